Source: an optimization exercise on an open RTL-to-GDS flow (aim: small area and a short achievable clock period). Production flows keep margins and buffers that such runs may drop.
Only simulation tests tie the RTL to the original design; equivalence was not proved.
Order is by start time. A run may have started before the one above it ended, and the first run may already hold edits.
The series may have gaps, and a smaller design here may also do less where the tests do not look.
Power is estimated from default activity; no workload was simulated.

`design/flow/constraint.sdc`:
```
create_clock -name core_clock -period 12.0 [get_ports {clk}]
set_input_delay 2.4000 -clock core_clock [delete_from_list [all_inputs] [get_ports {clk}]]
set_output_delay 2.4000 -clock core_clock [all_outputs]
set_load 0.01 [all_outputs]
```
`design/flow/config.mk`:
```
export PLATFORM = sky130hd
export DESIGN_NAME = MyFloatAccum
export DESIGN_NICKNAME = MyFloatAccum
export VERILOG_FILES = /design/flow/design.v
export SDC_FILE = /design/flow/constraint.sdc
export NUM_CORES = 4
export LEC_CHECK = 0
export CAP_MARGIN = 20
export CORE_MARGIN = 2
export CORE_UTILIZATION = 40
export SLEW_MARGIN = 20
```
`design/flow/design.v`:
```
`timescale 1ns / 1ps
module clz #(
             parameter DATA_W = 279,
             parameter OUT_W = 9
             )
  (
   input [DATA_W-1:0]     data_i,
   output reg [OUT_W-1:0] data_o
   );
   localparam BIT_W = $clog2(DATA_W+1);
   integer                         i;
   always @* begin
      data_o = DATA_W[BIT_W-1:0];
      for (i=0; i < DATA_W; i=i+1) begin
         if (data_i[i]) begin
            data_o = (DATA_W[BIT_W-1:0] - i[BIT_W-1:0] - 1);
         end
      end
   end
endmodule
`timescale 1ns / 1ps
module FloatToLargeInteger (
   input [31:0] in_i,
   output reg [278:0] out_o   
);
   wire [  7:0] exponent = in_i[30:23];
   wire [ 23:0] mantissa = {(exponent == 8'h00 ? 1'b0 : 1'b1), in_i[22:0]};
   wire         sign = in_i[31];
   reg  [278:0] temp;
   always @* begin
      temp       = 0;
      temp[23:0] = mantissa;
      out_o      = sign ? -(temp << exponent) : (temp << exponent);
   end
endmodule   
`timescale 1ns / 1ps
/*verilator lint_off WIDTH*/
module MyFloatAccum #(
   parameter DATA_W   = 32,
   parameter STRIDE_W = 16,
   parameter DELAY_W  = 7
) (
   input clk,
   input rst,
   input run,
   input running,
   input [STRIDE_W-1:0] strideMinusOne,
   input [DATA_W-1:0] in0,
   (* versat_latency = 4 *) output reg [31:0] out0,
   input [DELAY_W-1:0] delay0
);
   reg [31:0] delay;
   wire [31:0] delay0_int, stride_int;
   generate
      if (DELAY_W < 32) begin : gen_pad_delay0
         assign delay0_int = {{(32 - DELAY_W) {1'b0}}, delay0};
      end else begin : gen_delay0
         assign delay0_int = delay0;
      end
      if (STRIDE_W < 32) begin : gen_pad_stride
         assign stride_int = {{(32 - STRIDE_W) {1'b0}}, strideMinusOne};
      end else begin : gen_stride
         assign stride_int = strideMinusOne;
      end
   endgenerate
   always @(posedge clk, posedge rst) begin
      if (rst) begin
         delay <= 0;
      end else if (run) begin
         delay <= delay0_int;
      end else if (|delay) begin
         delay <= delay - 1;
      end else begin
         delay <= stride_int;
      end
   end
   wire         doAccum = (delay == 0);
   wire [278:0] in0_decoded;
   reg  [278:0] accum;
   reg          doAccum_2;
   FloatToLargeInteger conv (
      .in_i (in0),
      .out_o(in0_decoded)
   );
   reg [278:0] in0_decoded_reg;
   always @(posedge clk, posedge rst) begin
      if (rst) begin
         doAccum_2       <= 0;
         in0_decoded_reg <= 0;
      end else if (running) begin
         doAccum_2       <= doAccum;
         in0_decoded_reg <= in0_decoded;
      end
   end
   always @(posedge clk, posedge rst) begin
      if (rst) begin
         accum <= 0;
      end else begin
         if (doAccum_2) begin
            accum <= in0_decoded_reg;
         end else if (running) begin
            accum <= in0_decoded_reg + accum;
         end
      end
   end
   wire [8:0] lzc, nlzc;
   wire [278:0] negatedAccum = -accum;
   clz #(
      .DATA_W(279)
   ) count (
      .data_i(accum),
      .data_o(lzc)
   );
   clz #(
      .DATA_W(279)
   ) countNeg (
      .data_i(negatedAccum),
      .data_o(nlzc)
   );
   reg          sign_reg;
   reg  [  7:0] exponent;
   reg  [278:0] accum_reg;
   reg  [278:0] accumNeg_reg;
   wire         sign = accum[278];
   always @(posedge clk, posedge rst) begin
      if (rst) begin
         sign_reg     <= 0;
         accum_reg    <= 0;
         accumNeg_reg <= 0;
         exponent     <= 0;
      end else if (running) begin
         accum_reg    <= accum;
         accumNeg_reg <= negatedAccum;
         sign_reg     <= sign;
         if (lzc == 9'd279) begin
            exponent <= 0;
         end else begin
            if (sign) begin
               exponent <= 8'hff - nlzc[7:0];
            end else begin
               exponent <= 8'hff - lzc[7:0];
            end
         end
      end
   end
   reg        signal_final;
   reg [ 7:0] exponent_final;
   reg [22:0] mantissa_final;
   always @(posedge clk, posedge rst) begin
      if (rst) begin
         signal_final   <= 0;
         exponent_final <= 0;
         mantissa_final <= 0;
      end else if (running) begin
         signal_final   <= sign_reg;
         exponent_final <= exponent;
         if (sign_reg) begin
            mantissa_final <= accumNeg_reg[{1'b0, exponent}+:23];
         end else begin
            mantissa_final <= accum_reg[{1'b0, exponent}+:23];
         end
      end
   end
   assign out0 = {signal_final, exponent_final, mantissa_final};
endmodule
```
`design/flow/run.sh`:
```
#!/bin/bash
# synth_recipe.tcl (not shown) runs the flow's synth.tcl, then flattens the netlist and writes it again
# the make line also repeats each setting of config.mk as NAME=value (left out here)
make -C /OpenROAD-flow-scripts/flow DESIGN_CONFIG=/design/flow/config.mk WORK_HOME=/design/flow/orfs CLKGATE_MAP_FILE= SYNTH_SCRIPT=/design/flow/synth_recipe.tcl finish
```
==> results of run 1 <==
[worst reg2reg max path: stages, from the launching register on]
cell and delay [ns]:
dfrtp_1 0.36, buf_4 0.21, or4_1 0.64, or3_1 0.52
nor4_2 0.92, nand4_2 0.46, nor4_2 0.94, nand4_1 0.61
or3_1 0.70, nor4_2 0.69, nor2b_1 0.24, xnor2_1 0.11
or2_2 0.33, nor3_1 0.54, nor2b_1 0.37, nand2_1 0.18
nor2_1 0.21, nand3_1 0.20, o31ai_1 0.56, o22ai_1 0.16
[power by group through the flow]
stage	Sequential, mW	Clock [mW]	Combinational [mW]
after global routing	8.26	5.01	23.3
final	8.10	4.78	21.9
after detailed placement	8.02	0	21.2
after floorplan	6.66	0	14.9
after CTS	7.94	4.85	21.3
after global placement	7.91	0	20.9
[cells by family after synthesis]
family	Yosys count	synth area share, %
adder cells (fa/ha/maj)	285	3.45
XOR/XNOR	768	6.49
buffers and inverters	1109	4.12
multiplexers	1439	19.7
AO/OA/AOI/OAI	3160	18.7
flip-flops	1187	28.7
AND/OR/NAND/NOR	4233	18.8
[path summary, 6_finish.rpt]
check	slack, ns	to	cells after the start
setup / recovery	2.54	in0_decoded_reg[269]	19
hold / removal	0.50	exponent_final[4]	1
setup reg to reg	2.87	exponent[7]	19
hold reg to reg	0.50	exponent_final[4]	1
max in group asynchronous	7.56	accum[274]	5
min in group asynchronous	2.02	mantissa_final[12]	3
[per-layer routing]
| layer | vias to the layer above | GRT usage (%) |
|---|---|---|
| met5 | - | 0 |
| met4 | 0 | 20.2 |
| met3 | 938 | 8.86 |
| met2 | 5023 | 48.6 |
| met1 | 49800 | 48.8 |
| li1 | 44100 | - |
[cells in the mapped netlist (all sizes together) (85+ instances only)]
| cell type | n |
|---|---|
| nor2 | 1275 |
| o31ai | 92 |
| a31oi | 187 |
| xnor2 | 528 |
| nand2 | 1454 |
| inv | 233 |
| buf | 146 |
| mux2 | 595 |
| nand4 | 112 |
| clkbuf | 723 |
| ha | 284 |
| dfrtp | 1187 |
| and3 | 106 |
| nor3 | 284 |
| a21o | 187 |
| mux4 | 423 |
| or3 | 94 |
| o21ai | 847 |
| mux2i | 421 |
| a21oi | 1017 |
| nand2b | 112 |
| o21bai | 85 |
| nor4 | 179 |
| a211oi | 96 |
| xor2 | 240 |
| or2 | 86 |
| nand3 | 221 |
[per-stage QoR]
stage / std cells / setup WS (ns) / power, mW
5_1_grt: 15400 / 2.20 / 36.6
6_report: 15400 / 2.54 / 34.8
2_1_floorplan: 12200 / -6.79 / 21.6
4_1_cts: 15400 / 2.66 / 34.1
3_5_place_dp: 15100 / 1.82 / 29.2
3_3_place_gp: 15100 / 1.86 / 28.8
[cell type report]
type                            count  share of cell area, %
Inverter                          238                  0.811
Clock inverter                     70                  0.883
Tap cell                         3384                   3.73
Clock buffer                      196                   3.68
Multi-Input combinational cell   9885                   61.5
Sequential cell                  1187                   26.2
Antenna cell                       10                 0.0220
Timing Repair Buffer              422                   3.17
==> notes.md, run 1 <==
* Post-DP HPWL at ~370 mm
* Internal at around 17 mW
* Pins Over Slew Limit at 0
* Total CTS buffers at 149
* Async SR Flop Fraction at 100%
* Cell count after synthesis at ~12000
* Critical path arrival at approximately 10 ns
* Final setup fails at 0
* WHS at around 0.50 ns
* Area contributors post-synth: dfrtp_1 (29%), mux4_2 (9.2%), mux2_2 (6.5%), nand2_1 (5.3%), a21oi_1 (4.9%)
* Top FF cell, synth: dfrtp_1
* Clk buf depth at 3
* Worst hold path type: reg -> reg
* Fraction of the yosys area taken by sequential cells at 28.7%
* Final clock period utilization by the worst path at roughly four fifths
* Vias at approximately 100000
* DRC at 0
* Yosys reg bits at approximately 1200
* Initial DRC Count at between 10000 and 15000
* Die area at between 200000 and 300000 sq um
* Worst path max stage delay at approximately 0.76 ns
* Clock sinks at between 1000 and 1500
* Fillers at around 25000
* All-Layer GR Usage at 35.0%
* Most common cell after layout, fill and taps aside: nand2_1
* Rel. slew slack at between 15 and 20%
* Synth area leader: dfrtp_1
* CTS-repair resized insts at 0
* Status: complete, no violations
* Initial antenna violation count at 12
* Static leakage at approximately 45 nW
* Clock Latency Late Sink at between 0.8 and 0.9 ns
* Post-synth top area share at between 20 and 30%
* CTS tree: yes
* Met2 wire length at 190 mm
* Crit path cell chain: clkdlybuf4s50_1 -> buf_4 -> inv_1 -> buf_4 -> mux4_2 -> a22oi_2 -> o22ai_2 -> nor2_1 -> nand2_1 -> o41ai_1 -> nand3_1 -> nor3_2 -> nand3_1 -> or4_1 -> or2_1 -> a21o_1 -> o21ai_1 -> xnor2_1 -> mux2_2
* Final Hold Viols at 0
* Final core occ at 44.1%
* Routed met1 length at ~200 mm
* Dpl cell area at 108000 sq um
* Synth warn at 4
* Placer Congestion at roughly 1.1
* Max cap viols at 0
* Switching share of power at roughly half
* Comb pwr share at 63.0%
* Routed wire length at approximately 470 mm
* Synth Net Count at 12500
* Worst clock skew at between 0.04 and 0.05 ns
* Multi-input logic area at ~70000 sq um
* Post-CTS setup repair buffer count at 0
* FF+latch area at 29700 sq um
* CP max-delay cell: or4_1
* Mean Syn Cell Area at roughly 8.5 sq um
* Post-route cell area at 113000 sq um
* Seq pwr share at between 20% and 30%
* Worst-Margin Slew at 1.23 ns
* Die Span Y at a little over 500 microns
* Min-delay src: exponent_final[4]
* Psw at roughly 18 mW
* Crit path launch type: input port
* Crit path capture type: flip-flop
* Crit path buf inv count at 4
* Commonest non-fill, non-tap cells in the layout: nand2_1 (1453), nor2_1 (1270), dfrtp_1 (1180)
* Max reg flops at about 560
* Fraction of final layout cells with drive strength greater than 1 at between 10% and 20%
* Synthesized cell area at approximately 100000 sq um
* WL met3 at 48.6 mm
* CP startpoint: in0[25]
* Port Buffer Count at 90
* Post-synth EDFFs at 0
* Antenna Nets Post-Route at 0
* Die Wd at between 500 and 600 microns
* Largest delay contributor family on the critical path: simple AND/OR/NAND/NOR gates
* H-tree depth at 4
* Root Buffer: clkbuf_16
* P&R area growth vs syn at 9.55%
* Top Layer Used: met4
* Rows at ~190
* Final #Nets at 12200
* Largest net degree at the start of global routing at around 210
* Grt ovf at 0
* Setup TNS at 0 ns
* First-pass GRT wire length at ~670 mm
* P per Cell Area at between 300 and 400 nW/um^2
* Routed len/inst at between 30 and 40 microns
* Number of global-route vias before repair at approximately 93000
* Starting Density at approximately two fifths
* Worst r2r src: accum[39]
* RSZ-0062 raised after global routing: no
* Vias per inst at about 6.5
* Tmin final at 9.46 ns
* Boundary pin count at between 90 and 100
* Pre-antenna DRT Iters at 8
* Crit path max fanout at 25
* Crit Path Class: in -> reg
* Worst-path clk slew at 0.05 ns
* Core area at between 200000 and 300000 sq um
* Worst path required time at approximately 13 ns
* Post-synth cell types at 117
* VDD IR max at ~200 uV
* Fmax at roughly 0.11 GHz
* CTS Hold Bufs at 0
* Clock Power Share at between 10% and 20%
==> run 2: changes to the inputs <==
==> design/flow/design.v (replaced) <==
`timescale 1ns / 1ps
module clz #(
   parameter LOG_W = 8
) (
   input  [(1<<LOG_W)-1:0] data_i,
   output                  valid_o,
   output [   LOG_W-1:0]   pos_o
);
   localparam W = 1 << LOG_W;
   wire [W-1:0] v[0:LOG_W];
   wire [W*LOG_W-1:0] p[0:LOG_W];
   assign v[0] = data_i;
   assign p[0] = 0;
   genvar l, g;
   generate
      for (l = 1; l <= LOG_W; l = l + 1) begin : lvl
         for (g = 0; g < (W >> l); g = g + 1) begin : grp
            wire vh = v[l-1][2*g+1];
            wire vl = v[l-1][2*g];
            wire [LOG_W-1:0] ph = p[l-1][(2*g+1)*LOG_W+:LOG_W];
            wire [LOG_W-1:0] pl = p[l-1][(2*g)*LOG_W+:LOG_W];
            assign v[l][g] = vh | vl;
            assign p[l][g*LOG_W+:LOG_W] = vh ? (ph | (1 << (l - 1))) : pl;
         end
         assign v[l][W-1:(W>>l)] = 0;
         assign p[l][W*LOG_W-1:(W>>l)*LOG_W] = 0;
      end
   endgenerate
   assign valid_o = v[LOG_W][0];
   assign pos_o   = p[LOG_W][LOG_W-1:0];
endmodule
module ctz #(
   parameter LOG_W = 9
) (
   input  [(1<<LOG_W)-1:0] data_i,
   output                  valid_o,
   output [   LOG_W-1:0]   pos_o
);
   localparam W = 1 << LOG_W;
   wire [W-1:0] v[0:LOG_W];
   wire [W*LOG_W-1:0] p[0:LOG_W];
   assign v[0] = data_i;
   assign p[0] = 0;
   genvar l, g;
   generate
      for (l = 1; l <= LOG_W; l = l + 1) begin : lvl
         for (g = 0; g < (W >> l); g = g + 1) begin : grp
            wire vh = v[l-1][2*g+1];
            wire vl = v[l-1][2*g];
            wire [LOG_W-1:0] ph = p[l-1][(2*g+1)*LOG_W+:LOG_W];
            wire [LOG_W-1:0] pl = p[l-1][(2*g)*LOG_W+:LOG_W];
            assign v[l][g] = vh | vl;
            assign p[l][g*LOG_W+:LOG_W] = vl ? pl : (ph | (1 << (l - 1)));
         end
         assign v[l][W-1:(W>>l)] = 0;
         assign p[l][W*LOG_W-1:(W>>l)*LOG_W] = 0;
      end
   endgenerate
   assign valid_o = v[LOG_W][0];
   assign pos_o   = p[LOG_W][LOG_W-1:0];
endmodule
`timescale 1ns / 1ps
module FloatToLargeInteger (
   input  [31:0] in_i,
   output [55:0] win_o,
   output [ 2:0] seg_o
);
   wire [ 7:0] exponent = in_i[30:23];
   wire [23:0] mantissa = {(|exponent), in_i[22:0]};
   wire        sign     = in_i[31];
   wire [24:0] smant    = sign ? -{1'b0, mantissa} : {1'b0, mantissa};
   assign win_o = {{31{smant[24]}}, smant} << exponent[4:0];
   assign seg_o = exponent[7:5];
endmodule   
module FloatToLargeIntegerPlace (
   input      [ 55:0] win_i,
   input      [  2:0] seg_i,
   output reg [278:0] out_o
);
   wire        fill = win_i[55];
   reg  [ 7:0] sel;
   integer j, k;
   always @* begin
      for (k = 0; k < 8; k = k + 1) sel[k] = (seg_i == k);
      for (j = 0; j < 279; j = j + 1) begin
         out_o[j] = 1'b0;
         for (k = 0; k < 8; k = k + 1) begin
            if (j >= 32 * k && j < 32 * k + 56) out_o[j] = out_o[j] | (sel[k] & win_i[j-32*k]);
            else if (j >= 32 * k + 56) out_o[j] = out_o[j] | (sel[k] & fill);
         end
      end
   end
endmodule   
`timescale 1ns / 1ps
/*verilator lint_off WIDTH*/
module MyFloatAccum #(
   parameter DATA_W   = 32,
   parameter STRIDE_W = 16,
   parameter DELAY_W  = 7
) (
   input clk,
   input rst,
   input run,
   input running,
   input [STRIDE_W-1:0] strideMinusOne,
   input [DATA_W-1:0] in0,
   (* versat_latency = 4 *) output reg [31:0] out0,
   input [DELAY_W-1:0] delay0
);
   localparam CNT_W = (STRIDE_W > DELAY_W) ? STRIDE_W : DELAY_W;
   reg [CNT_W-1:0] delay;
   always @(posedge clk, posedge rst) begin
      if (rst) begin
         delay <= 0;
      end else if (run) begin
         delay <= delay0;
      end else if (|delay) begin
         delay <= delay - 1;
      end else begin
         delay <= strideMinusOne;
      end
   end
   wire [55:0] win0;
   wire [ 2:0] seg0;
   FloatToLargeInteger conv (
      .in_i (in0),
      .win_o(win0),
      .seg_o(seg0)
   );
   reg  [55:0] win0_reg;
   reg  [ 2:0] seg0_reg;
   reg         doAccum_2;
   always @(posedge clk, posedge rst) begin
      if (rst) begin
         doAccum_2 <= 0;
         win0_reg  <= 0;
         seg0_reg  <= 0;
      end else if (running) begin
         doAccum_2 <= (delay == 0);
         win0_reg  <= win0;
         seg0_reg  <= seg0;
      end
   end
   wire [278:0] addend;
   FloatToLargeIntegerPlace place (
      .win_i(win0_reg),
      .seg_i(seg0_reg),
      .out_o(addend)
   );
   reg  [278:0] accum;
   wire [278:0] sum;
   add279 adder (
      .a_i ((doAccum_2 ? 279'd0 : accum)),
      .b_i (addend),
      .en_i(doAccum_2 | running),
      .y_o (sum)
   );
   always @(posedge clk, posedge rst) begin
      if (rst) begin
         accum <= 0;
      end else begin
         accum <= sum;
      end
   end
   wire         sign = accum[278];
   wire [278:0] y = accum ^ {279{sign}};
   wire         hiValid;
   wire [  7:0] hiPos;
   clz #(
      .LOG_W(8)
   ) countHi (
      .data_i (y[278:23]),
      .valid_o(hiValid),
      .pos_o  (hiPos)
   );
   reg  [  4:0] loPos;
   reg          loValid;
   integer i;
   always @* begin
      loPos   = 0;
      loValid = 0;
      for (i = 0; i < 23; i = i + 1) begin
         if (y[i]) begin
            loPos   = i;
            loValid = 1;
         end
      end
   end
   wire [277:0] sh0 = y[277:0];
   wire [149:0] sh7 = hiPos[7] ? sh0[128+:150] : sh0[0+:150];
   wire [ 85:0] sh6 = hiPos[6] ? sh7[64+:86] : sh7[0+:86];
   wire [ 53:0] sh5 = hiPos[5] ? sh6[32+:54] : sh6[0+:54];
   wire [  2:0] onesHi = {&sh0[127:0], &sh7[63:0], &sh6[31:0]};
   wire         carryHi = sign & (&(onesHi | ~hiPos[7:5]));
   wire [ 22:0] yLo = y[22:0];
   wire         carryLo = sign & ~|(yLo & (yLo + 23'd1));
   wire [  7:0] expo = hiValid ? hiPos : loValid ? (8'd233 + loPos) : sign ? 8'd232 : 8'd0;
   reg          sign_reg;
   reg          small_reg;
   reg          carry_reg;
   reg  [  7:0] expo_reg;
   reg  [ 53:0] sh5_reg;
   always @(posedge clk, posedge rst) begin
      if (rst) begin
         sign_reg  <= 0;
         small_reg <= 0;
         carry_reg <= 0;
         expo_reg  <= 0;
         sh5_reg   <= 0;
      end else if (running) begin
         sign_reg  <= sign;
         small_reg <= ~hiValid;
         carry_reg <= hiValid ? carryHi : carryLo;
         expo_reg  <= expo;
         sh5_reg   <= sh5;
      end
   end
   wire [ 37:0] sh4 = expo_reg[4] ? sh5_reg[16+:38] : sh5_reg[0+:38];
   wire [ 29:0] sh3 = expo_reg[3] ? sh4[8+:30] : sh4[0+:30];
   wire [ 25:0] sh2 = expo_reg[2] ? sh3[4+:26] : sh3[0+:26];
   wire [ 23:0] sh1 = expo_reg[1] ? sh2[2+:24] : sh2[0+:24];
   wire [ 22:0] win = expo_reg[0] ? sh1[1+:23] : sh1[0+:23];
   wire [  4:0] onesLo = {&sh5_reg[15:0], &sh4[7:0], &sh3[3:0], &sh2[1:0], sh1[0]};
   wire         carry = carry_reg & (small_reg | (&(onesLo | ~expo_reg[4:0])));
   wire [ 23:0] mantSum = {1'b0, win} + carry;
   wire         expInc = small_reg ? carry : mantSum[23];
   always @(posedge clk, posedge rst) begin
      if (rst) begin
         out0 <= 0;
      end else if (running) begin
         out0 <= {sign_reg, expo_reg + expInc, small_reg ? 23'd0 : mantSum[22:0]};
      end
   end
endmodule
module add279 (
   input  [278:0] a_i,
   input  [278:0] b_i,
   input          en_i,
   output [278:0] y_o
);
   localparam N = 279;
   reg [N-1:0] g, p, G, P;
   integer i, l;
   always @* begin
      g = a_i & b_i;
      p = a_i ^ b_i;
      G = g;
      P = p;
      for (l = 0; l < 9; l = l + 1) begin
         for (i = 0; i < N; i = i + 1) begin
            if (i & (1 << l)) begin
               G[i] = G[i] | (P[i] & G[((i>>l)<<l)-1]);
               P[i] = P[i] & P[((i>>l)<<l)-1];
            end
         end
      end
   end
   assign y_o = a_i ^ ({N{en_i}} & (b_i ^ {G[N-2:0], 1'b0}));
endmodule
--- a/design/flow/config.mk
+++ b/design/flow/config.mk
@@ -9,3 +9,3 @@
 export CORE_MARGIN = 2
-export CORE_UTILIZATION = 40
+export CORE_UTILIZATION = 55
 export SLEW_MARGIN = 20
==> notes.md, run 2 <==
* Status: complete, no violations
* Async SR Flop Fraction at 100%
* Grt ovf at 0
* Final Hold Viols at 0
* Worst Hold End: out0[0]
* P per Cell Area at ~240 nW/um^2
* Worst-case reg-to-reg path depth at 22
* Most instantiated cells after synthesis: nand2_1 (599), nor2_1 (576), a21oi_1 (471)
* All-Layer GR Usage at 46.2%
* Top FF cell, synth: dfrtp_1
* Worst r2r src: seg0_reg[2]
* Post-synth cell types at between 100 and 150
* Number of global-route vias before repair at roughly 48000
* Worst path max stage delay at around 0.90 ns
* Largest net degree at the start of global routing at between 150 and 200
* CP max-delay cell: o221ai_1
* Fraction of the yosys area taken by sequential cells at a little over a fifth
* CTS Hold Bufs at 0
* Synth Net Count at approximately 7000
* Synth warn at 4
* Die area at approximately 96000 sq um
* Pins Over Slew Limit at 0
* Area contributors post-synth: dfrtp_1 (22%), xnor2_1 (7.6%), ha_1 (6.9%), a21oi_1 (4.6%), nand2_1 (4.4%)
* Boundary pin count at slightly above 90
* Fmax at between 0.1 and 0.15 GHz
* Clock sinks at ~450
* Setup TNS at 0 ns
* DRC at 0
* Crit path max fanout at 33
* Worst-path clk slew at approximately 0.060 ns
* CTS tree: yes
* Rows at about 110
* Min-delay src: out0[0]
* Post-synth top area share at a little over a fifth
* Crit path capture type: flip-flop
* Max reg flops at around 280
* Synth area leader: dfrtp_1
* Clock Latency Late Sink at around 0.70 ns
* Crit path launch type: flip-flop
* Worst path required time at between 10 and 15 ns
* Max cap viols at 0
* Crit path cell chain: nor2b_2 -> buf_4 -> nor2b_2 -> buf_4 -> a21o_1 -> buf_4 -> a21oi_1 -> inv_1 -> ha_1 -> nand4_1 -> nor3_1 -> a221oi_1 -> o21ai_0 -> a211oi_2 -> o221ai_1 -> o2111ai_1 -> a21boi_1 -> o211ai_1 -> a21boi_0 -> o21a_1 -> o21ai_0 -> xnor2_1
* Worst-Margin Slew at 1.39 ns
* Most common cell in the synthesized netlist: nand2_1
* Yosys reg bits at about 450
* Starting Density at a little under three fifths
* CP most frequent cell: buf_4
* Post-DP HPWL at 167 mm
* Commonest non-fill, non-tap cells in the layout: nand2_1 (598), nor2_1 (574), a21oi_1 (471)
* Core area at about 93000 sq um
* Final setup fails at 0
* Final clock period utilization by the worst path at between 60% and 70%
* Fillers at between 8000 and 9000
* Initial DRC Count at around 7700
* Placer Congestion at approximately 1.1
* Cell count after synthesis at ~6700
* Port Buffer Count at 90
* Static leakage at 23.2 nW
* Antenna Nets Post-Route at 0
* Post-synth EDFFs at 0
* Crit Path Class: reg -> reg
* Fraction of final layout cells with drive strength greater than 1 at ~6.4%
* Vias per inst at between 6 and 7
* Worst hold path type: reg -> reg
* First-pass GRT wire length at between 300 and 400 mm
* RSZ-0062 raised after global routing: no
* Mean Syn Cell Area at between 7 and 8 sq um
* Routed wire length at around 230 mm
* Die Wd at 310 microns
* Root Buffer: clkbuf_16
* Reg-to-reg endpoint: accum[174]
* Tmin final at between 7 and 8 ns
* VDD IR max at ~170 uV
* Setup Slack @ Placement at between 5 and 6 ns
* CTS-repair resized insts at 0
* Worst clock skew at 0.0315 ns
* Clk buf depth at 3
* Critical path arrival at ~8.0 ns
* Flop-to-flop setup slack at 4.55 ns
* Vias at ~54000
* Pre-antenna DRT Iters at 7
* Total CTS buffers at 56
* Post-CTS setup repair buffer count at 0
* Most common cell after layout, fill and taps aside: nand2_1
* Initial antenna violation count at 21
* Worst Hold Path Cells at 1
* P&R area growth vs syn at 6.06%
* Synthesized cell area at 51500 sq um
* Rel. slew slack at ~7.5%
* Final #Nets at just under 7000
* H-tree depth at 2
* Die Span Y at approximately 310 microns
* Setup WS post-layout at approximately 4.6 ns
* Routed len/inst at 29.5 microns
## run 2: changes by cell type after synthesis, sizes merged, moves of 374 or more
cell / before / now
dfrtp: 1187 / 452
o21ai: 847 / 388
nand2: 1454 / 600
mux4: 423 / 35
a21oi: 1017 / 479
clkbuf: 723 / 349
mux2: 595 / 61
nor2: 1275 / 576
## run 2: worst max-delay path, delay by kind of cell, from the launching register on
kind            cells  cell delay, ns
compound gates     12            3.71
simple gates        4            1.37
buf+inv             4            1.31
flops               1            0.51
xor+xnor            1            0.18
fa+ha+maj           1            0.16
## run 2: final cells by class
type	count	area [sq um]	area share, %
multi-input combinational	5462	37200	68.0
timing repair buffer	186	1690	3.09
inverter	250	945	1.73
antenna	22	55.1	0.101
tap	1254	1570	2.87
clock inverter	25	338	0.618
sequential	452	11300	20.7
clock buffer	77	1550	2.84
## run 2: how the worst max path moves through the flow
stage            startpoint         end  slack, ns  depth (start not counted)
2_1_floorplan           rst    accum[0]       3.49                          1
3_3_place_gp   win0_reg[55]  accum[174]       5.17                         22
3_5_place_dp    seg0_reg[2]  accum[167]       5.06                         22
4_1_cts         seg0_reg[2]  accum[167]       5.00                         22
5_1_grt         seg0_reg[2]  accum[174]       4.47                         22
6_report        seg0_reg[2]  accum[174]       4.55                         22
## run 2: cell families after synthesis
| group | after synthesis | synth area share [%] |
|---|---|---|
| xor gates and xnor gates | 652 | 11.1 |
| buffers and inverters | 770 | 6.04 |
| muxes | 263 | 6.12 |
| AOI/OAI and AO/OA | 1970 | 26.1 |
| and+or+nand+nor | 2292 | 21.8 |
| DFF | 452 | 21.9 |
| adders and majority gates | 285 | 6.92 |
## run 2: metal layers
metal	part of all wire (%)	GRT usage [%]	up-vias
li1	-	-	23800
met3	13	15.7	755
met5	0.14	1.06	-
met4	7.6	30.3	29
met1	38	58.5	25600
met2	41	66.5	3329
## run 2: per-stage QoR
step / util [%] / power [mW] / instances / cell area (sq um) / hold WS (ns)
floorplan: - / 8.19 / 6684 / 51500 / 0.467
global placement: 56.7 / 10.7 / 7604 / 52700 / 0.472
detailed placement: 56.7 / 10.8 / 7604 / 52700 / 0.473
CTS: 58.7 / 12.6 / 7706 / 54600 / 0.489
global route: 58.7 / 13.6 / 7712 / 54600 / 0.502
finish: 58.7 / 13.0 / 7728 / 54700 / 0.483
## run 2: report_power, final
part / total [mW] / internal (mW) / switching, mW / leakage (nW)
combinational: 7.56 / 2.94 / 4.61 / 16.7
clock: 1.84 / 1.05 / 0.784 / 0.920
sequential: 3.62 / 2.08 / 1.54 / 5.57
total: 13.0 / 6.08 / 6.93 / 23.2
==> run 3: changes to the inputs <==
--- a/design/flow/design.v
+++ b/design/flow/design.v
@@ -65,3 +65,5 @@
    output [55:0] win_o,
-   output [ 2:0] seg_o
+   output [ 7:0] selLo_o,
+   output [ 8:1] selHi_o,
+   output [ 8:2] selFill_o
 );
@@ -71,4 +73,19 @@
    wire [24:0] smant    = sign ? -{1'b0, mantissa} : {1'b0, mantissa};
-   assign win_o = {{31{smant[24]}}, smant} << exponent[4:0];
-   assign seg_o = exponent[7:5];
+   wire        fill     = smant[24];
+   wire [ 2:0] seg      = exponent[7:5];
+   assign win_o = {{31{fill}}, smant} << exponent[4:0];
+   genvar m;
+   generate
+      for (m = 0; m <= 8; m = m + 1) begin : gen_sel
+         if (m <= 7) begin : gen_lo
+            assign selLo_o[m] = (seg == m);
+         end
+         if (m >= 1) begin : gen_hi
+            assign selHi_o[m] = (seg == m - 1);
+         end
+         if (m >= 2) begin : gen_fill
+            assign selFill_o[m] = fill & (seg < m - 1);
+         end
+      end
+   endgenerate
 endmodule   
@@ -76,16 +93,17 @@
    input      [ 55:0] win_i,
-   input      [  2:0] seg_i,
+   input      [  7:0] selLo_i,
+   input      [  8:1] selHi_i,
+   input      [  8:2] selFill_i,
    output reg [278:0] out_o
 );
-   wire        fill = win_i[55];
-   reg  [ 7:0] sel;
-   integer j, k;
+   wire [63:0] winx = {{8{win_i[55]}}, win_i};
+   integer j, m, t;
    always @* begin
-      for (k = 0; k < 8; k = k + 1) sel[k] = (seg_i == k);
       for (j = 0; j < 279; j = j + 1) begin
+         m = j / 32;
+         t = j % 32;
          out_o[j] = 1'b0;
-         for (k = 0; k < 8; k = k + 1) begin
-            if (j >= 32 * k && j < 32 * k + 56) out_o[j] = out_o[j] | (sel[k] & win_i[j-32*k]);
-            else if (j >= 32 * k + 56) out_o[j] = out_o[j] | (sel[k] & fill);
-         end
+         if (m <= 7) out_o[j] = out_o[j] | (selLo_i[m] & winx[t]);
+         if (m >= 1) out_o[j] = out_o[j] | (selHi_i[m] & winx[32+t]);
+         if (m >= 2) out_o[j] = out_o[j] | selFill_i[m];
       end
@@ -123,10 +141,16 @@
    wire [55:0] win0;
-   wire [ 2:0] seg0;
+   wire [ 7:0] selLo;
+   wire [ 8:1] selHi;
+   wire [ 8:2] selFill;
    FloatToLargeInteger conv (
-      .in_i (in0),
-      .win_o(win0),
-      .seg_o(seg0)
+      .in_i     (in0),
+      .win_o    (win0),
+      .selLo_o  (selLo),
+      .selHi_o  (selHi),
+      .selFill_o(selFill)
    );
    reg  [55:0] win0_reg;
-   reg  [ 2:0] seg0_reg;
+   reg  [ 7:0] selLo_reg;
+   reg  [ 8:1] selHi_reg;
+   reg  [ 8:2] selFill_reg;
    reg         doAccum_2;
@@ -134,9 +158,13 @@
       if (rst) begin
-         doAccum_2 <= 0;
-         win0_reg  <= 0;
-         seg0_reg  <= 0;
+         doAccum_2   <= 0;
+         win0_reg    <= 0;
+         selLo_reg   <= 0;
+         selHi_reg   <= 0;
+         selFill_reg <= 0;
       end else if (running) begin
-         doAccum_2 <= (delay == 0);
-         win0_reg  <= win0;
-         seg0_reg  <= seg0;
+         doAccum_2   <= (delay == 0);
+         win0_reg    <= win0;
+         selLo_reg   <= selLo;
+         selHi_reg   <= selHi;
+         selFill_reg <= selFill;
       end
@@ -145,6 +173,16 @@
    FloatToLargeIntegerPlace place (
-      .win_i(win0_reg),
-      .seg_i(seg0_reg),
-      .out_o(addend)
-   );
+      .win_i    (win0_reg),
+      .selLo_i  (selLo_reg),
+      .selHi_i  (selHi_reg),
+      .selFill_i(selFill_reg),
+      .out_o    (addend)
+   );
+   reg          accumZero;
+   always @(posedge clk, posedge rst) begin
+      if (rst) begin
+         accumZero <= 1'b1;
+      end else begin
+         accumZero <= 1'b0;
+      end
+   end
    reg  [278:0] accum;
@@ -152,3 +190,3 @@
    add279 adder (
-      .a_i ((doAccum_2 ? 279'd0 : accum)),
+      .a_i (((doAccum_2 | accumZero) ? 279'd0 : accum)),
       .b_i (addend),
@@ -157,8 +195,4 @@
    );
-   always @(posedge clk, posedge rst) begin
-      if (rst) begin
-         accum <= 0;
-      end else begin
-         accum <= sum;
-      end
+   always @(posedge clk) begin
+      accum <= sum;
    end
@@ -210,6 +244,6 @@
       end else if (running) begin
-         sign_reg  <= sign;
-         small_reg <= ~hiValid;
-         carry_reg <= hiValid ? carryHi : carryLo;
-         expo_reg  <= expo;
+         sign_reg  <= sign & ~accumZero;
+         small_reg <= ~hiValid | accumZero;
+         carry_reg <= (hiValid ? carryHi : carryLo) & ~accumZero;
+         expo_reg  <= accumZero ? 8'd0 : expo;
          sh5_reg   <= sh5;
--- a/design/flow/config.mk
+++ b/design/flow/config.mk
@@ -10,2 +10,3 @@
 export CORE_UTILIZATION = 55
+export SETUP_SLACK_MARGIN = 5
 export SLEW_MARGIN = 20
==> notes.md, run 3 <==
* Main combinational cell family by area after synthesis: compound AO/OA/AOI/OAI gates
* Crit path launch type: flip-flop
* Synth warn at 4
* Non-filler cells, final at 7839
* DRC at 0
* Setup TNS at 0 ns
* Post-synth cell types at 96
* Post-synth top area share at between 10 and 15%
* Fmax at approximately 0.15 GHz
* Reg-to-reg endpoint: carry_reg
* Area contributors post-synth: dfxtp_1 (11%), dfrtp_1 (9.1%), xnor2_1 (7.8%), ha_1 (7.0%), nand2_1 (5.8%)
* Max cap viols at 0
* Number of global-route vias before repair at between 40000 and 50000
* Starting Density at 55.4%
* Post-Synth Adder-Cell Area at 7.04%
* Die area at approximately 95000 sq um
* Most instantiated cells after synthesis: nand2_1 (780), a21oi_1 (545), nor2_1 (527)
* Worst Hold End: win0_reg[16]
* Async SR Flop Fraction at between 40% and 50%
* Antenna Nets Post-Route at 0
* Largest net degree at the start of global routing at ~150
* Routed wire length at about 230 mm
* Final clock period utilization by the worst path at a little under three fifths
* Root Buffer: clkbuf_16
* Routed len/inst at 29.3 microns
* Min-delay src: win0_reg[16]
* FF+latch area at between 10000 and 15000 sq um
* Worst-case reg-to-reg path depth at 16
* Final #Nets at 6934
* H-tree depth at 2
* Pins Over Slew Limit at 0
* Most common cell in the synthesized netlist: nand2_1
* CTS Hold Bufs at 0
* Mean Syn Cell Area at approximately 7.4 sq um
* Total CTS buffers at 58
* Post-synth EDFFs at 0
* Switching share of power at about half
* Seq pwr share at a little under a third
* Placer Congestion at ~1.1
* Comb pwr share at 47.7%
* Final total power at between 9 and 10 mW
* Final Hold Viols at 0
* Post-DP HPWL at between 150 and 200 mm
* Routed met1 length at 89.3 mm
* Static leakage at 22.7 nW
* Compound-Gate Fraction of Synth Area at between 20% and 30%
* Grt ovf at 0
* Fraction of final layout cells with drive strength greater than 1 at about 5.8%
* Fillers at 8631
* Worst-Margin Slew at approximately 1.4 ns
* Post-synthesis mux area share at just over 6%
* Clock Power Share at between 20% and 30%
* VDD IR max at approximately 130 uV
* Simple-gate share of the synthesized area at approximately a quarter
* Yosys reg bits at approximately 470
* Rel. slew slack at under 10%
* Fraction of the yosys area taken by sequential cells at a little over 20%
* Psw at around 4.5 mW
* First-pass GRT wire length at roughly 330 mm
* Post-Synth XOR/XNOR Area at between 10% and 20%
* Flop-to-flop setup slack at between 5 and 6 ns
* Final setup fails at 0
* Crit path cell chain: buf_4 -> nand2_1 -> o22ai_1 -> nand4_2 -> nor4_4 -> buf_4 -> and2_4 -> buf_6 -> mux2i_1 -> mux2i_1 -> xnor2_1 -> nor4_1 -> nand4_1 -> nor4_1 -> a41oi_1 -> o41ai_1
* Worst hold path type: reg -> reg
* Die Span Y at slightly above 300 microns
* Status: complete, no violations
* WL met3 at roughly 32 mm
* CTS tree: yes
* Commonest non-fill, non-tap cells in the layout: nand2_1 (779), a21oi_1 (545), nor2_1 (525)
* Worst path max stage delay at around 0.9 ns
* Vias at ~55000
* Synthesized cell area at around 51000 sq um
* Multi-input logic area at approximately 38000 sq um
* Initial DRC Count at between 8000 and 9000
* Synth area leader: dfxtp_1
* Clock Latency Late Sink at roughly 0.71 ns
* Crit path max fanout at 74
* P&R area growth vs syn at 6.82%
* Crit path capture type: flip-flop
* Internal at around 4.8 mW
* Worst clock skew at ~0.053 ns
* Met2 wire length at 90.2 mm
* Cell count after synthesis at roughly 6800
* Top Layer Used: met5
* Top FF cell, synth: dfxtp_1
* All-Layer GR Usage at 46.8%
* Crit Path Class: reg -> reg
* RSZ-0062 raised after global routing: yes
* Critical path arrival at ~7.5 ns
* Most common cell after layout, fill and taps aside: nand2_1
* Boundary pin count at between 90 and 100
* Worst Hold Path Cells at 1
* Max reg flops at 279
* Worst-path clk slew at about 0.08 ns
* Vias per inst at about 7
* Synth Net Count at 7184
* Tmin final at about 6.9 ns
* Clock sinks at roughly 470
* P per Cell Area at 172 nW/um^2
* Initial antenna violation count at 11
* Worst r2r src: accum[278]
* Core area at between 90000 and 100000 sq um
* Port Buffer Count at 90
* Worst path required time at about 13 ns
* Clk buf depth at 3
* Die Wd at roughly 310 microns
* Pre-antenna DRT Iters at 7
* Rows at 111
* Placed cells at roughly 7700
* CP max-delay cell: dfxtp_4
-- run 3: cell types whose count changed in the layout (fill, tap and decap cells not counted), sizes merged, moves of 57 or more --
cell,before,now
nand2,600,781
nor2b,222,40
dfxtp,0,279
dfrtp,452,185
o21ai,388,331
and2,72,255
a21oi,479,546
-- run 3: worst max path at each step --
stage | slack (ns) | to | cells past startpoint | from
floorplan | 6.63 | win0_reg[31] | 12 | in0[12]
global placement | 5.23 | accum[241] | 17 | selHi_reg[5]
detailed placement | 5.17 | carry_reg | 16 | accum[278]
CTS | 5.09 | carry_reg | 16 | accum[278]
global route | 4.91 | carry_reg | 16 | accum[278]
finish | 5.12 | carry_reg | 16 | accum[278]
-- run 3: kinds of logic (layout without fill, tap and decap cells) --
kind of cell | after synthesis | in the layout
fa+ha+maj | 285 | 285
simple gates | 2500 | 2500
flops | 465 | 465
compound gates | 1932 | 1932
other cells | 1 | 14
xor+xnor | 651 | 651
mux | 263 | 263
buf+inv | 743 | 543
-- run 3: worst max-delay path: cells and delay by family (launching register included) --
kind,cells,cell delay [ns]
and+or+nand+nor,7,2.51
buffers and inverters,3,1.56
AOI/OAI and AO/OA,3,0.95
DFF,1,0.91
muxes,2,0.53
xor gates and xnor gates,1,0.17
-- run 3: repair_timing --
action / 4_1_cts / 5_1_grt
gates resized for setup: 0 / 7
endpoints found under the setup margin: 0 / 8
setup buffers: 0 / 0
-- run 3: metal layers --
layer  vias to the layer above  track usage [%]
met5                         -             1.09
li1                      24400                -
met4                        12             30.7
met3                       831             14.2
met1                     25800             61.9
met2                      3802             65.2
-- run 3: final cells by class --
cell class | instances | area share [%]
antenna | 13 | 0.0601
timing repair buffer | 208 | 3.40
clock buffer | 77 | 2.96
tap | 1186 | 2.74
clock inverter | 33 | 0.976
multi-input combinational | 5632 | 69.3
inverter | 225 | 1.57
sequential | 465 | 19.0
-- run 3: power groups by stage --
| stage | combinational, mW | clock (mW) | sequential [mW] |
|---|---|---|---|
| floorplan | 3.15 | 0 | 2.18 |
| global placement | 4.19 | 0 | 2.77 |
| detailed placement | 4.24 | 0 | 2.77 |
| CTS | 4.26 | 2.02 | 2.74 |
| global route | 4.70 | 2.07 | 2.81 |
| finish | 4.43 | 2.03 | 2.83 |
-- run 3: metrics by stage --
step / instance area, sq um / hold slack (ns) / utilization, % / setup slack (ns)
after floorplan: 50700 / 0.448 / - / 6.63
after global placement: 51900 / 0.462 / 56.7 / 5.23
after detailed placement: 51900 / 0.467 / 56.7 / 5.17
after CTS: 54000 / 0.483 / 59.0 / 5.09
after global routing: 54100 / 0.500 / 59.1 / 4.91
final: 54100 / 0.476 / 59.1 / 5.12
==> run 4: changes to the inputs <==
--- a/design/flow/config.mk
+++ b/design/flow/config.mk
@@ -10,3 +10,2 @@
 export CORE_UTILIZATION = 55
-export SETUP_SLACK_MARGIN = 5
 export SLEW_MARGIN = 20
==> notes.md, run 4 <==
* Status: complete, no violations
* Clk buf depth at 3
* Flop-to-flop setup slack at roughly 4.8 ns
* DRC at 0
* Critical path arrival at ~7.8 ns
* Crit path launch type: flip-flop
* Die Wd at 307 microns
* Synth Net Count at 7184
* CTS-repair resized insts at 0
* Fraction of final layout cells with drive strength greater than 1 at 5.70%
* Fmax at approximately 0.14 GHz
* Initial antenna violation count at 13
* Pre-antenna DRT Iters at 9
* Clock Latency Late Sink at approximately 0.73 ns
* Top FF cell, synth: dfxtp_1
* Vias at about 55000
* Static leakage at roughly 23 nW
* Post-synth cell types at between 90 and 100
* Post-DP HPWL at around 170 mm
* Largest delay contributor family on the critical path: compound AO/OA/AOI/OAI gates
* P&R area growth vs syn at 6.40%
* Most common cell in the synthesized netlist: nand2_1
* Rel. slew slack at between 10% and 20%
* Crit path buf inv count at 3
* Async SR Flop Fraction at 40.0%
* Total CTS buffers at 57
* Dpl cell area at around 52000 sq um
* All-Layer GR Usage at 46.6%
* Post-route cell area at about 54000 sq um
* Synthesized cell area at approximately 50000 sq um
* Crit path capture type: flip-flop
* RSZ-0062 raised after global routing: no
* Synth area leader: dfxtp_1
* Initial DRC Count at 8108
* Die area at 94600 sq um
* Final Hold Viols at 0
* Clock sinks at between 400 and 500
* Area contributors post-synth: dfxtp_1 (11%), dfrtp_1 (9.1%), xnor2_1 (7.8%), ha_1 (7.0%), nand2_1 (5.8%)
* Port Buffer Count at 90
* Tmin final at around 7.2 ns
* CTS tree: yes
* CTS Hold Bufs at 0
* Antenna Nets Post-Route at 0
* Vias per inst at 6.99
* Mean Syn Cell Area at 7.41 sq um
* Worst path max stage delay at around 0.87 ns
* Final setup fails at 0
* Worst-Margin Slew at ~1.3 ns
* Worst Hold Path Cells at 1
* Most common cell after layout, fill and taps aside: nand2_1
* Worst r2r src: doAccum_2
* Final total power at 9.10 mW
* Worst-path clk slew at around 0.06 ns
* CP most frequent cell: buf_4
* Routed len/inst at roughly 30 microns
* GRT busiest layer: met2
* Number of global-route vias before repair at just under 50000
* GR Util met1 at a little over three fifths
* Starting Density at 55.4%
* Placer Congestion at between 1 and 1.5
* Worst path required time at about 13 ns
* Boundary pin count at 91
* Max cap viols at 0
* Largest net degree at the start of global routing at between 200 and 250
* GR Util met2 at around two thirds
* Worst Hold End: win0_reg[23]
* Crit path max fanout at 56
* Setup TNS at 0 ns
* Pins Over Slew Limit at 0
* Final clock period utilization by the worst path at approximately three fifths
* Crit Path Class: reg -> reg
* P per Cell Area at around 170 nW/um^2
* Met3 Usage GRT at ~13%
* Core area at 91500 sq um
* Cell count after synthesis at roughly 6800
* Fraction of the yosys area taken by sequential cells at approximately a fifth
* Grt ovf at 0
* Commonest non-fill, non-tap cells in the layout: nand2_1 (779), a21oi_1 (544), nor2_1 (525)
* Worst-case reg-to-reg path depth at 19
* Final #Nets at about 7000
* Post-synth top area share at 11.0%
* First-pass GRT wire length at about 330 mm
* VDD IR max at 124 uV
* Post-CTS setup repair buffer count at 0
* Fillers at between 8000 and 9000
* H-tree depth at 2
* Most instantiated cells after synthesis: nand2_1 (780), a21oi_1 (545), nor2_1 (527)
* Crit path cell chain: nor2_4 -> buf_4 -> buf_4 -> and2_1 -> ha_1 -> a211oi_1 -> o211ai_1 -> a21oi_1 -> o21ai_0 -> a211oi_1 -> buf_4 -> a2111o_1 -> nand3_1 -> a31oi_1 -> o21ai_0 -> a21boi_0 -> a21o_1 -> nand2_1 -> a2111oi_0
* Max reg flops at 279
* Worst clock skew at between 0.06 and 0.07 ns
* Reg-to-reg endpoint: accum[155]
* Rows at 111
* Synth warn at 4
* Post-synth EDFFs at 0
* Min-delay src: win0_reg[23]
* CP max-delay cell: a31oi_1
* Die Span Y at approximately 300 microns
* Root Buffer: clkbuf_16
* Worst hold path type: reg -> reg
* Routed wire length at roughly 230 mm
* Yosys reg bits at about 470
-- run 4: cell types whose count changed in the layout (fill, tap and decap cells not counted), sizes merged --
cell / before / now
bufinv: 12 / 6
diode: 13 / 8
clkbuf: 77 / 81
buf: 119 / 122
inv: 224 / 222
clkinv: 18 / 17
clkinvlp: 4 / 3
-- run 4: where the power goes --
| group | leakage (nW) | switching (mW) | internal [mW] |
|---|---|---|---|
| sequential | 4.59 | 0.899 | 1.91 |
| clock | 0.957 | 0.792 | 1.08 |
| combinational | 17.1 | 2.75 | 1.66 |
| total | 22.7 | 4.44 | 4.65 |
-- run 4: area by class of cell --
type | instances | area (sq um) | share of cell area [%]
diodes | 8 | 20.0 | 0.0371
flip-flops and latches | 465 | 10300 | 19.0
multi-input cells | 5632 | 37500 | 69.6
clock inverters | 23 | 312 | 0.578
inverters | 225 | 855 | 1.59
clock buffers | 81 | 1650 | 3.05
repair buffers | 211 | 1840 | 3.41
well taps | 1186 | 1480 | 2.75
-- run 4: worst max-delay path by stage --
| stage | startpoint | end | slack [ns] | depth (start not counted) |
|---|---|---|---|---|
| 2_1_floorplan | rst | carry_reg | 4.54 | 1 |
| 3_3_place_gp | doAccum_2 | accum[155] | 5.45 | 19 |
| 3_5_place_dp | doAccum_2 | accum[155] | 5.23 | 19 |
| 4_1_cts | doAccum_2 | accum[155] | 5.21 | 19 |
| 5_1_grt | doAccum_2 | accum[155] | 4.73 | 19 |
| 6_report | doAccum_2 | accum[155] | 4.79 | 19 |
-- run 4: metrics by stage --
step / util, % / hold WS (ns) / setup slack, ns / instances
2_1_floorplan: - / 0.448 / 4.54 / 6840
3_3_place_gp: 56.7 / 0.466 / 5.45 / 7719
3_5_place_dp: 56.7 / 0.468 / 5.23 / 7719
4_1_cts: 58.9 / 0.483 / 5.21 / 7823
5_1_grt: 58.9 / 0.502 / 4.73 / 7823
6_report: 58.9 / 0.483 / 4.79 / 7831
-- run 4: metal layers --
layer	up-vias	wire length, microns
li1	24400	-
met1	26100	89500
met2	3521	89900
met3	738	31300
met4	4	17500
met5	-	22
-- run 4: kinds of logic (layout without fill, tap and decap cells) --
kind of cell,Yosys count,in the layout,synth area share (%)
AND/OR/NAND/NOR,2500,2500,23.9
AO/OA/AOI/OAI,1932,1932,25.6
buffers and inverters,743,540,5.86
XOR/XNOR,651,651,11.3
flip-flops,465,465,20.2
adder cells (fa/ha/maj),285,285,7.04
multiplexers,263,263,6.09
other,1,9,0.00740
==> run 5: changes to the inputs <==
--- a/design/flow/design.v
+++ b/design/flow/design.v
@@ -67,3 +67,4 @@
    output [ 8:1] selHi_o,
-   output [ 8:2] selFill_o
+   output [ 8:0] selConst_o,
+   output        cin_o
 );
@@ -72,6 +73,7 @@
    wire        sign     = in_i[31];
-   wire [24:0] smant    = sign ? -{1'b0, mantissa} : {1'b0, mantissa};
-   wire        fill     = smant[24];
    wire [ 2:0] seg      = exponent[7:5];
-   assign win_o = {{31{fill}}, smant} << exponent[4:0];
+   wire [24:0] xmant    = {1'b0, mantissa} ^ {25{sign}};
+   assign win_o = ({{31{sign}}, xmant} << exponent[4:0]) |
+                  ({56{sign}} & ~({56{1'b1}} << exponent[4:0]));
+   assign cin_o = sign;
    genvar m;
@@ -85,5 +87,3 @@
          end
-         if (m >= 2) begin : gen_fill
-            assign selFill_o[m] = fill & (seg < m - 1);
-         end
+         assign selConst_o[m] = sign & ((m > seg + 1) | (m < seg));
       end
@@ -95,3 +95,3 @@
    input      [  8:1] selHi_i,
-   input      [  8:2] selFill_i,
+   input      [  8:0] selConst_i,
    output reg [278:0] out_o
@@ -104,6 +104,5 @@
          t = j % 32;
-         out_o[j] = 1'b0;
+         out_o[j] = selConst_i[m];
          if (m <= 7) out_o[j] = out_o[j] | (selLo_i[m] & winx[t]);
          if (m >= 1) out_o[j] = out_o[j] | (selHi_i[m] & winx[32+t]);
-         if (m >= 2) out_o[j] = out_o[j] | selFill_i[m];
       end
@@ -143,9 +142,11 @@
    wire [ 8:1] selHi;
-   wire [ 8:2] selFill;
+   wire [ 8:0] selConst;
+   wire        cin;
    FloatToLargeInteger conv (
-      .in_i     (in0),
-      .win_o    (win0),
-      .selLo_o  (selLo),
-      .selHi_o  (selHi),
-      .selFill_o(selFill)
+      .in_i      (in0),
+      .win_o     (win0),
+      .selLo_o   (selLo),
+      .selHi_o   (selHi),
+      .selConst_o(selConst),
+      .cin_o     (cin)
    );
@@ -154,3 +155,4 @@
    reg  [ 8:1] selHi_reg;
-   reg  [ 8:2] selFill_reg;
+   reg  [ 8:0] selConst_reg;
+   reg         cin_reg;
    reg         doAccum_2;
@@ -162,3 +164,4 @@
          selHi_reg   <= 0;
-         selFill_reg <= 0;
+         selConst_reg <= 0;
+         cin_reg     <= 0;
       end else if (running) begin
@@ -168,3 +171,4 @@
          selHi_reg   <= selHi;
-         selFill_reg <= selFill;
+         selConst_reg <= selConst;
+         cin_reg     <= cin;
       end
@@ -176,3 +180,3 @@
       .selHi_i  (selHi_reg),
-      .selFill_i(selFill_reg),
+      .selConst_i(selConst_reg),
       .out_o    (addend)
@@ -187,7 +191,30 @@
    end
+   localparam ZERO_COPIES = 4;
+   localparam ZERO_PART = (279 + ZERO_COPIES - 1) / ZERO_COPIES;
+   reg  [ZERO_COPIES-1:0] zeroAccum;
+   genvar zc;
+   generate
+      for (zc = 0; zc < ZERO_COPIES; zc = zc + 1) begin : gen_zero
+         always @(posedge clk, posedge rst) begin
+            if (rst) begin
+               zeroAccum[zc] <= 1'b1;
+            end else if (running) begin
+               zeroAccum[zc] <= (delay == 0);
+            end else begin
+               zeroAccum[zc] <= zeroAccum[zc] & ~accumZero;
+            end
+         end
+      end
+   endgenerate
    reg  [278:0] accum;
+   reg  [278:0] accumIn;
+   integer b;
+   always @* begin
+      for (b = 0; b < 279; b = b + 1) accumIn[b] = accum[b] & ~zeroAccum[b/ZERO_PART];
+   end
    wire [278:0] sum;
    add279 adder (
-      .a_i (((doAccum_2 | accumZero) ? 279'd0 : accum)),
+      .a_i (accumIn),
       .b_i (addend),
+      .c_i (cin_reg),
       .en_i(doAccum_2 | running),
@@ -199,12 +226,21 @@
    wire         sign = accum[278];
-   wire [278:0] y = accum ^ {279{sign}};
-   wire         hiValid;
-   wire [  7:0] hiPos;
+   wire         hiValidP, hiValidN;
+   wire [  7:0] hiPosP, hiPosN;
+   clz #(
+      .LOG_W(8)
+   ) countHiP (
+      .data_i (accum[278:23]),
+      .valid_o(hiValidP),
+      .pos_o  (hiPosP)
+   );
    clz #(
       .LOG_W(8)
-   ) countHi (
-      .data_i (y[278:23]),
-      .valid_o(hiValid),
-      .pos_o  (hiPos)
+   ) countHiN (
+      .data_i (~accum[278:23]),
+      .valid_o(hiValidN),
+      .pos_o  (hiPosN)
    );
+   wire         hiValid = sign ? hiValidN : hiValidP;
+   wire [  7:0] hiPos = sign ? hiPosN : hiPosP;
+   wire [ 22:0] yLo = accum[22:0] ^ {23{sign}};
    reg  [  4:0] loPos;
@@ -216,3 +252,3 @@
       for (i = 0; i < 23; i = i + 1) begin
-         if (y[i]) begin
+         if (yLo[i]) begin
             loPos   = i;
@@ -222,3 +258,3 @@
    end
-   wire [277:0] sh0 = y[277:0];
+   wire [277:0] sh0 = accum[277:0];
    wire [149:0] sh7 = hiPos[7] ? sh0[128+:150] : sh0[0+:150];
@@ -226,5 +262,4 @@
    wire [ 53:0] sh5 = hiPos[5] ? sh6[32+:54] : sh6[0+:54];
-   wire [  2:0] onesHi = {&sh0[127:0], &sh7[63:0], &sh6[31:0]};
-   wire         carryHi = sign & (&(onesHi | ~hiPos[7:5]));
-   wire [ 22:0] yLo = y[22:0];
+   wire [  2:0] zerosHi = {~|sh0[127:0], ~|sh7[63:0], ~|sh6[31:0]};
+   wire         carryHi = sign & (&(zerosHi | ~hiPos[7:5]));
    wire         carryLo = sign & ~|(yLo & (yLo + 23'd1));
@@ -255,5 +290,5 @@
    wire [ 23:0] sh1 = expo_reg[1] ? sh2[2+:24] : sh2[0+:24];
-   wire [ 22:0] win = expo_reg[0] ? sh1[1+:23] : sh1[0+:23];
-   wire [  4:0] onesLo = {&sh5_reg[15:0], &sh4[7:0], &sh3[3:0], &sh2[1:0], sh1[0]};
-   wire         carry = carry_reg & (small_reg | (&(onesLo | ~expo_reg[4:0])));
+   wire [ 22:0] win = (expo_reg[0] ? sh1[1+:23] : sh1[0+:23]) ^ {23{sign_reg}};
+   wire [  4:0] zerosLo = {~|sh5_reg[15:0], ~|sh4[7:0], ~|sh3[3:0], ~|sh2[1:0], ~sh1[0]};
+   wire         carry = carry_reg & (small_reg | (&(zerosLo | ~expo_reg[4:0])));
    wire [ 23:0] mantSum = {1'b0, win} + carry;
@@ -271,2 +306,3 @@
    input  [278:0] b_i,
+   input          c_i,
    input          en_i,
@@ -280,2 +316,3 @@
       p = a_i ^ b_i;
+      g[0] = g[0] | (p[0] & c_i);
       G = g;
@@ -291,3 +328,3 @@
    end
-   assign y_o = a_i ^ ({N{en_i}} & (b_i ^ {G[N-2:0], 1'b0}));
+   assign y_o = a_i ^ ({N{en_i}} & (b_i ^ {G[N-2:0], c_i}));
 endmodule
==> design/flow/flow/run.sh (new file) <==
#!/bin/bash
set -o pipefail
cp standard.sh standard_sh_copy.log
export SETUP_SLACK_MARGIN=6.5
bash standard.sh > standard.log 2>&1
==> design/flow/standard.sh (new file) <==
#!/bin/bash
# synth_recipe.tcl (not shown) runs the flow's synth.tcl, then flattens the netlist and writes it again
# the make line also repeats each setting of config.mk as NAME=value (left out here)
make -C /OpenROAD-flow-scripts/flow DESIGN_CONFIG=/design/flow/config.mk WORK_HOME=/design/flow/orfs CLKGATE_MAP_FILE= SYNTH_SCRIPT=/design/flow/synth_recipe.tcl "${@:-finish}"
removed: design/flow/run.sh
==> notes.md, run 5 <==
* Status: complete, no violations
* Routed len/inst at between 20 and 30 microns
* Non-filler cells, final at 7451
* Post-synth top area share at a little under an eighth
* Worst-Margin Slew at approximately 1.3 ns
* Rows at between 100 and 150
* Top FF cell, synth: dfxtp_1
* Worst clock skew at 0.0370 ns
* Crit Path Class: reg -> reg
* Pins Over Slew Limit at 0
* Crit path cell chain: a221o_1 -> ha_1 -> nand4_1 -> or4_1 -> nor4_2 -> buf_2 -> and3_1 -> a21boi_4 -> a21oi_4 -> a21oi_4 -> o21ai_0 -> a21boi_0 -> o21a_1 -> o21ai_0 -> xnor2_1
* Starting Density at between 50% and 60%
* Worst path required time at between 10 and 15 ns
* Post-synth cell types at 118
* Initial antenna violation count at 20
* Grt ovf at 0
* Fraction of the yosys area taken by sequential cells at between 20% and 30%
* WL met3 at roughly 31 mm
* Critical path arrival at between 6 and 7 ns
* CTS Hold Bufs at 0
* Async SR Flop Fraction at between 40% and 50%
* Routed wire length at 221 mm
* P&R area growth vs syn at 8.13%
* Crit path max fanout at 9
* Commonest non-fill, non-tap cells in the layout: nand2_1 (864), nor2_1 (512), a21oi_1 (505)
* Die area at 90000 sq um
* Clock sinks at approximately 470
* Clk buf depth at 3
* Antenna Nets Post-Route at 0
* Most instantiated cells after synthesis: nand2_1 (865), a21oi_1 (515), nor2_1 (515)
* Die Span Y at around 300 microns
* Core area at between 80000 and 90000 sq um
* Routed met1 length at about 84 mm
* CTS tree: yes
* Worst-path clk slew at approximately 0.07 ns
* H-tree depth at 2
* Synth warn at 4
* Crit path capture type: flip-flop
* DRC at 0
* Rel. slew slack at between 10 and 15%
* VDD IR max at between 200 and 250 uV
* Pre-antenna DRT Iters at 8
* Initial DRC Count at 7681
* Met2 wire length at roughly 90 mm
* Clock Latency Late Sink at 0.72 ns
* Cell count after synthesis at between 6000 and 7000
* Area contributors post-synth: dfxtp_1 (12%), dfrtp_1 (9.7%), xnor2_1 (8.0%), ha_1 (7.4%), nand2_1 (6.7%)
* Post-synth EDFFs at 0
* Vias per inst at about 7
* First-pass GRT wire length at around 320 mm
* Fmax at between 0.15 and 0.2 GHz
* Placed cells at approximately 7300
* Number of global-route vias before repair at approximately 47000
* Synthesized cell area at 48200 sq um
* Die Wd at 300 microns
* Final clock period utilization by the worst path at between 40 and 50%
* Max cap viols at 0
* Top Layer Used: met5
* WHS at about 0.5 ns
* Tmin final at roughly 5.5 ns
* Most common cell in the synthesized netlist: nand2_1
* Fraction of final layout cells with drive strength greater than 1 at under 10%
* Largest net degree at the start of global routing at 142
* Worst hold path type: reg -> reg
* Final #Nets at 6576
* Final Hold Viols at 0
* Placer Congestion at between 1 and 1.5
* Static leakage at ~22 nW
* Final setup fails at 0
* All-Layer GR Usage at a little under half
* Vias at roughly 52000
* Boundary pin count at ~90
* RSZ-0062 raised after global routing: yes
* Mean Syn Cell Area at between 7 and 8 sq um
* Total CTS buffers at 60
* Worst path max stage delay at 0.82 ns
* Root Buffer: clkbuf_16
* Synth area leader: dfxtp_1
* CP max-delay cell: dfrtp_1
* Crit path launch type: flip-flop
* P per Cell Area at 285 nW/um^2
* Max reg flops at 279
* Post-DP HPWL at between 150 and 200 mm
* Most common cell after layout, fill and taps aside: nand2_1
* Synth Net Count at 6741
* Yosys reg bits at between 400 and 500
* Port Buffer Count at 90
* Setup TNS at 0 ns
run 5: changes by cell type after synthesis, sizes merged, moves of 52 or more:
cell / change
clkbuf: -54
nand2: +86
o22ai: -52
and2: -229
nand3: -62
nor2b: +185
run 5: layout make-up:
cell class	instances	area [sq um]
Inverter	207	785
Antenna cell	13	32.5
Tap cell	1155	1450
Clock inverter	28	383
Sequential cell	471	10400
Clock buffer	86	1770
Timing Repair Buffer	189	1680
Fill cell	8036	34600
Multi-Input combinational cell	5302	35600
run 5: where the power goes:
group          leakage, nW  internal [mW]  switching (mW)  total (mW)
clock network         1.05           1.19           0.815        2.01
logic                 16.2           3.58            5.13        8.71
registers             4.64           2.29            1.85        4.14
total                 21.9           7.06            7.79        14.9
run 5: worst paths after layout:
kind                               from           end  slack, ns  depth (start not counted)
setup / recovery           win0_reg[50]    accum[274]       6.53                         15
hold / removal                  out0[2]       out0[2]       0.49                          1
setup reg to reg           win0_reg[50]    accum[274]       6.53                         15
hold reg to reg                 out0[2]       out0[2]       0.49                          1
max in group asynchronous           rst  win0_reg[17]       7.71                          4
min in group asynchronous           rst     doAccum_2       2.10                          2
run 5: cell families after synthesis:
family | share of synthesized area [%]
multiplexers | 7.12
adder cells (fa/ha/maj) | 7.42
other | 0.00778
flip-flops | 21.6
AO/OA/AOI/OAI | 23.8
XOR/XNOR | 11.2
AND/OR/NAND/NOR | 23.8
buffers and inverters | 5.08
run 5: per-layer routing:
metal / vias to the layer above / track usage [%]
li1: 22800 / -
met1: 24400 / 60.6
met2: 3517 / 66.7
met3: 854 / 17.5
met4: 12 / 31.4
met5: - / 0.582
run 5: worst max-delay path: cells and delay by family, from the launching register on:
kind / cells / cell delay [ns]
simple gates: 4 / 1.44
compound gates: 8 / 2.24
xor+xnor: 1 / 0.16
fa+ha+maj: 1 / 0.36
buf+inv: 1 / 0.29
flops: 1 / 0.82
run 5: what timing repair did:
| item | 4_1_cts | 5_1_grt |
|---|---|---|
| setup endpoints to repair | 147 | 105 |
| endpoints found under the hold margin | 0 | 0 |
| pin swaps | 2 | 4 |
| gates resized for setup | 20 | 42 |
| setup buffers | 4 | 1 |
run 5: through the flow:
step | instance area [sq um] | power (mW) | util (%) | worst slack [ns]
after global routing | 52100 | 15.6 | 60.0 | 6.41
after global placement | 49600 | 12.2 | 57.2 | 5.16
final | 52100 | 14.9 | 60.1 | 6.53
after floorplan | 48200 | 9.45 | - | 7.13
after CTS | 51900 | 14.4 | 59.8 | 6.50
after detailed placement | 49600 | 12.3 | 57.2 | 5.83
==> run 6: changes to the inputs <==
--- a/design/flow/design.v
+++ b/design/flow/design.v
@@ -262,4 +262,6 @@
    wire [ 53:0] sh5 = hiPos[5] ? sh6[32+:54] : sh6[0+:54];
-   wire [  2:0] zerosHi = {~|sh0[127:0], ~|sh7[63:0], ~|sh6[31:0]};
-   wire         carryHi = sign & (&(zerosHi | ~hiPos[7:5]));
+   wire [ 37:0] sh4 = hiPos[4] ? sh5[16+:38] : sh5[0+:38];
+   wire [ 29:0] sh3 = hiPos[3] ? sh4[8+:30] : sh4[0+:30];
+   wire [  4:0] zerosHi = {~|sh0[127:0], ~|sh7[63:0], ~|sh6[31:0], ~|sh5[15:0], ~|sh4[7:0]};
+   wire         carryHi = sign & (&(zerosHi | ~hiPos[7:3]));
    wire         carryLo = sign & ~|(yLo & (yLo + 23'd1));
@@ -270,3 +272,3 @@
    reg  [  7:0] expo_reg;
-   reg  [ 53:0] sh5_reg;
+   reg  [ 29:0] sh3_reg;
    always @(posedge clk, posedge rst) begin
@@ -277,3 +279,3 @@
          expo_reg  <= 0;
-         sh5_reg   <= 0;
+         sh3_reg   <= 0;
       end else if (running) begin
@@ -283,12 +285,10 @@
          expo_reg  <= accumZero ? 8'd0 : expo;
-         sh5_reg   <= sh5;
+         sh3_reg   <= sh3;
       end
    end
-   wire [ 37:0] sh4 = expo_reg[4] ? sh5_reg[16+:38] : sh5_reg[0+:38];
-   wire [ 29:0] sh3 = expo_reg[3] ? sh4[8+:30] : sh4[0+:30];
-   wire [ 25:0] sh2 = expo_reg[2] ? sh3[4+:26] : sh3[0+:26];
+   wire [ 25:0] sh2 = expo_reg[2] ? sh3_reg[4+:26] : sh3_reg[0+:26];
    wire [ 23:0] sh1 = expo_reg[1] ? sh2[2+:24] : sh2[0+:24];
    wire [ 22:0] win = (expo_reg[0] ? sh1[1+:23] : sh1[0+:23]) ^ {23{sign_reg}};
-   wire [  4:0] zerosLo = {~|sh5_reg[15:0], ~|sh4[7:0], ~|sh3[3:0], ~|sh2[1:0], ~sh1[0]};
-   wire         carry = carry_reg & (small_reg | (&(zerosLo | ~expo_reg[4:0])));
+   wire [  2:0] zerosLo = {~|sh3_reg[3:0], ~|sh2[1:0], ~sh1[0]};
+   wire         carry = carry_reg & (small_reg | (&(zerosLo | ~expo_reg[2:0])));
    wire [ 23:0] mantSum = {1'b0, win} + carry;
==> design/flow/flow/run.sh (replaced) <==
#!/bin/bash
set -o pipefail
cp standard.sh standard_sh_copy.log
export SETUP_SLACK_MARGIN=7
bash standard.sh > standard.log 2>&1
==> notes.md, run 6 <==
* Commonest non-fill, non-tap cells in the layout: nand2_1 (768), nor2_1 (587), a21oi_1 (469)
* Grt ovf at 0
* Final total power at ~15 mW
* Reg-to-reg endpoint: accum[239]
* Crit path max fanout at 7
* Fraction of the yosys area taken by sequential cells at 21.3%
* Pre-antenna DRT Iters at 9
* P per Cell Area at just under 300 nW/um^2
* Critical path arrival at roughly 5.7 ns
* Rows at between 100 and 150
* Worst-Margin Slew at roughly 1.3 ns
* Worst path required time at 12.56 ns
* Rel. slew slack at a little over a tenth
* Boundary pin count at 91
* Routed len/inst at 31.0 microns
* Post-synth EDFFs at 0
* Final #Nets at roughly 6500
* Pins Over Slew Limit at 0
* Crit path capture type: flip-flop
* Max cap viols at 0
* Die area at about 86000 sq um
* Most common cell in the synthesized netlist: nand2_1
* Crit Path Class: reg -> reg
* Post-DP HPWL at ~170 mm
* Worst Hold Path Cells at 1
* Port Buffer Count at 90
* Root Buffer: clkbuf_16
* VDD IR max at ~190 uV
* Final setup fails at 0
* Most instantiated cells after synthesis: nand2_1 (770), nor2_1 (600), a21oi_1 (489)
* Yosys reg bits at around 450
* DRC at 0
* Number of global-route vias before repair at roughly 45000
* All-Layer GR Usage at between 40% and 50%
* Antenna Nets Post-Route at 0
* Worst clock skew at 0.0421 ns
* Placer Congestion at 1.14
* Final Hold Viols at 0
* Setup TNS at 0 ns
* H-tree depth at 2
* Synth warn at 4
* First-pass GRT wire length at ~310 mm
* Max reg flops at between 200 and 300
* Static leakage at ~22 nW
* Largest net degree at the start of global routing at 133
* Clock sinks at 447
* Most common cell after layout, fill and taps aside: nand2_1
* CTS tree: yes
* Synth Net Count at between 6000 and 7000
* Cell count after synthesis at between 6000 and 7000
* Clk buf depth at 3
* Clock Latency Late Sink at a little over 0.7 ns
* Core area at 83300 sq um
* Post-synth cell types at 86
* Total CTS buffers at between 50 and 60
* Final clock period utilization by the worst path at 43.1%
* Vias at between 50000 and 60000
* Synth area leader: dfxtp_1
* Die Wd at a little under 300 microns
* Fraction of final layout cells with drive strength greater than 1 at 11.0%
* Initial DRC Count at about 7800
* Die Span Y at a little under 300 microns
* Worst Hold End: win0_reg[14]
* Fmax at 0.193 GHz
* Vias per inst at between 6 and 7
* Fillers at ~7400
* RSZ-0062 raised after global routing: yes
* Worst-path clk slew at ~0.06 ns
* Flop-to-flop setup slack at approximately 6.8 ns
* Async SR Flop Fraction at 37.6%
* Tmin final at just over 5 ns
* Post-synth top area share at between 10% and 20%
* Crit path launch type: flip-flop
* Worst hold path type: reg -> reg
* Worst-case reg-to-reg path depth at 19
* Mean Syn Cell Area at 7.43 sq um
* Min-delay src: win0_reg[14]
* Initial antenna violation count at 11
* Status: complete, no violations
* P&R area growth vs syn at 13.1%
* Synthesized cell area at 46100 sq um
* Starting Density at 55.3%
* Routed wire length at around 230 mm
* Top FF cell, synth: dfxtp_1
* Area contributors post-synth: dfxtp_1 (12%), dfrtp_1 (8.9%), xnor2_1 (8.4%), ha_1 (7.8%), nand2_1 (6.3%)
* Worst r2r src: selHi_reg[3]
[run 6: changes by cell type after synthesis, moves of 35 or more]
cell,previous run,this run
nor3_1,135,100
o21ai_0,293,333
a31oi_1,98,50
nor2_1,515,600
o21ai_1,19,63
a21o_1,100,159
mux2_2,39,95
and3_1,73,23
mux2i_1,202,124
nand2_1,865,770
[run 6: cells by family (layout without fill, tap and decap cells)]
family | after synthesis | in the layout | share of synthesized area, %
buffers and inverters | 612 | 603 | 5.31
xor gates and xnor gates | 653 | 653 | 12.4
other | 1 | 14 | 0.00814
AOI/OAI and AO/OA | 1712 | 1714 | 24.3
DFF | 447 | 447 | 21.3
adders and majority gates | 286 | 286 | 7.77
muxes | 248 | 248 | 6.38
and+or+nand+nor | 2241 | 2242 | 22.6
[run 6: area by class of cell]
| type | instances | area (sq um) | area share, % |
|---|---|---|---|
| inverters | 205 | 792 | 1.52 |
| clock inverters | 26 | 428 | 0.821 |
| well taps | 1080 | 1350 | 2.59 |
| multi-input cells | 5144 | 35000 | 67.2 |
| repair buffers | 292 | 3000 | 5.76 |
| clock buffers | 80 | 1590 | 3.06 |
| flip-flops and latches | 447 | 9880 | 19.0 |
| diodes | 13 | 32.5 | 0.0624 |
[run 6: metrics by stage]
step           hold WS, ns  area [sq um]  setup WS (ns)  utilization (%)  instances
6_report             0.479         52100           6.83             62.6       7287
5_1_grt              0.493         52100           6.86             62.5       7274
4_1_cts              0.482         50800           6.99             61.0       7220
3_5_place_dp         0.461         47600           5.32             57.2       7076
3_3_place_gp         0.452         47600           5.26             57.1       7074
2_1_floorplan        0.463         46100           7.15                -       6200
[run 6: power by group]
part / internal (mW) / total, mW / switching, mW / leakage, nW
logic: 3.98 / 9.68 / 5.70 / 16.4
registers: 2.22 / 3.83 / 1.61 / 4.37
clock network: 1.12 / 1.93 / 0.808 / 0.978
[run 6: worst max-delay path, stage by stage (launching register included)]
cell	delay, ns
dfrtp_4	0.59
buf_12	0.19
a221o_1	0.40
ha_4	0.29
nand4_1	0.23
nor2_1	0.21
nand3_2	0.16
or4_4	0.47
or2_4	0.26
o22ai_4	0.33
a31oi_4	0.15
buf_12	0.18
clkbuf_16	0.16
o211ai_4	0.34
a21o_1	0.29
a21oi_1	0.13
o21bai_1	0.23
xnor2_1	0.14
nor2_1	0.07
xor2_1	0.18
[run 6: how the worst max path moves through the flow]
stage	slack, ns	start	depth (start not counted)	to
after global placement	5.26	selConst_reg[2]	16	accum[277]
after detailed placement	5.32	selConst_reg[2]	17	accum[277]
final	6.83	selHi_reg[3]	19	accum[239]
after global routing	6.86	selHi_reg[1]	20	accum[190]
after floorplan	7.15	expo_reg[2]	20	out0[29]
after CTS	6.99	accum[174]	16	carry_reg
[run 6: what timing repair did]
| action | 4_1_cts | 5_1_grt |
|---|---|---|
| gates resized for setup | 186 | 158 |
| buffers inserted | 33 | 45 |
| hold buffers | 0 | 0 |
| gates cloned | 5 | 9 |
| setup endpoints to repair | 237 | 160 |
| pin swaps | 29 | 57 |
[run 6: routing by layer]
metal  vias to the layer above  wire length, microns  track usage [%]
li1                      22100                     -                -
met1                     24000                 86300             66.1
met3                       835                 34300             17.2
met4                        10                 16800             28.7
met5                         -                   106                0
met2                      3741                 88100             68.8
==> run 7: changes to the inputs <==
==> design/flow/flow/run.sh (replaced) <==
#!/bin/bash
set -o pipefail
cp standard.sh standard_sh_copy.log
export SETUP_SLACK_MARGIN=7
export CTS_ARGS="-sink_clustering_enable -repair_clock_nets -dont_use_dummy_load -buf_list sky130_fd_sc_hd__clkbuf_8"
bash standard.sh > standard.log 2>&1
==> notes.md, run 7 <==
* Worst-Margin Slew at 1.40 ns
* Cell count after synthesis at 6200
* Worst-path clk slew at 0.06 ns
* Total CTS buffers at 90
* Routed len/inst at 30.9 microns
* VDD IR max at between 150 and 200 uV
* Internal at around 6.9 mW
* Vias per inst at 6.98
* Psw at around 8 mW
* Fraction of final layout cells with drive strength greater than 1 at 11.1%
* Worst clock skew at ~0.12 ns
* First-pass GRT wire length at 315 mm
* Placer Congestion at approximately 1.1
* Largest net degree at the start of global routing at roughly 130
* Yosys reg bits at ~450
* Die Wd at 293 microns
* Mean Syn Cell Area at 7.43 sq um
* Worst path required time at roughly 13 ns
* Antenna Nets Post-Route at 0
* Synthesized cell area at 46100 sq um
* Max reg flops at about 280
* DRC at 0
* Static leakage at around 21 nW
* Rel. slew slack at 6.59%
* Initial antenna violation count at 19
* Fraction of the yosys area taken by sequential cells at 21.3%
* Comb pwr share at about two thirds
* Final total power at around 15 mW
* Commonest non-fill, non-tap cells in the layout: nand2_1 (768), nor2_1 (588), a21oi_1 (466)
* Routed wire length at 225 mm
* Die area at approximately 86000 sq um
* Rows at roughly 110
* Clock Power Share at roughly 9%
* Vias at roughly 51000
* Crit path max fanout at 87
* Status: complete, no violations
* Grt ovf at 0
* Seq pwr share at 25.8%
* Setup TNS at 0 ns
* Fmax at about 0.19 GHz
* Final clock period utilization by the worst path at 43.5%
* P per Cell Area at ~290 nW/um^2
* Crit path launch type: flip-flop
* P&R area growth vs syn at 11.6%
* Post-synth EDFFs at 0
* Synth warn at 4
* Post-synth top area share at 12.1%
* Crit Path Class: reg -> reg
* CTS tree: yes
* RSZ-0062 raised after global routing: yes
* Post-DP HPWL at about 170 mm
* Pre-antenna DRT Iters at 7
* Clock Latency Late Sink at between 0.8 and 0.9 ns
* Post-route cell area at between 50000 and 60000 sq um
* Post-synth cell types at 86
* Synth Net Count at about 6500
* Port Buffer Count at 90
* H-tree depth at 3
* Core area at between 80000 and 90000 sq um
* Dpl cell area at between 40000 and 50000 sq um
* Top FF cell, synth: dfxtp_1
* Switching share of power at 53.9%
* Most common cell after layout, fill and taps aside: nand2_1
* Worst hold path type: reg -> reg
* Most instantiated cells after synthesis: nand2_1 (770), nor2_1 (600), a21oi_1 (489)
* Number of global-route vias before repair at 45900
* All-Layer GR Usage at approximately half
* Max cap viols at 0
* Die Span Y at 293 microns
* WHS at 0.480 ns
* Area contributors post-synth: dfxtp_1 (12%), dfrtp_1 (8.9%), xnor2_1 (8.4%), ha_1 (7.8%), nand2_1 (6.3%)
* Root Buffer: clkbuf_8
* Critical path arrival at just under 6 ns
* Synth area leader: dfxtp_1
* Boundary pin count at 91
* Crit path capture type: flip-flop
* Clock sinks at 447
* Pins Over Slew Limit at 0
* Most common cell in the synthesized netlist: nand2_1
* Tmin final at 5.22 ns
* Initial DRC Count at 8006
* Final Hold Viols at 0
* Clk buf depth at 3
* Final setup fails at 0
* Async SR Flop Fraction at 37.6%
* Starting Density at 55.3%
* Final #Nets at approximately 6500
[run 7: changes by cell type in the layout (fill, tap and decap cells not counted), moves of 6 or more]
cell | previous run | this run
buf_4 | 150 | 159
clkbuf_8 | 7 | 90
bufinv_16 | 9 | 0
clkbuf_1 | 16 | 0
o21ai_0 | 308 | 314
clkinv_2 | 7 | 0
clkbuf_16 | 65 | 2
[run 7: cell type report]
type                       count  area [sq um]
fill                        7614         31900
timing repair buffer         301          3060
multi-input combinational   5145         35100
inverter                     205           788
clock buffer                  90          1240
antenna                       14          35.0
tap                         1080          1350
sequential                   447          9880
[run 7: final timing paths]
| check | start | slack, ns | end | depth (start not counted) |
|---|---|---|---|---|
| min | win0_reg[14] | 0.48 | win0_reg[14] | 1 |
| max | accum[145] | 6.78 | carry_reg | 15 |
| min reg2reg | win0_reg[14] | 0.48 | win0_reg[14] | 1 |
| max in group asynchronous | rst | 8.26 | selHi_reg[8] | 4 |
| min in group asynchronous | rst | 1.99 | delay[10] | 2 |
| max reg2reg | accum[145] | 6.78 | carry_reg | 15 |
[run 7: logic make-up (layout without fill, tap and decap cells)]
kind of cell / Yosys count / in the layout / synth area share (%)
compound gates: 1712 / 1715 / 24.3
xor+xnor: 653 / 653 / 12.4
fa+ha+maj: 286 / 286 / 7.77
buf+inv: 612 / 596 / 5.31
flops: 447 / 447 / 21.3
mux: 248 / 248 / 6.38
other cells: 1 / 15 / 0.00814
simple gates: 2241 / 2242 / 22.6
[run 7: power groups by stage]
stage,Combinational (mW),Clock [mW],Sequential [mW]
floorplan,6.66,0,2.77
finish,9.68,1.37,3.83
global placement,8.57,0,3.65
global route,10.3,1.40,3.83
detailed placement,8.72,0,3.65
CTS,9.05,1.35,3.67
[run 7: critical path, stage by stage (launching register included)]
cell	delay, ns
dfxtp_1	0.63
nand4_1	0.25
nor4_2	0.47
and2_1	0.35
and3_1	0.32
and2_2	0.31
nor2_1	0.13
o22ai_4	0.27
buf_16	0.38
o211ai_1	0.31
o21ai_1	0.44
nand4_1	0.28
nor4_2	0.32
a41oi_1	0.17
a211o_1	0.31
o21ai_1	0.11
[run 7: layer usage]
layer / global-route usage (%) / part of all wire, % / vias up
met1: 66.1 / 38 / 24100
li1: - / - / 22100
met3: 17.8 / 15 / 846
met5: 0.567 / 0.059 / -
met2: 68.7 / 39 / 3762
met4: 30.1 / 7.5 / 12
[run 7: per-stage QoR]
stage               setup WS (ns)  util, %  cells
floorplan                    7.15        -   6200
detailed placement           5.32     57.2   7076
global route                 6.86     61.7   7271
global placement             5.26     57.1   7074
finish                       6.78     61.7   7282
CTS                          6.98     60.4   7215
[run 7: what timing repair did]
action,4_1_cts,5_1_grt
setup buffers,42,49
pin swaps,39,57
endpoints found under the setup margin,234,173
gates cloned,7,4
hold buffers,0,0
gates resized for setup,212,134
==> run 8: changes to the inputs <==
==> design/flow/flow/run.sh (replaced) <==
#!/bin/bash
set -o pipefail
cp standard.sh standard_sh_copy.log
export SETUP_SLACK_MARGIN=7
export CTS_ARGS="-sink_clustering_enable -repair_clock_nets -dont_use_dummy_load"
export BUFFER_PORTS_ARGS="-inputs -outputs -buffer_cell sky130_fd_sc_hd__buf_1"
bash standard.sh > standard.log 2>&1
==> notes.md, run 8 <==
* Cell count after synthesis at 6200
* Final Hold Viols at 0
* Most common cell after layout, fill and taps aside: nand2_1
* Synth warn at 4
* Rows at approximately 110
* DRC at 0
* Pins Over Slew Limit at 0
* Worst-path clk slew at around 0.06 ns
* Pre-antenna DRT Iters at 9
* Core area at 83300 sq um
* Final #Nets at between 6000 and 7000
* Placer Congestion at between 1 and 1.5
* Routed wire length at between 200 and 250 mm
* Fraction of final layout cells with drive strength greater than 1 at between 10% and 20%
* Boundary pin count at about 90
* WHS at around 0.49 ns
* CTS tree: yes
* Crit path launch type: flip-flop
* Non-filler cells, final at slightly above 7000
* Static leakage at around 21 nW
* Crit path capture type: flip-flop
* Crit Path Class: reg -> reg
* All-Layer GR Usage at between 40% and 50%
* Synthesized cell area at roughly 46000 sq um
* Flop-to-flop setup slack at 6.87 ns
* H-tree depth at 2
* Post-route cell area at 51100 sq um
* Port Buffer Count at 90
* Post-synth cell types at 86
* Total CTS buffers at 57
* Tmin final at a little over 5 ns
* Initial DRC Count at 7039
* First-pass GRT wire length at roughly 300 mm
* Post-synth top area share at 12.1%
* VDD IR max at 187 uV
* Clock Power Share at 10.3%
* End of the critical path: carry_reg
* Worst-Margin Slew at 1.23 ns
* Worst hold path type: reg -> reg
* Die Wd at a little under 300 microns
* Antenna Nets Post-Route at 0
* Top FF cell, synth: dfxtp_1
* Mean Syn Cell Area at 7.43 sq um
* Worst r2r src: accum[140]
* Most common cell in the synthesized netlist: nand2_1
* Final clock period utilization by the worst path at between 40% and 50%
* Psw at 7.76 mW
* Worst clock skew at about 0.092 ns
* Die area at approximately 86000 sq um
* Reg-to-reg endpoint: carry_reg
* Comb pwr share at 63.8%
* Yosys reg bits at between 400 and 500
* Synth Net Count at approximately 6500
* Commonest non-fill, non-tap cells in the layout: nand2_1 (765), nor2_1 (588), a21oi_1 (471)
* Routed len/inst at around 30 microns
* Internal at 6.93 mW
* Worst path required time at between 10 and 15 ns
* Vias at 49800
* Fraction of the yosys area taken by sequential cells at roughly a fifth
* Max reg flops at approximately 280
* Most instantiated cells after synthesis: nand2_1 (770), nor2_1 (600), a21oi_1 (489)
* Post-DP HPWL at approximately 160 mm
* Setup TNS at 0 ns
* Clock Latency Late Sink at around 0.68 ns
* Vias per inst at ~6.9
* Clk buf depth at 3
* Clock sinks at 447
* Die Span Y at about 290 microns
* Synth area leader: dfxtp_1
* Dpl cell area at 46900 sq um
* Largest net degree at the start of global routing at ~110
* Starting Density at between 50 and 60%
* Post-synth EDFFs at 0
* Switching share of power at 52.8%
* Final setup fails at 0
* Worst-case reg-to-reg path depth at 15
* Max cap viols at 0
* Async SR Flop Fraction at between 30% and 40%
* Area contributors post-synth: dfxtp_1 (12%), dfrtp_1 (8.9%), xnor2_1 (8.4%), ha_1 (7.8%), nand2_1 (6.3%)
* P per Cell Area at roughly 290 nW/um^2
* CP startpoint: accum[140]
* Grt ovf at 0
* Critical path arrival at between 5 and 6 ns
* Crit path max fanout at 52
* Seq pwr share at 25.9%
* Fmax at about 0.20 GHz
* P&R area growth vs syn at 10.9%
* Status: complete, no violations
* Rel. slew slack at about 17%
* Initial antenna violation count at 13
* Placed cells at 7065
* Number of global-route vias before repair at 44900
* Root Buffer: clkbuf_16
* RSZ-0062 raised after global routing: yes
-- run 8: repair_timing --
item	in CTS	in global routing
endpoints found under the setup margin	253	150
buffers inserted	50	47
pin swaps	28	79
gates resized for setup	218	187
cloned	7	4
hold buffers	0	0
-- run 8: how the worst min path moves through the flow --
stage	end	cells past startpoint	startpoint
2_1_floorplan	sh3_reg[2]	1	sh3_reg[2]
3_3_place_gp	win0_reg[48]	1	win0_reg[48]
3_5_place_dp	out0[7]	1	out0[7]
4_1_cts	out0[14]	1	out0[14]
5_1_grt	out0[11]	1	out0[11]
6_report	out0[14]	1	out0[14]
-- run 8: kinds of logic after synthesis --
| logic type | share of synthesized area (%) |
|---|---|
| xor gates and xnor gates | 12.4 |
| other | 0.00814 |
| muxes | 6.38 |
| and+or+nand+nor | 22.6 |
| buffers and inverters | 5.31 |
| AOI/OAI and AO/OA | 24.3 |
| adders and majority gates | 7.77 |
| DFF | 21.3 |
-- run 8: metal layers --
layer / share of wire (%) / routed length (microns) / GRT usage, %
met2: 39 / 84700 / 65.3
met4: 7.9 / 17000 / 33.1
met1: 38 / 82300 / 61.7
met5: 0.095 / 206 / 0
met3: 15 / 31900 / 18.9
-- run 8: worst max-delay path: stages, from the launching register on --
cell and delay (ns):
dfxtp_1 0.41, nor4_1 0.69, nand4_1 0.42, or2_2 0.45
nor4_2 0.13, buf_4 0.21, nor2_1 0.08, o22ai_4 0.29
buf_12 0.29, o211ai_1 0.35, o21ai_1 0.44, mux2i_1 0.18
mux2i_1 0.38, and4_1 0.25, a41oi_1 0.16, o21ai_1 0.25
-- run 8: metrics by stage --
stage / util, % / setup slack [ns] / power [mW]
2_1_floorplan: - / 7.15 / 9.44
3_3_place_gp: 56.4 / 5.28 / 12.0
3_5_place_dp: 56.4 / 5.21 / 12.1
4_1_cts: 59.9 / 6.99 / 13.9
5_1_grt: 61.3 / 6.87 / 15.4
6_report: 61.4 / 6.87 / 14.7
-- run 8: cell type report --
cell class | instances | area [sq um]
multi-input cells | 5142 | 35000
fillers | 7697 | 32200
flip-flops and latches | 447 | 9910
repair buffers | 299 | 2580
clock buffers | 57 | 1430
well taps | 1080 | 1350
inverters | 205 | 792
diodes | 23 | 57.6
-- run 8: power groups by stage --
stage	clock, mW	combinational [mW]	sequential, mW
final	1.52	9.37	3.80
after CTS	1.51	8.72	3.67
after global routing	1.56	10.1	3.80
after floorplan	0	6.66	2.77
after global placement	0	8.34	3.66
after detailed placement	0	8.45	3.66
==> run 9: changes to the inputs <==
==> design/flow/flow/run.sh (replaced) <==
#!/bin/bash
set -o pipefail
cp standard.sh standard_sh_copy.log
export SETUP_SLACK_MARGIN=7
export CTS_ARGS="-sink_clustering_enable -repair_clock_nets -dont_use_dummy_load -buf_list sky130_fd_sc_hd__clkbuf_8"
export BUFFER_PORTS_ARGS="-inputs -outputs -buffer_cell sky130_fd_sc_hd__buf_1"
bash standard.sh > standard.log 2>&1
==> notes.md, run 9 <==
* Status: complete, no violations
* Worst-path clk slew at around 0.060 ns
* Die Span Y at between 200 and 300 microns
* Pre-antenna DRT Iters at 10
* Initial DRC Count at between 7000 and 8000
* Synth warn at 4
* Post-synth EDFFs at 0
* Worst hold path type: reg -> reg
* Rel. slew slack at between 10% and 20%
* Core area at between 80000 and 90000 sq um
* Fillers at approximately 8000
* Setup Slack @ Placement at 5.21 ns
* Crit path max fanout at 76
* Fmax at roughly 0.20 GHz
* Area contributors post-synth: dfxtp_1 (12%), dfrtp_1 (8.9%), xnor2_1 (8.4%), ha_1 (7.8%), nand2_1 (6.3%)
* Initial antenna violation count at 16
* Synth Net Count at around 6500
* Max cap viols at 0
* Most instantiated cells after synthesis: nand2_1 (770), nor2_1 (600), a21oi_1 (489)
* All-Layer GR Usage at around half
* Number of global-route vias before repair at approximately 45000
* P&R area growth vs syn at 9.42%
* CTS tree: yes
* Rows at approximately 110
* Yosys reg bits at roughly 450
* Most common cell in the synthesized netlist: nand2_1
* Synth area leader: dfxtp_1
* Crit path capture type: flip-flop
* Mean Syn Cell Area at approximately 7.4 sq um
* Vias at between 40000 and 50000
* Flop-to-flop setup slack at approximately 7 ns
* P per Cell Area at between 200 and 300 nW/um^2
* Final Hold Viols at 0
* Largest net degree at the start of global routing at about 110
* Setup TNS at 0 ns
* Pins Over Slew Limit at 0
* RSZ-0062 raised after global routing: yes
* Worst clock skew at 0.0680 ns
* Antenna Nets Post-Route at 0
* Port Buffer Count at 90
* Root Buffer: clkbuf_8
* Vias per inst at between 6 and 7
* Die area at between 80000 and 90000 sq um
* Routed len/inst at 29.9 microns
* Max reg flops at 279
* First-pass GRT wire length at 305 mm
* Final #Nets at ~6500
* Clock Latency Late Sink at 0.77 ns
* Clock sinks at between 400 and 500
* Commonest non-fill, non-tap cells in the layout: nand2_1 (768), nor2_1 (589), a21oi_1 (477)
* Crit Path Class: reg -> reg
* Async SR Flop Fraction at roughly 38%
* Fraction of final layout cells with drive strength greater than 1 at between 10% and 20%
* Grt ovf at 0
* Starting Density at a little under three fifths
* H-tree depth at 3
* Routed wire length at roughly 220 mm
* Static leakage at 21.1 nW
* Cell count after synthesis at 6200
* Boundary pin count at 91
* Setup WS post-layout at around 6.9 ns
* Total CTS buffers at 89
* Multi-input logic area at about 35000 sq um
* Post-synth top area share at around 12%
* Top FF cell, synth: dfxtp_1
* Final clock period utilization by the worst path at between 40% and 50%
* Post-DP HPWL at 157 mm
* Final setup fails at 0
* CTS Hold Bufs at 0
* Die Wd at just under 300 microns
* Synthesized cell area at 46100 sq um
* Clk buf depth at 3
* Critical path arrival at between 5 and 6 ns
* Crit path launch type: flip-flop
* Worst-Margin Slew at approximately 1.2 ns
* Tmin final at 5.12 ns
* Most common cell after layout, fill and taps aside: nand2_1
* FF+latch area at 9900 sq um
* Fraction of the yosys area taken by sequential cells at about a fifth
* Worst path required time at between 10 and 15 ns
* VDD IR max at 164 uV
* Placer Congestion at between 1 and 1.5
* Post-synth cell types at 86
* DRC at 0
run 9: power by group:
| group | internal [mW] | leakage (nW) | switching [mW] |
|---|---|---|---|
| logic | 3.79 | 16.1 | 5.40 |
| registers | 2.23 | 4.37 | 1.60 |
| clock network | 0.647 | 0.640 | 0.697 |
| total | 6.67 | 21.1 | 7.70 |
run 9: path summary, 6_finish.rpt:
check,startpoint,endpoint,depth (start not counted)
setup / recovery,accum[230],carry_reg,14
hold / removal,out0[14],out0[14],1
setup reg to reg,accum[230],carry_reg,14
hold reg to reg,out0[14],out0[14],1
max in group asynchronous,rst,selHi_reg[8],3
min in group asynchronous,rst,delay[7],2
run 9: cells by family (layout without fill, tap and decap cells):
| logic type | after synthesis | count (layout) | synth area share, % |
|---|---|---|---|
| buffers and inverters | 612 | 557 | 5.31 |
| adders and majority gates | 286 | 286 | 7.77 |
| AOI/OAI and AO/OA | 1712 | 1713 | 24.3 |
| other | 1 | 25 | 0.00814 |
| DFF | 447 | 447 | 21.3 |
| xor gates and xnor gates | 653 | 653 | 12.4 |
| and+or+nand+nor | 2241 | 2241 | 22.6 |
| muxes | 248 | 248 | 6.38 |
run 9: stage by stage:
| stage | utilization [%] | cell area, sq um | instances | hold WS [ns] | power, mW |
|---|---|---|---|---|---|
| 2_1_floorplan | - | 46100 | 6200 | 0.463 | 9.44 |
| 3_3_place_gp | 56.4 | 46900 | 7065 | 0.467 | 12.0 |
| 3_5_place_dp | 56.4 | 46900 | 7065 | 0.473 | 12.1 |
| 4_1_cts | 59.3 | 49400 | 7196 | 0.487 | 13.7 |
| 5_1_grt | 60.5 | 50400 | 7228 | 0.505 | 15.1 |
| 6_report | 60.5 | 50400 | 7250 | 0.484 | 14.4 |
run 9: per-layer routing:
layer	share of wire [%]	global-route usage [%]
met5	0.14	0
met4	7.8	31.5
met3	15	18.6
met2	39	66.3
met1	38	62.0
run 9: final cells by class:
cell class	count	share of cell area, %
Tap cell	1080	2.68
Clock buffer	89	2.43
Multi-Input combinational cell	5142	69.1
Antenna cell	24	0.119
Sequential cell	447	19.6
Inverter	205	1.57
Timing Repair Buffer	263	4.44
run 9: timing repair:
| action | CTS | global route |
|---|---|---|
| cloned | 4 | 5 |
| pin swaps | 20 | 31 |
| buffers inserted | 38 | 25 |
| resized for setup | 213 | 147 |
| endpoints found under the setup margin | 252 | 145 |
run 9: critical path, cell delays in order (launching register included):
cell and delay, ns:
dfxtp_1 0.52, nand4_1 0.33, or4_1 0.78, nor3_2 0.27, nand2b_4 0.20, nor2_4 0.30
nor2_4 0.20, buf_12 0.26, o211ai_1 0.85, o21ai_2 0.26, mux2i_1 0.25, mux2_2 0.23
nor2_1 0.06, a41oi_1 0.22, o21ai_1 0.16
==> run 10: changes to the inputs <==
==> design/flow/flow/run.sh (replaced) <==
#!/bin/bash
set -o pipefail
cp standard.sh standard_sh_copy.log
export SETUP_SLACK_MARGIN=7
export CTS_ARGS="-sink_clustering_enable -repair_clock_nets -dont_use_dummy_load -sink_clustering_size 18 -sink_clustering_max_diameter 130"
export BUFFER_PORTS_ARGS="-inputs -outputs -buffer_cell sky130_fd_sc_hd__buf_1"
bash standard.sh > standard.log 2>&1
==> notes.md, run 10 <==
* Final Hold Viols at 0
* Synth area leader: dfxtp_1
* Post-synth EDFFs at 0
* Fraction of final layout cells with drive strength greater than 1 at around a tenth
* CTS Hold Bufs at 0
* Vias at slightly below 50000
* Core area at between 80000 and 90000 sq um
* Worst r2r src: accum[149]
* CP max-delay cell: dfxtp_2
* Worst hold path type: reg -> reg
* Rel. slew slack at between 10% and 20%
* Placed cells at slightly above 7000
* Synth Net Count at 6545
* Pre-antenna DRT Iters at 7
* Post-DP HPWL at approximately 160 mm
* Final setup fails at 0
* Number of global-route vias before repair at 44300
* First-pass GRT wire length at between 300 and 400 mm
* Crit path launch type: flip-flop
* Initial antenna violation count at 14
* Crit path cell chain: nand4_1 -> nor4_2 -> and2_1 -> and3_1 -> and2_1 -> nor2_1 -> o22ai_4 -> buf_12 -> nand3_1 -> o21ai_1 -> mux2i_1 -> mux2i_1 -> and4_1 -> a41oi_1 -> o21ai_1
* VDD IR max at ~180 uV
* Dpl cell area at ~47000 sq um
* Final total power at roughly 14 mW
* Met3 Usage GRT at 16.3%
* Critical path arrival at about 5.8 ns
* Crit path capture type: flip-flop
* Non-filler cells, final at 7178
* P&R area growth vs syn at 8.21%
* Boundary pin count at 91
* P per Cell Area at around 280 nW/um^2
* Crit path buf inv count at 1
* GR Util met1 at approximately 62%
* Fmax at ~0.19 GHz
* Post-route cell area at about 50000 sq um
* Setup TNS at 0 ns
* Largest delay contributor family on the critical path: simple AND/OR/NAND/NOR gates
* RSZ-0062 raised after global routing: yes
* Max cap viols at 0
* Root Buffer: clkbuf_16
* Async SR Flop Fraction at between 30% and 40%
* Area contributors post-synth: dfxtp_1 (12%), dfrtp_1 (8.9%), xnor2_1 (8.4%), ha_1 (7.8%), nand2_1 (6.3%)
* Static leakage at approximately 21 nW
* Routed wire length at 213 mm
* Worst-case reg-to-reg path depth at 15
* Total CTS buffers at 30
* Die Span Y at around 300 microns
* Final #Nets at 6436
* Worst path required time at ~13 ns
* Most common cell in the synthesized netlist: nand2_1
* Min-delay src: out0[14]
* Setup WS post-layout at 6.79 ns
* Worst Hold Path Cells at 1
* Die Wd at between 200 and 300 microns
* Grt ovf at 0
* All-Layer GR Usage at between 40% and 50%
* CTS tree: yes
* Worst-Margin Slew at between 1 and 1.5 ns
* DRC at 0
* Worst-path clk slew at 0.08 ns
* Worst path max stage delay at 0.57 ns
* Post-synth top area share at around 12%
* Setup Slack @ Placement at around 5.2 ns
* Yosys reg bits at approximately 450
* Final clock period utilization by the worst path at 43.4%
* Synth warn at 4
* Port Buffer Count at 90
* Starting Density at between 50 and 60%
* Status: complete, no violations
* Top FF cell, synth: dfxtp_1
* Most common cell after layout, fill and taps aside: nand2_1
* Most instantiated cells after synthesis: nand2_1 (770), nor2_1 (600), a21oi_1 (489)
* Crit Path Class: reg -> reg
* Commonest non-fill, non-tap cells in the layout: nand2_1 (769), nor2_1 (591), a21oi_1 (475)
* Clk buf depth at 3
* Cell count after synthesis at 6200
* Pins Over Slew Limit at 0
* GRT busiest layer: met2
* Placer Congestion at 1.19
* Clock sinks at between 400 and 500
* H-tree depth at 1
* WHS at roughly 0.49 ns
* Rows at roughly 110
* Worst clock skew at 0.0618 ns
* Post-synth cell types at 86
* GR Util met2 at around two thirds
* Vias per inst at 6.87
* Levels on crit path at 15
* Tmin final at 5.21 ns
* Initial DRC Count at around 7200
* Synthesized cell area at around 46000 sq um
* Max reg flops at approximately 280
* Fraction of the yosys area taken by sequential cells at about a fifth
* Antenna Nets Post-Route at 0
* Routed len/inst at between 20 and 30 microns
* Mean Syn Cell Area at 7.43 sq um
* Final core occ at between 50 and 60%
* Die area at 86100 sq um
* Clock Latency Late Sink at 0.69 ns
* CP startpoint: accum[149]
* Largest net degree at the start of global routing at roughly 110
* Crit path max fanout at between 50 and 60
-- run 10: cell counts after synthesis --
No cell type changed its count.
-- run 10: final cells by class --
type	count	area, sq um
multi-input cells	5141	34800
fillers	7858	33400
well taps	1080	1350
clock buffers	30	751
inverters	205	796
diodes	9	22.5
flip-flops and latches	447	9910
repair buffers	266	2180
-- run 10: kinds of logic (layout without fill, tap and decap cells) --
logic type	count (synthesis)	after routing	share of synthesized area (%)
compound gates	1712	1712	24.3
xor+xnor	653	653	12.4
fa+ha+maj	286	286	7.77
buf+inv	612	501	5.31
flops	447	447	21.3
mux	248	248	6.38
other cells	1	10	0.00814
simple gates	2241	2241	22.6
-- run 10: layer usage --
layer,up-vias,share of wire [%]
li1,21900,-
met1,23400,39
met2,3252,39
met3,772,14
met4,20,8.0
met5,-,0.071
-- run 10: power by group --
| part | switching (mW) | internal [mW] |
|---|---|---|
| logic | 5.37 | 3.79 |
| registers | 1.60 | 2.22 |
| clock network | 0.616 | 0.440 |
-- run 10: final timing paths --
path | to | slack (ns)
max | carry_reg | 6.79
min | out0[14] | 0.49
max reg2reg | carry_reg | 6.79
min reg2reg | out0[14] | 0.49
max in group asynchronous | selHi_reg[1] | 8.47
min in group asynchronous | delay[5] | 1.91
-- run 10: worst register-to-register path, delay by kind of cell, from the launching register on --
family	cells	cell delay, ns
compound gates	4	1.14
flops	1	0.57
mux	2	0.44
buf+inv	1	0.29
simple gates	8	2.63
-- run 10: timing repair --
| action | CTS | global route |
|---|---|---|
| pin swaps | 17 | 34 |
| endpoints found under the setup margin | 253 | 156 |
| resized for setup | 189 | 167 |
| gates cloned | 2 | 4 |
| setup buffers | 29 | 39 |
==> run 11: changes to the inputs <==
==> design/flow/flow/run.sh (replaced) <==
#!/bin/bash
set -o pipefail
cp standard.sh standard_sh_copy.log
export SETUP_SLACK_MARGIN=7.25
export CTS_ARGS="-sink_clustering_enable -repair_clock_nets -dont_use_dummy_load -buf_list sky130_fd_sc_hd__clkbuf_8"
export BUFFER_PORTS_ARGS="-inputs -outputs -buffer_cell sky130_fd_sc_hd__buf_1"
bash standard.sh > standard.log 2>&1
==> notes.md, run 11 <==
* Most instantiated cells after synthesis: nand2_1 (770), nor2_1 (600), a21oi_1 (489)
* Placed cells at ~7100
* Vias per inst at around 7.0
* Static leakage at roughly 22 nW
* Rows at between 100 and 150
* Die area at between 80000 and 90000 sq um
* Critical path arrival at between 5 and 6 ns
* Post-synth top area share at around an eighth
* Dpl cell area at around 47000 sq um
* Worst-Margin Slew at between 1 and 1.5 ns
* Setup Slack @ Placement at 5.27 ns
* Max cap viols at 0
* Initial DRC Count at approximately 7900
* Worst path required time at about 13 ns
* CTS Hold Bufs at 0
* Clk buf depth at 3
* Port Buffer Count at 90
* Pre-antenna DRT Iters at 10
* Largest delay contributor family on the critical path: compound AO/OA/AOI/OAI gates
* Die Span Y at 293 microns
* Crit path capture type: flip-flop
* Max reg flops at about 280
* Routed len/inst at a little over 30 microns
* Boundary pin count at 91
* Top FF cell, synth: dfxtp_1
* Final Hold Viols at 0
* Most common cell in the synthesized netlist: nand2_1
* Setup TNS at 0 ns
* Vias at just over 50000
* Commonest non-fill, non-tap cells in the layout: nand2_1 (765), nor2_1 (581), a21oi_1 (448)
* Starting Density at a little under three fifths
* Yosys reg bits at approximately 450
* P&R area growth vs syn at 14.4%
* First-pass GRT wire length at between 300 and 400 mm
* Fraction of final layout cells with drive strength greater than 1 at 14.1%
* Post-DP HPWL at ~160 mm
* Root Buffer: clkbuf_8
* Non-filler cells, final at around 7400
* Pins Over Slew Limit at 0
* Placer Congestion at 1.21
* Most common cell after layout, fill and taps aside: nand2_1
* Crit path launch type: flip-flop
* CP max-delay cell: dfrtp_1
* Crit path max fanout at 6
* Area contributors post-synth: dfxtp_1 (12%), dfrtp_1 (8.9%), xnor2_1 (8.4%), ha_1 (7.8%), nand2_1 (6.3%)
* Synth warn at 4
* Crit path buf inv count at 2
* VDD IR max at 180 uV
* Worst hold path type: reg -> reg
* Core area at ~83000 sq um
* P per Cell Area at approximately 290 nW/um^2
* All-Layer GR Usage at around half
* Worst path max stage delay at around 0.54 ns
* Routed wire length at 224 mm
* Number of global-route vias before repair at 45800
* Largest net degree at the start of global routing at 95
* Clock sinks at roughly 450
* Post-synth cell types at 86
* Synth Net Count at 6545
* Die Wd at a little under 300 microns
* Crit path cell chain: inv_1 -> o21ai_0 -> ha_1 -> nand3_1 -> nor4_2 -> nand2_1 -> or2_4 -> o22ai_4 -> a31oi_4 -> buf_12 -> o31a_1 -> o31ai_2 -> a21o_1 -> a21oi_1 -> xnor2_1 -> nand2_1 -> xnor2_1
* Fmax at 0.200 GHz
* Final core occ at a little over three fifths
* Final total power at 15.1 mW
* Clock Latency Late Sink at 0.78 ns
* Grt ovf at 0
* Antenna Nets Post-Route at 0
* WHS at roughly 0.48 ns
* Cell count after synthesis at 6200
* Synth area leader: dfxtp_1
* Setup WS post-layout at 7.01 ns
* Mean Syn Cell Area at 7.43 sq um
* Async SR Flop Fraction at between 30 and 40%
* Total CTS buffers at 90
* RSZ-0062 raised after global routing: yes
* Final clock period utilization by the worst path at slightly above 40%
* Rel. slew slack at a little under 30%
* Tmin final at 4.99 ns
* Worst-path clk slew at 0.06 ns
* H-tree depth at 3
* Synthesized cell area at 46100 sq um
* Final #Nets at ~6600
* Final setup fails at 0
* Worst clock skew at 0.0824 ns
* Status: complete, no violations
* Post-route cell area at between 50000 and 60000 sq um
* Crit Path Class: reg -> reg
* Fraction of the yosys area taken by sequential cells at 21.3%
* CTS tree: yes
* DRC at 0
* Initial antenna violation count at 20
* Post-synth EDFFs at 0
==> run 11: logic make-up (layout without fill, tap and decap cells) <==
family	Yosys count	in the layout	share of synthesized area, %
buf+inv	612	683	5.31
mux	248	248	6.38
flops	447	447	21.3
xor+xnor	653	653	12.4
simple gates	2241	2241	22.6
fa+ha+maj	286	286	7.77
other cells	1	45	0.00814
compound gates	1712	1714	24.3
==> run 11: layout make-up <==
type | count | area, sq um
flip-flops and latches | 447 | 9920
multi-input cells | 5143 | 35700
well taps | 1080 | 1350
inverters | 205 | 792
repair buffers | 388 | 3610
diodes | 44 | 110
clock buffers | 90 | 1240
fillers | 7574 | 30600
==> run 11: timing repair <==
action                                  in CTS  in global routing
pin swaps                                   55                112
endpoints found under the setup margin     283                170
buffers inserted                            98                 67
gates cloned                                17                  8
resized for setup                          310                216
==> run 11: worst reg2reg max path, delay by kind of cell (launching register included) <==
family,cells,cell delay (ns)
buf+inv,2,0.74
compound gates,7,1.68
flops,1,0.54
xor+xnor,2,0.37
simple gates,5,1.17
fa+ha+maj,1,0.38
==> run 11: power by group <==
part	leakage [nW]	total (mW)	switching [mW]	internal (mW)
registers	4.37	3.80	1.57	2.23
logic	16.9	9.90	5.75	4.15
clock network	0.647	1.35	0.700	0.655
total	21.9	15.1	8.02	7.03
==> run 11: routing by layer <==
metal / global-route usage, % / routed length (microns)
met3: 20.7 / 33300
met4: 35.8 / 21100
met1: 61.4 / 82800
met5: 0.908 / 355
met2: 67.5 / 86800
==> run 11: worst paths after layout <==
kind,from,slack (ns),cells past startpoint,endpoint
setup / recovery,win0_reg[29],7.01,17,accum[158]
hold / removal,win0_reg[48],0.48,1,win0_reg[48]
setup reg to reg,win0_reg[29],7.01,17,accum[158]
hold reg to reg,win0_reg[48],0.48,1,win0_reg[48]
max in group asynchronous,rst,8.64,3,expo_reg[2]
min in group asynchronous,rst,1.81,2,delay[12]

## afterwards: timing with drivers on the ports
In the flow no input, the clock included, has a driving cell. The finished layouts below were timed again as built, in two steps.
Step 1 (the two cells are an assumption about what drives the block):
set clk [get_ports {clk}]
set_driving_cell -lib_cell sky130_fd_sc_hd__clkbuf_16 $clk
set_driving_cell -lib_cell sky130_fd_sc_hd__buf_2 [delete_from_list [all_inputs] $clk]
Step 2 moves the port delays by t, midway between the first and last clock arrival at a register: inputs arrive t later, outputs are due t later. That takes back most of the time a late clock gives input paths.
Three values: no drivers, after step 1, after step 2; two values: the first two.
run | t, ns | setup slack, ns | hold slack, ns | pins driven straight from the clock port
run 1 | 0.954 | 2.535 / 2.622 / 1.668 | 0.503 / 0.503 / 0.503 | 1
run 2 | 0.754 | 4.553 / 4.553 / 4.553 | 0.483 / 0.483 / 0.483 | 1
run 3 | 0.760 | 5.118 / 5.118 / 5.118 | 0.476 / 0.476 / 0.476 | 1
run 4 | 0.776 | 4.787 / 4.787 / 4.787 | 0.483 / 0.483 / 0.483 | 1
run 5 | 0.776 | 6.529 / 6.529 / 6.488 | 0.486 / 0.486 / 0.486 | 1
run 6 | 0.766 | 6.831 / 6.831 / 6.426 | 0.479 / 0.479 / 0.479 | 1
run 7 | 0.827 | 6.779 / 6.779 / 6.313 | 0.480 / 0.480 / 0.480 | 1
run 8 | 0.705 | 6.873 / 6.873 / 6.517 | 0.485 / 0.485 / 0.485 | 1
run 9 | 0.810 | 6.880 / 6.880 / 6.393 | 0.484 / 0.484 / 0.484 | 1
run 10 | 0.726 | 6.791 / 6.791 / 6.537 | 0.491 / 0.491 / 0.491 | 1
run 11 | 0.812 | 7.012 / 7.012 / 6.612 | 0.483 / 0.483 / 0.483 | 1
After both steps every run listed still meets setup and hold. The setup slack of run 1, which loses most, moves by +0.087 ns with the drivers and by -0.867 ns with both steps.
